From an optimization exercise on the open Yosys and OpenROAD flow, aimed at small area; shortcuts taken in it are not production practice.
RTL that was checked went through simulation tests only; none was proved equivalent to the original.
Runs are listed by start time; runs that overlapped did not see each other's results, and the first one shown may already differ from the original design.
Some runs may be left out. An edit can pass the tests and still lose a function that they never use.
Only the layout flow was run in runs 1 to 3; the RTL was not checked for function there.

File: flow/run.sh
#!/bin/bash
# synth_recipe.tcl (not shown) runs the flow's synth.tcl, then flattens the netlist and writes it again
# the make line also repeats each setting of config.mk as NAME=value (left out here)
make -C /OpenROAD-flow-scripts/flow DESIGN_CONFIG=/design/flow/config.mk WORK_HOME=/design/flow/orfs CLKGATE_MAP_FILE= SYNTH_SCRIPT=/design/flow/synth_recipe.tcl finish
File: flow/config.mk
export PLATFORM = sky130hd
export DESIGN_NAME = dsp_top
export DESIGN_NICKNAME = dsp_top
export VERILOG_FILES = /design/flow/design.v
export SDC_FILE = /design/flow/constraint.sdc
export NUM_CORES = 4
export LEC_CHECK = 0
export CAP_MARGIN = 20
export CORE_MARGIN = 2
export CORE_UTILIZATION = 40
export SLEW_MARGIN = 20
File: flow/constraint.sdc
create_clock -name core_clock -period 26.0 [get_ports {clk}]
set_input_delay 5.2000 -clock core_clock [delete_from_list [all_inputs] [get_ports {clk}]]
set_output_delay 5.2000 -clock core_clock [all_outputs]
set_load 0.01 [all_outputs]
File: flow/design.v
module dsp_top #(
  parameter DATA_WIDTH = 16,
  parameter COEF_WIDTH = 16,
  parameter MAX_TAPS   = 8,
  parameter IIR_SECTIONS = 2,
  parameter FFT_N      = 8
)(
  input  logic clk,
  input  logic rst_n,
  input  logic [1:0] mode,
  input  logic signed [DATA_WIDTH-1:0] din_real,
  input  logic signed [DATA_WIDTH-1:0] din_imag,
  input  logic                         din_valid,
  output logic                         din_ready,
  output logic signed [DATA_WIDTH-1:0] dout_real,
  output logic signed [DATA_WIDTH-1:0] dout_imag,
  output logic                         dout_valid,
  input  logic                         fir_coeff_wr_en,
  input  logic [$clog2(MAX_TAPS)-1:0]  fir_coeff_index,
  input  logic signed [COEF_WIDTH-1:0] fir_coeff_value,
  input  logic                         iir_coeff_wr_en,
  input  logic [$clog2(IIR_SECTIONS)-1:0] iir_section_index,
  input  logic [2:0]                   iir_coeff_sel,
  input  logic signed [COEF_WIDTH-1:0] iir_coeff_value,
  input  logic start,
  output logic done
);
  logic fir_valid_out;
  logic signed [DATA_WIDTH-1:0] fir_dout;
  fir #(
    .DATA_WIDTH(DATA_WIDTH), .COEF_WIDTH(COEF_WIDTH), .MAX_TAPS(MAX_TAPS)
  ) u_fir (
    .clk(clk), .rst_n(rst_n),
    .din(din_real), .din_valid(din_valid && (mode == 2'd0)),
    .dout(fir_dout), .dout_valid(fir_valid_out),
    .coeff_wr_en(fir_coeff_wr_en), .coeff_index(fir_coeff_index), .coeff_value(fir_coeff_value)
  );
  logic iir_valid_out;
  logic signed [DATA_WIDTH-1:0] iir_dout;
  iir #(
    .DATA_WIDTH(DATA_WIDTH), .COEF_WIDTH(COEF_WIDTH), .NUM_SECTIONS(IIR_SECTIONS)
  ) u_iir (
    .clk(clk), .rst_n(rst_n),
    .din(din_real), .din_valid(din_valid && (mode == 2'd1)),
    .dout(iir_dout), .dout_valid(iir_valid_out),
    .coeff_wr_en(iir_coeff_wr_en), .section_index(iir_section_index),
    .coeff_sel(iir_coeff_sel), .coeff_value(iir_coeff_value)
  );
  logic fft_valid_out;
  logic signed [DATA_WIDTH-1:0] fft_dout_real, fft_dout_imag;
  logic fft_din_ready;
  fft_radix2 #(
    .N(FFT_N), .DATA_WIDTH(DATA_WIDTH), .TWID_WIDTH(COEF_WIDTH)
  ) u_fft (
    .clk(clk), .rst_n(rst_n),
    .din_ready(fft_din_ready),
    .din_real(din_real), .din_imag(din_imag),
    .din_valid(din_valid && (mode == 2'd2)),
    .dout_real(fft_dout_real), .dout_imag(fft_dout_imag),
    .dout_valid(fft_valid_out),
    .start(start), .done(done)
  );
  always_comb begin
    case (mode)
      2'd0: begin
        dout_real  = fir_dout;
        dout_imag  = 0;
        dout_valid = fir_valid_out;
        din_ready  = 1;
      end
      2'd1: begin
        dout_real  = iir_dout;
        dout_imag  = 0;
        dout_valid = iir_valid_out;
        din_ready  = 1;
      end
      2'd2: begin
        dout_real  = fft_dout_real;
        dout_imag  = fft_dout_imag;
        dout_valid = fft_valid_out;
        din_ready  = fft_din_ready; 
      end
      default: begin
        dout_real  = 0;
        dout_imag  = 0;
        dout_valid = 0;
        din_ready  = 0;
      end
    endcase
  end
endmodule
module fir #(
  parameter DATA_WIDTH = 16,
  parameter COEF_WIDTH = 16,
  parameter MAX_TAPS   = 8
)(
  input  logic                      clk,
  input  logic                      rst_n,
  input  logic signed [DATA_WIDTH-1:0] din,
  input  logic                          din_valid,
  output logic                         dout_valid,
  output logic signed [DATA_WIDTH-1:0] dout,
  input  logic                          coeff_wr_en,
  input  logic [$clog2(MAX_TAPS)-1:0]   coeff_index,
  input  logic signed [COEF_WIDTH-1:0]  coeff_value
);
  logic signed [DATA_WIDTH-1:0] shift_reg [0:MAX_TAPS-1];
  logic signed [COEF_WIDTH-1:0] coeffs    [0:MAX_TAPS-1];
  always_ff @(posedge clk or negedge rst_n) begin
    if (!rst_n) begin
      for (int i = 0; i < MAX_TAPS; i++) coeffs[i] <= 0;
    end else if (coeff_wr_en) begin
      coeffs[coeff_index] <= coeff_value;
    end
  end
  logic signed [DATA_WIDTH + COEF_WIDTH - 1:0] acc;
  always_ff @(posedge clk or negedge rst_n) begin
    if (!rst_n) begin
      for (int i = 0; i < MAX_TAPS; i++) shift_reg[i] <= 0;
      dout <= 0;
      dout_valid <= 0;
    end else if (din_valid) begin
      for (int i = MAX_TAPS-1; i > 0; i--)
        shift_reg[i] <= shift_reg[i-1];
      shift_reg[0] <= din;
      acc = 0;
      for (int i = 0; i < MAX_TAPS; i++)
        acc += shift_reg[i] * coeffs[i];
      dout <= acc >>> COEF_WIDTH;  
      dout_valid <= 1;
    end else begin
      dout_valid <= 0;
    end
  end
endmodule
module iir #(
  parameter DATA_WIDTH   = 16,
  parameter COEF_WIDTH   = 16,
  parameter NUM_SECTIONS = 2
)(
  input  logic clk,
  input  logic rst_n,
  input  logic signed [DATA_WIDTH-1:0] din,
  input  logic                         din_valid,
  output logic signed [DATA_WIDTH-1:0] dout,
  output logic                         dout_valid,
  input  logic                         coeff_wr_en,
  input  logic [$clog2(NUM_SECTIONS)-1:0] section_index,
  input  logic [2:0]                   coeff_sel,   
  input  logic signed [COEF_WIDTH-1:0] coeff_value
);
  logic signed [DATA_WIDTH-1:0] x1 [0:NUM_SECTIONS-1];
  logic signed [DATA_WIDTH-1:0] x2 [0:NUM_SECTIONS-1];
  logic signed [DATA_WIDTH-1:0] y1 [0:NUM_SECTIONS-1];
  logic signed [DATA_WIDTH-1:0] y2 [0:NUM_SECTIONS-1];
  logic signed [COEF_WIDTH-1:0] b0 [0:NUM_SECTIONS-1];
  logic signed [COEF_WIDTH-1:0] b1 [0:NUM_SECTIONS-1];
  logic signed [COEF_WIDTH-1:0] b2 [0:NUM_SECTIONS-1];
  logic signed [COEF_WIDTH-1:0] a1 [0:NUM_SECTIONS-1];
  logic signed [COEF_WIDTH-1:0] a2 [0:NUM_SECTIONS-1];
  always_ff @(posedge clk or negedge rst_n) begin
    if (!rst_n) begin
      for (int s = 0; s < NUM_SECTIONS; s++) begin
        b0[s] <= 16'sd4096;
        b1[s] <= 16'sd8192;
        b2[s] <= 16'sd4096;
        a1[s] <= 16'sd8192;
        a2[s] <= 16'sd4096;
      end
    end else if (coeff_wr_en) begin
      case (coeff_sel)
        3'd0: b0[section_index] <= coeff_value;
        3'd1: b1[section_index] <= coeff_value;
        3'd2: b2[section_index] <= coeff_value;
        3'd3: a1[section_index] <= coeff_value;
        3'd4: a2[section_index] <= coeff_value;
        default: ; 
      endcase
    end
  end
  logic signed [DATA_WIDTH-1:0] section_in, section_out;
  logic signed [DATA_WIDTH+COEF_WIDTH-1:0] acc;
  assign dout = section_out;
  always_ff @(posedge clk or negedge rst_n) begin
    if (!rst_n) begin
      for (int s = 0; s < NUM_SECTIONS; s++) begin
        x1[s] <= 0; x2[s] <= 0;
        y1[s] <= 0; y2[s] <= 0;
      end
      dout_valid <= 0;
    end else if (din_valid) begin
      section_in = din;
      for (int s = 0; s < NUM_SECTIONS; s++) begin
        acc =  b0[s] * section_in +
               b1[s] * x1[s] +
               b2[s] * x2[s] -
               a1[s] * y1[s] -
               a2[s] * y2[s];
        section_out = acc >>> COEF_WIDTH;
        x2[s] <= x1[s];
        x1[s] <= section_in;
        y2[s] <= y1[s];
        y1[s] <= section_out;
        section_in = section_out; 
      end
      dout_valid <= 1;
    end else begin
      dout_valid <= 0;
    end
  end
endmodule
module fft_radix2 #(
  parameter N = 8,
  parameter DATA_WIDTH = 16,
  parameter TWID_WIDTH = 16
)(
  input  logic clk,
  input  logic rst_n,
  input  logic signed [DATA_WIDTH-1:0] din_real,
  input  logic signed [DATA_WIDTH-1:0] din_imag,
  input  logic                         din_valid,
  output logic                         din_ready,
  output logic signed [DATA_WIDTH-1:0] dout_real,
  output logic signed [DATA_WIDTH-1:0] dout_imag,
  output logic                         dout_valid,
  input  logic start,
  output logic done
);
  localparam STAGES = $clog2(N);
  logic signed [DATA_WIDTH-1:0] real_buf [0:N-1];
  logic signed [DATA_WIDTH-1:0] imag_buf [0:N-1];
  logic [$clog2(N)-1:0] sample_idx;
  logic [$clog2(N)-1:0] output_idx;
  logic loading, computing, outputting;
  assign din_ready = loading;
  assign dout_real = real_buf[output_idx];
  assign dout_imag = imag_buf[output_idx];
  function automatic [2*TWID_WIDTH-1:0] get_twiddle(input integer k);
    case (k)
      0:       get_twiddle = {16'sh8000,  16'sd0};
      1:       get_twiddle = {16'sd23170, -16'sd23170};
      2:       get_twiddle = {16'sd0,     16'sh8000};
      3:       get_twiddle = {-16'sd23170, -16'sd23170};
      default: get_twiddle = {2*TWID_WIDTH{1'b0}};
    endcase
  endfunction
  typedef enum logic [1:0] {IDLE, LOAD, COMPUTE, OUTPUT} state_t;
  state_t state;
  logic signed [DATA_WIDTH+TWID_WIDTH-1:0] tempr, tempi;
  logic signed [TWID_WIDTH-1:0] wr, wi;
  integer fs, fk, fj, fh, fi1, fi2;
  always_ff @(posedge clk or negedge rst_n) begin
    if (!rst_n) begin
      state <= IDLE;
      sample_idx <= 0;
      output_idx <= 0;
      loading <= 0;
      computing <= 0;
      outputting <= 0;
      done <= 0;
      dout_valid <= 0;
    end else begin
      case (state)
        IDLE: begin
          if (start) begin
            loading <= 1;
            sample_idx <= 0;
            state <= LOAD;
            done <= 0;
          end
        end
        LOAD: begin
          if (din_valid && loading) begin
            real_buf[sample_idx] <= din_real;
            imag_buf[sample_idx] <= din_imag;
            sample_idx <= sample_idx + 1;
            if (sample_idx == N - 1) begin
              loading <= 0;
              state <= COMPUTE;
            end
          end
        end
        COMPUTE: begin
          for (fs = 0; fs < STAGES; fs = fs + 1) begin
            for (fk = 0; fk < N / 2; fk = fk + 1) begin
              fh  = 1 << fs;                           
              fj  = fk % fh;                           
              fi1 = (fk / fh) * (2 * fh) + fj;         
              fi2 = fi1 + fh;                          
              {wr, wi} = get_twiddle(fj << (STAGES - fs - 1));
              tempr = (real_buf[fi2] * wr - imag_buf[fi2] * wi) >>> (TWID_WIDTH - 1);
              tempi = (real_buf[fi2] * wi + imag_buf[fi2] * wr) >>> (TWID_WIDTH - 1);
              real_buf[fi2] <= real_buf[fi1] - tempr;
              imag_buf[fi2] <= imag_buf[fi1] - tempi;
              real_buf[fi1] <= real_buf[fi1] + tempr;
              imag_buf[fi1] <= imag_buf[fi1] + tempi;
            end
          end
          state <= OUTPUT;
          output_idx <= 0;
        end
        OUTPUT: begin
          dout_valid <= 1;
          output_idx <= output_idx + 1;
          if (output_idx == N - 1) begin
            state <= IDLE;
            dout_valid <= 0;
            done <= 1;
          end
        end
      endcase
    end
  end
endmodule
==> metrics.cfg, run 1 <==
[placement]
portBuffers = 113
dp_cells = 34870
gp_congestion = 0.9516
dp_hpwl_um = 685100

[clocking]
ctsHoldBuffers = 0
cts.sinks = 813
cts_max_path_buffers = 4
cts-root-buf = clkbuf_16
clk_pin_slew_ns = 0.06
clk_latency_ns = 0.98
h-tree-depth = 3
cts_tree = yes
post-cts-setup-buffers = 0
cts_resized = 0
cts_made_buffers = 120

[die]
ioPinCount = 114
die-area_um2 = 659600
fp-row-count = 296
die_h_um = 812.2
start_util = 0.4017
core_um2 = 650300
die_x_um = 812.2

[detailed_routing]
antenna_left = 0
num_vias = 177300
wl_per_cell_um = 23.14
drc = 0
drt_iter0_markers = 13000
drt_wl_total_um = 812900
viasPerCell = 5.047
dr.pass1.iters = 12

[grt]
antenna_found_initial = 59
grt_util_all_layers = 0.2542
grt_pass1_vias = 195700
grt_pass1_wl_um = 1256000
grt_max_degree = 70
grt-ovfl-total = 0

[cells_and_area]
fin_cells = 35120
final_layout_size_suffix_gt1_frac = 0.04008
final_cell_mix = 7687 x inv_1, 6594 x fa_1, 3504 x nand2_1
fillers = 63350
syn_to_final_growth_pct = 5.964
nets = 35290
final_common_cell = inv_1

[sta]
final-setup-viol-count = 0
finalCritPeriodShare = 0.8751
finalSetupTns_ns = 0
rsz0062_at_grt = false
maxSlewViolCount = 0
tightest_slew_ns = 1.238
finalCriticalPeriod_ns = 22.75
finalHoldViolCount = 0
fmax_mhz = 43.95
max_slew_margin = 0.1747
final.setup_skew_ns = 0.1001

[synth]
synth_edf_count = 272
yosys_warnings = 17
synthCells = 26720
synth_fa_ha_area_frac = 0.6138
synthSimpleGateAreaFrac = 0.1105
async_reset_ff_frac = 0.6654
synth_top_family_by_area = adder cells
synth_cell_types = 92
seq_area_frac_synth = 0.08313
syn-mean-instance-area_um2 = 9.779
synth-seq-cells = 813
synth_xor_area_frac = 0.02362
synth_mux_area_frac = 0.01618
yosys_most_used_dff = dfrtp_1
synth_compound_area_frac = 0.02768
netlist_area_um2 = 261300

[hold_path]
hold_path.class = flop to flop

[status]
status = complete, no violations

[worst_setup_path]
start_kind = input port
cp-end-kind = flop
cp.required_ns = 26.85
arrival_ns = 23.60
slowest_stage = clkdlybuf4s50_1
critPathMaxFanout = 13
critPathKind = input port to flop
critPathMaxStageDelay_ns = 1.26
crit_top_cell = fa_1

[run]
cap_violations = 0

[per-stage QoR]
stage,area (um^2),hold slack (ns),utilization,setup WS [ns]
final,276800,0.4789,0.4257,3.247
after global placement,272600,0.4520,0.4192,2.318
after global routing,276700,0.5131,0.4255,2.383
after CTS,276700,0.4798,0.4254,3.344
after floorplan,261300,0.4380,-,4.784
after detailed placement,272600,0.4545,0.4192,2.327
[critical path, delay by kind of cell]
| kind | cells | cell delay, ns |
|---|---|---|
| xor+xnor | 2 | 1.01 |
| simple gates | 4 | 0.60 |
| fa+ha+maj | 22 | 10.69 |
| mux | 1 | 0.26 |
| compound gates | 15 | 3.78 |
| buf+inv | 14 | 2.02 |
[path summary, 6_finish.rpt]
path                                            start                           endpoint  slack, ns  cells past startpoint
min in group asynchronous                       rst_n  u_fir.shift_reg[1][7]$_DFFE_PN0P_       4.19                      1
hold / removal             u_iir.y1[1][4]$_DFFE_PN0P_         u_iir.y1[1][4]$_DFFE_PN0P_       0.48                      2
setup reg to reg           u_iir.x1[0][0]$_DFFE_PN0P_        u_iir.y1[1][15]$_DFFE_PN0P_       7.28                     53
setup / recovery                          din_real[3]        u_iir.y1[1][15]$_DFFE_PN0P_       3.25                     58
hold reg to reg            u_iir.y1[1][4]$_DFFE_PN0P_         u_iir.y1[1][4]$_DFFE_PN0P_       0.48                      2
max in group asynchronous                       rst_n         u_iir.b2[0][3]$_DFFE_PN0P_      17.46                      6
[cell families (layout without fill, tap and decap cells)]
family                     count (synthesis)  in the layout
DFF                                      813            813
other                                      1             39
muxes                                    379            379
xor gates and xnor gates                 702            702
adders and majority gates               8860           8860
AOI/OAI and AO/OA                       1120           1120
and+or+nand+nor                         6143           6143
buffers and inverters                   8698           8426
[Yosys cell counts, types with 12 or more instances]
library cell	n	area, um^2
nand4_1	15	93.84
clkbuf_1	958	3596
o21bai_1	80	600.6
fa_1	6595	132000
xnor2_1	559	4896
buf_1	32	120.1
buf_2	12	60.06
a31oi_1	45	281.5
and3_1	42	262.8
o31ai_1	20	150.1
a22oi_1	16	120.1
a211oi_1	26	195.2
o211ai_1	17	127.6
or3_1	20	125.1
xor2_1	140	1226
o22ai_1	20	125.1
nor3_1	76	380.4
a221oi_1	21	183.9
mux2_2	345	3885
and2_1	1718	10750
nand3_1	79	395.4
or2_2	22	137.6
a21oi_1	363	1817
o21ai_0	227	1136
a222oi_1	34	340.3
o21a_1	27	202.7
ha_1	2265	28340
a21o_1	88	660.6
edfxtp_1	272	8168
nor2_1	277	1040
inv_1	7688	28860
mux2i_1	33	330.3
nand2_1	3504	13150
or4_1	15	112.6
dfrtp_1	531	13290
nand2b_1	232	1451
nor2b_1	96	600.6
[layout make-up]
type,instances,area (um^2),area share
multi-input combinational,17210,207200,0.7484
timing repair buffer,512,4114,0.01486
inverter,7694,28890,0.1043
clock inverter,65,704.4,0.002545
clock buffer,155,3331,0.01203
sequential,813,21720,0.07846
tap,8642,10810,0.03906
antenna,37,92.59,0.0003345
[routing by layer]
layer / vias up / routed length, um / part of all wire / GRT usage
met5: - / 125 / 0.00015 / 0
met2: 6088 / 379100 / 0.47 / 0.4124
met4: 20 / 30670 / 0.038 / 0.07952
met3: 1116 / 64260 / 0.079 / 0.04736
met1: 94250 / 338800 / 0.42 / 0.3465
li1: 75790 / - / - / -
Power of run 1 is left out: the tool's default activity adds up to more than one toggle a clock period on the data nets, which glitch-free logic cannot reach.
## Run 2: large edit since run 1, in outline
flow/design.v: 314 -> 9275 lines; modules unchanged: 0
  dsp_top: edited, 91 -> 168 lines
  dsp_sop0: new, 4473 lines, not shown
  dsp_sop1: new, 4537 lines, shown in part
  dsp_addsub16: new, 97 lines
  removed: fir, iir, fft_radix2
==> module dsp_top as of run 2 <==
module dsp_top #(
  parameter DATA_WIDTH = 16,
  parameter COEF_WIDTH = 16,
  parameter MAX_TAPS   = 8,
  parameter IIR_SECTIONS = 2,
  parameter FFT_N      = 8
)(
  input  logic clk,
  input  logic rst_n,
  input  logic [1:0] mode,
  input  logic signed [DATA_WIDTH-1:0] din_real,
  input  logic signed [DATA_WIDTH-1:0] din_imag,
  input  logic                         din_valid,
  output logic                         din_ready,
  output logic signed [DATA_WIDTH-1:0] dout_real,
  output logic signed [DATA_WIDTH-1:0] dout_imag,
  output logic                         dout_valid,
  input  logic                         fir_coeff_wr_en,
  input  logic [$clog2(MAX_TAPS)-1:0]  fir_coeff_index,
  input  logic signed [COEF_WIDTH-1:0] fir_coeff_value,
  input  logic                         iir_coeff_wr_en,
  input  logic [$clog2(IIR_SECTIONS)-1:0] iir_section_index,
  input  logic [2:0]                   iir_coeff_sel,
  input  logic signed [COEF_WIDTH-1:0] iir_coeff_value,
  input  logic start,
  output logic done
);
  localparam logic [1:0] S_IDLE = 2'd0, S_LOAD = 2'd1, S_COMP = 2'd2, S_OUT = 2'd3;
  wire m_fir = (mode == 2'd0);
  wire m_iir = (mode == 2'd1);
  wire m_fft = (mode == 2'd2);
  wire fir_acc = din_valid & m_fir;
  wire iir_acc = din_valid & m_iir;
  logic [15:0] h [0:7];      
  logic [15:0] sr [0:7];     
  logic [15:0] fir_q;
  logic        fir_v;
  for (genvar i = 0; i < 8; i++) begin : g_fir
    always_ff @(posedge clk or negedge rst_n) begin
      if (!rst_n) h[i] <= 16'd0;
      else if (fir_coeff_wr_en && fir_coeff_index == i) h[i] <= fir_coeff_value;
    end
    always_ff @(posedge clk or negedge rst_n) begin
      if (!rst_n) sr[i] <= 16'd0;
      else if (fir_acc) sr[i] <= (i == 0) ? din_real : sr[(i == 0) ? 0 : i-1];
    end
  end
  logic [15:0] cb0 [0:1], cb1 [0:1], cb2 [0:1], ca1 [0:1], ca2 [0:1];
  logic [15:0] x1, x2, y1a, y2a, y1b, y2b;
  logic        iir_v;
  for (genvar s = 0; s < 2; s++) begin : g_iirc
    always_ff @(posedge clk or negedge rst_n) begin
      if (!rst_n) begin
        cb0[s] <= 16'd4096; cb1[s] <= 16'd8192; cb2[s] <= 16'd4096;
        ca1[s] <= 16'd8192; ca2[s] <= 16'd4096;
      end else if (iir_coeff_wr_en && iir_section_index == s) begin
        case (iir_coeff_sel)
          3'd0: cb0[s] <= iir_coeff_value;
          3'd1: cb1[s] <= iir_coeff_value;
          3'd2: cb2[s] <= iir_coeff_value;
          3'd3: ca1[s] <= iir_coeff_value;
          3'd4: ca2[s] <= iir_coeff_value;
          default: ;
        endcase
      end
    end
  end
  logic [1:0]  st;
  logic [2:0]  cnt;           
  logic        done_q;
  logic [15:0] fr [0:7], fi [0:7];
  wire fft_acc = din_valid & m_fft & (st == S_LOAD);
  wire fft_rot = (st == S_OUT);
  always_ff @(posedge clk or negedge rst_n) begin
    if (!rst_n) begin
      st <= S_IDLE;
      cnt <= 3'd0;
      done_q <= 1'b0;
    end else begin
      case (st)
        S_IDLE: if (start) begin st <= S_LOAD; done_q <= 1'b0; end
        S_LOAD: if (fft_acc) begin
                  cnt <= cnt + 3'd1;
                  if (cnt == 3'd7) st <= S_COMP;
                end
        S_COMP: st <= S_OUT;
        S_OUT:  begin
                  cnt <= cnt + 3'd1;
                  if (cnt == 3'd7) begin st <= S_IDLE; done_q <= 1'b1; end
                end
      endcase
    end
  end
  for (genvar i = 0; i < 8; i++) begin : g_fft
    always_ff @(posedge clk) begin
      if (fft_acc || fft_rot) begin
        if (i == 0) begin
          fr[i] <= fft_acc ? din_real : fr[3];
          fi[i] <= fft_acc ? din_imag : fi[3];
        end else if (i == 4) begin
          fr[i] <= fft_acc ? fr[3] : fr[7];
          fi[i] <= fft_acc ? fi[3] : fi[7];
        end else begin
          fr[i] <= fr[(i == 0) ? 0 : i-1];
          fi[i] <= fi[(i == 0) ? 0 : i-1];
        end
      end
    end
  end
  logic [15:0] wr, wi;
  always_comb begin
    case (cnt[1:0])
      2'd0: begin wr = 16'h8000; wi = 16'h0000; end
      2'd1: begin wr = 16'h5A82; wi = 16'hA57E; end
      2'd2: begin wr = 16'h0000; wi = 16'h8000; end
      default: begin wr = 16'hA57E; wi = 16'hA57E; end
    endcase
  end
  wire md1 = mode[1];
  wire md0 = mode[0];
  logic [31:0] acc0, acc1;
  dsp_sop0 u_s0 (
    .a0(md1 ? wr : md0 ? cb0[0] : h[0]),                 .b0(md1 ? fr[3] : md0 ? din_real : sr[0]),
    .a1({16{~md1}} & (md0 ? cb1[0] : h[1])),             .b1(md0 ? x1 : sr[1]),
    .a2({16{~md1}} & (md0 ? cb2[0] : h[2])),             .b2(md0 ? x2 : sr[2]),
    .a3(md1 ? wi : md0 ? ca1[0] : h[3]),                 .b3(md1 ? fi[3] : md0 ? y1a : sr[3]),
    .a4({16{~md1}} & (md0 ? ca2[0] : h[4])),             .b4(md0 ? y2a : sr[4]),
    .sub(md1 | md0),
    .y(acc0)
  );
  dsp_sop1 u_s1 (
    .a0({16{~md1}} & (md0 ? cb0[1] : h[5])),             .b0(md0 ? acc0[31:16] : sr[5]),
    .a1(md1 ? wi : md0 ? cb1[1] : h[6]),                 .b1(md1 ? fr[3] : md0 ? y1a : sr[6]),
    .a2(md1 ? wr : md0 ? cb2[1] : h[7]),                 .b2(md1 ? fi[3] : md0 ? y2a : sr[7]),
    .a3({16{~md1 & md0}} & ca1[1]),                      .b3(y1b),
    .a4({16{~md1 & md0}} & ca2[1]),                      .b4(y2b),
    .e({32{m_fir}} & acc0),
    .y(acc1)
  );
  logic [15:0] xr_o, xi_o;
  dsp_addsub16 u_br (.x(fr[7]), .t(acc0[30:15]), .s(cnt[2]), .y(xr_o));
  dsp_addsub16 u_bi (.x(fi[7]), .t(acc1[30:15]), .s(cnt[2]), .y(xi_o));
  always_ff @(posedge clk) fir_q <= acc1[31:16];
  always_ff @(posedge clk or negedge rst_n) begin
    if (!rst_n) begin
      fir_v <= 1'b0;
      iir_v <= 1'b0;
    end else begin
      fir_v <= fir_acc;
      iir_v <= iir_acc;
    end
  end
  always_ff @(posedge clk or negedge rst_n) begin
    if (!rst_n) begin
      x1 <= 16'd0; x2 <= 16'd0; y1a <= 16'd0; y2a <= 16'd0; y1b <= 16'd0; y2b <= 16'd0;
    end else if (iir_acc) begin
      x1 <= din_real; x2 <= x1;
      y1a <= acc0[31:16]; y2a <= y1a;
      y1b <= acc1[31:16]; y2b <= y1b;
    end
  end
  wire fft_valid = (st == S_OUT) && (cnt != 3'd0);
  assign done       = done_q;
  assign din_ready  = ~md1 | (~md0 & (st == S_LOAD));
  assign dout_valid = m_fir ? fir_v : m_iir ? iir_v : m_fft ? fft_valid : 1'b0;
  assign dout_real  = md1 ? xr_o : md0 ? y1b : fir_q;
  assign dout_imag  = {16{md1}} & xi_o;
endmodule
==> module dsp_sop1 as of run 2, first 107 of 4537 lines <==
module dsp_sop1 (input logic [15:0] a0, input logic [15:0] b0, input logic [15:0] a1, input logic [15:0] b1, input logic [15:0] a2, input logic [15:0] b2, input logic [15:0] a3, input logic [15:0] b3, input logic [15:0] a4, input logic [15:0] b4, input logic [31:0] e, output logic [31:0] y);
  logic one0;
  logic two1;
  logic neg2;
  logic pp3;
  logic pp4;
  logic pp5;
  logic pp6;
  logic pp7;
  logic pp8;
  logic pp9;
  logic pp10;
  logic pp11;
  logic pp12;
  logic pp13;
  logic pp14;
  logic pp15;
  logic pp16;
  logic pp17;
  logic pp18;
  logic pp19;
  logic one20;
  logic two21;
  logic neg22;
  logic pp23;
  logic pp24;
  logic pp25;
  logic pp26;
  logic pp27;
  logic pp28;
  logic pp29;
  logic pp30;
  logic pp31;
  logic pp32;
  logic pp33;
  logic pp34;
  logic pp35;
  logic pp36;
  logic pp37;
  logic pp38;
  logic pp39;
  logic one40;
  logic two41;
  logic neg42;
  logic pp43;
  logic pp44;
  logic pp45;
  logic pp46;
  logic pp47;
  logic pp48;
  logic pp49;
  logic pp50;
  logic pp51;
  logic pp52;
  logic pp53;
  logic pp54;
  logic pp55;
  logic pp56;
  logic pp57;
  logic pp58;
  logic pp59;
  logic one60;
  logic two61;
  logic neg62;
  logic pp63;
  logic pp64;
  logic pp65;
  logic pp66;
  logic pp67;
  logic pp68;
  logic pp69;
  logic pp70;
  logic pp71;
  logic pp72;
  logic pp73;
  logic pp74;
  logic pp75;
  logic pp76;
  logic pp77;
  logic pp78;
  logic pp79;
  logic one80;
  logic two81;
  logic neg82;
  logic pp83;
  logic pp84;
  logic pp85;
  logic pp86;
  logic pp87;
  logic pp88;
  logic pp89;
  logic pp90;
  logic pp91;
  logic pp92;
  logic pp93;
  logic pp94;
  logic pp95;
  logic pp96;
  logic pp97;
  logic pp98;
  logic pp99;
  logic one100;
  logic two101;
  logic neg102;
  logic pp103;
  logic pp104;
  logic pp105;
==> module dsp_addsub16 as of run 2 <==
module dsp_addsub16 (input logic [15:0] x, input logic [15:0] t, input logic s, output logic [15:0] y);
  logic w0;
  logic w1;
  logic w2;
  logic w3;
  logic w4;
  logic w5;
  logic w6;
  logic w7;
  logic w8;
  logic w9;
  logic w10;
  logic w11;
  logic w12;
  logic w13;
  logic w14;
  logic w15;
  logic w16;
  logic w17;
  logic w18;
  logic w19;
  logic w20;
  logic w21;
  logic w22;
  logic w23;
  logic w24;
  logic w25;
  logic w26;
  logic w27;
  logic w28;
  logic w29;
  logic w30;
  logic w31;
  logic w32;
  logic w33;
  logic w34;
  logic w35;
  logic w36;
  logic w37;
  logic w38;
  logic w39;
  logic w40;
  logic w41;
  logic w42;
  logic w43;
  logic w44;
  logic w45;
  logic w46;
  assign w0 = t[0] ^ s;
  assign w1 = x[0] ^ w0 ^ s;
  assign w2 = (x[0] & w0) | (x[0] & s) | (w0 & s);
  assign w3 = t[1] ^ s;
  assign w4 = x[1] ^ w3 ^ w2;
  assign w5 = (x[1] & w3) | (x[1] & w2) | (w3 & w2);
  assign w6 = t[2] ^ s;
  assign w7 = x[2] ^ w6 ^ w5;
  assign w8 = (x[2] & w6) | (x[2] & w5) | (w6 & w5);
  assign w9 = t[3] ^ s;
  assign w10 = x[3] ^ w9 ^ w8;
  assign w11 = (x[3] & w9) | (x[3] & w8) | (w9 & w8);
  assign w12 = t[4] ^ s;
  assign w13 = x[4] ^ w12 ^ w11;
  assign w14 = (x[4] & w12) | (x[4] & w11) | (w12 & w11);
  assign w15 = t[5] ^ s;
  assign w16 = x[5] ^ w15 ^ w14;
  assign w17 = (x[5] & w15) | (x[5] & w14) | (w15 & w14);
  assign w18 = t[6] ^ s;
  assign w19 = x[6] ^ w18 ^ w17;
  assign w20 = (x[6] & w18) | (x[6] & w17) | (w18 & w17);
  assign w21 = t[7] ^ s;
  assign w22 = x[7] ^ w21 ^ w20;
  assign w23 = (x[7] & w21) | (x[7] & w20) | (w21 & w20);
  assign w24 = t[8] ^ s;
  assign w25 = x[8] ^ w24 ^ w23;
  assign w26 = (x[8] & w24) | (x[8] & w23) | (w24 & w23);
  assign w27 = t[9] ^ s;
  assign w28 = x[9] ^ w27 ^ w26;
  assign w29 = (x[9] & w27) | (x[9] & w26) | (w27 & w26);
  assign w30 = t[10] ^ s;
  assign w31 = x[10] ^ w30 ^ w29;
  assign w32 = (x[10] & w30) | (x[10] & w29) | (w30 & w29);
  assign w33 = t[11] ^ s;
  assign w34 = x[11] ^ w33 ^ w32;
  assign w35 = (x[11] & w33) | (x[11] & w32) | (w33 & w32);
  assign w36 = t[12] ^ s;
  assign w37 = x[12] ^ w36 ^ w35;
  assign w38 = (x[12] & w36) | (x[12] & w35) | (w36 & w35);
  assign w39 = t[13] ^ s;
  assign w40 = x[13] ^ w39 ^ w38;
  assign w41 = (x[13] & w39) | (x[13] & w38) | (w39 & w38);
  assign w42 = t[14] ^ s;
  assign w43 = x[14] ^ w42 ^ w41;
  assign w44 = (x[14] & w42) | (x[14] & w41) | (w42 & w41);
  assign w45 = t[15] ^ s;
  assign w46 = x[15] ^ w45 ^ w44;
  assign y = {w46, w43, w40, w37, w34, w31, w28, w25, w22, w19, w16, w13, w10, w7, w4, w1};
endmodule
==> metrics.cfg, run 2 <==
[synth]
yosys_warnings = 19  ; +2
synth_top_cells_by_count = 1508 x inv_1, 1406 x fa_1, 1132 x o21ai_0
synthTopCellsByArea = fa_1 26%, dfrtp_1 12%, edfxtp_1 7.0%
synth_top_family_by_area = adder cells
synthCells = 12570  ; -53%
synth_xor_area_frac = 0.03665  ; +0.01303
seq_area_frac_synth = 0.1911  ; +0.1079
async_reset_ff_frac = 0.6566  ; -0.008871
synth_compound_area_frac = 0.2412  ; +0.2135
synth_cell_types = 96  ; +4.3%
synth_edf_count = 256  ; -5.9%
netlist_area_um2 = 110100  ; -58%
yosysMostFrequentCell = inv_1
syn-mean-instance-area_um2 = 8.757  ; -10%
synthSimpleGateAreaFrac = 0.07552  ; -0.03496
synth_top_area_frac = 0.2557  ; -0.2497
synth-seq-cells = 792  ; -2.6%
yosys_most_used_dff = dfrtp_1
yosysTopAreaCell = fa_1
synth_fa_ha_area_frac = 0.2689  ; -0.3449
synth_mux_area_frac = 0.07918  ; +0.06300

[placement]
portBuffers = 113  ; unchanged
dp_cells = 17180  ; -51%
dp_hpwl_um = 451000  ; -34%
preCtsSetupSlack_ns = -6.950  ; -9.277 ns
gp_congestion = 1.102  ; +16%

[worst_setup_path]
crit_top_cell = fa_2
arrival_ns = 26.91  ; +3.31 ns
critPathMaxFanout = 8  ; -5
r2r-start = cnt[0]$_DFFE_PN0P_
start_kind = input port
reg2reg_setup_slack_ns = 4.61  ; -2.67 ns
critPathKind = input port to output pin
r2r_cells = 81  ; +53%
slowest_stage = fa_1
cp-end-kind = output pin
r2r_end = y1b[15]$_DFFE_PN0P_
critPathMaxStageDelay_ns = 0.60  ; -0.66 ns
cp.required_ns = 20.80  ; -6.05 ns

[clocking]
cts.sinks = 792  ; -2.6%
cts_made_buffers = 95  ; -21%
clk_latency_ns = 0.84  ; -0.14 ns
cts_max_path_buffers = 3  ; -1
clk_pin_slew_ns = 0.06  ; about the same
ctsHoldBuffers = 0  ; unchanged
h-tree-depth = 3  ; unchanged
cts_tree = yes
cts-root-buf = clkbuf_16

[grt]
grt-ovfl-total = 0  ; unchanged
grt_pass1_vias = 102400  ; -48%
antenna_found_initial = 58  ; -1.7%
grt_max_degree = 180  ; +160%
grt_pass1_wl_um = 781000  ; -38%
grt_util_all_layers = 0.3900  ; +0.1358

[run]
cap_violations = 0  ; unchanged

[hold_path]
hp-start = fr[2][4]$_DFFE_PP_
min_path_cells = 0  ; -2
hold_path.class = flop to flop
hold_path_end = fr[3][4]$_DFFE_PP_

[sta]
whs_ns = 0.3921  ; -0.08680 ns
rsz0062_at_grt = true
finalCritPeriodShare = 1.235  ; +0.3597
final.setup_skew_ns = 0.09292  ; -0.007229 ns
max_slew_margin = 0.1510  ; -0.02371
fmax_mhz = 31.15  ; -29%
maxSlewViolCount = 0  ; unchanged
finalHoldViolCount = 0  ; unchanged
finalCriticalPeriod_ns = 32.11  ; +9.352 ns
tightest_slew_ns = 1.273  ; +0.03557 ns
finalSetupTns_ns = -59.05  ; -59.05 ns
final-setup-viol-count = 17  ; +17
setup_slack_ns = -6.105  ; -9.352 ns

[status]
status = finished with violations
failed_checks = setup timing

[detailed_routing]
drt_wl_total_um = 555100  ; -32%
viasPerCell = 6.329  ; +25%
num_vias = 110200  ; -38%
drc = 0  ; unchanged
dr.pass1.iters = 12  ; unchanged
antenna_left = 0  ; unchanged
drt_iter0_markers = 18100  ; +39%
wl_per_cell_um = 31.88  ; +38%

[die]
start_util = 0.4023  ; +0.0006242
die_h_um = 528.6  ; -35%
fp-row-count = 192  ; -35%
core_um2 = 273600  ; -58%
ioPinCount = 114  ; unchanged
die_x_um = 528.6  ; -35%
die-area_um2 = 279400  ; -58%

[cells_and_area]
nets = 15250  ; -57%
final_layout_size_suffix_gt1_frac = 0.2569  ; +0.2168
syn_to_final_growth_pct = 20.73
final_common_cell = buf_4
fin_cells = 17410  ; -50%
final_cell_mix = 2102 x buf_4, 1487 x inv_1, 1309 x fa_1

==> run 2: how the worst max path moves through the flow <==
stage	from	to	slack [ns]	cells after the start
after floorplan	mode[0]	dout_imag[15]	-5.58	83
after global placement	mode[0]	dout_imag[15]	-6.83	76
after detailed placement	mode[0]	dout_imag[15]	-6.95	76
after CTS	mode[0]	dout_imag[15]	-6.20	78
after global routing	mode[0]	dout_imag[15]	-6.62	82
final	mode[0]	dout_imag[15]	-6.11	80
==> run 2: per-stage QoR <==
step                  util  instance area, um^2
finish              0.4857               132900
global route        0.4855               132800
CTS                 0.4826               132000
detailed placement  0.4691               128300
global placement    0.4690               128300
floorplan                -               110500
==> run 2: cell type report <==
| cell class | instances | area (um^2) |
|---|---|---|
| fill | 26190 | 140700 |
| timing repair inverter | 1 | 7.507 |
| tap | 3589 | 4491 |
| timing repair buffer | 2359 | 19600 |
| inverter | 1548 | 5828 |
| clock inverter | 59 | 765.7 |
| antenna | 38 | 95.09 |
| clock buffer | 121 | 2555 |
| multi-input combinational | 8904 | 78530 |
| sequential | 792 | 21040 |
==> run 2: what timing repair did <==
item                                    in CTS  in global routing
endpoints found under the setup margin      22                 24
resized for setup                          179                181
hold endpoints to repair                     0                  0
pin swaps                                   20                 61
gates cloned                                 2                  4
setup buffers                                5                  6
==> run 2: logic make-up (layout without fill, tap and decap cells) <==
logic type / after synthesis / count (layout)
xor gates and xnor gates: 459 / 459
DFF: 792 / 792
adders and majority gates: 1536 / 1536
other: 0 / 38
buffers and inverters: 2875 / 4088
muxes: 771 / 771
and+or+nand+nor: 1887 / 1887
AOI/OAI and AO/OA: 4251 / 4251
==> run 2: critical path, delay by kind of cell <==
family	cells	cell delay [ns]
and+or+nand+nor	3	0.44
buffers and inverters	19	1.81
AOI/OAI and AO/OA	7	0.79
muxes	3	0.65
xor gates and xnor gates	3	0.47
adders and majority gates	45	17.46
==> run 2: per-layer routing <==
metal / GRT usage / vias to the layer above / part of all wire
met4: 0.1973 / 44 / 0.063
li1: - / 46100 / -
met5: 0 / - / 0.00063
met1: 0.5246 / 54830 / 0.38
met2: 0.5281 / 7785 / 0.40
met3: 0.1662 / 1429 / 0.16
Power of run 2 is left out for the same reason.
==> run 3: too many edits to list; what changed since run 2 <==
flow/design.v: 9275 -> 11355 lines; modules unchanged: 0
  dsp_top: edited, 168 -> 170 lines
  dsp_fa: new, 4 lines
  dsp_ha: new, 4 lines
  dsp_xor: new, 3 lines
  dsp_ao: new, 3 lines
  dsp_sop0: edited, 4473 -> 5539 lines, not shown
  dsp_sop1: edited, 4537 -> 5632 lines, shown in part
  removed: dsp_addsub16
==> module dsp_top, changes in run 3 <==
@@ -118,28 +118,30 @@
   end
   wire md1 = mode[1];
   wire md0 = mode[0];
+  wire fk2 = md1 & cnt[2];
+  wire [15:0] rnd = {1'b0, {15{fk2}}};
   logic [31:0] acc0, acc1;
   dsp_sop0 u_s0 (
-    .a0(md1 ? wr : md0 ? cb0[0] : h[0]),                 .b0(md1 ? fr[3] : md0 ? din_real : sr[0]),
-    .a1({16{~md1}} & (md0 ? cb1[0] : h[1])),             .b1(md0 ? x1 : sr[1]),
-    .a2({16{~md1}} & (md0 ? cb2[0] : h[2])),             .b2(md0 ? x2 : sr[2]),
-    .a3(md1 ? wi : md0 ? ca1[0] : h[3]),                 .b3(md1 ? fi[3] : md0 ? y1a : sr[3]),
-    .a4({16{~md1}} & (md0 ? ca2[0] : h[4])),             .b4(md0 ? y2a : sr[4]),
-    .sub(md1 | md0),
+    .a0(md1 ? wr : md0 ? cb0[0] : h[0]),            .b0(md1 ? fr[3] : md0 ? din_real : sr[0]),
+    .a1(md1 ? 16'h0001 : md0 ? cb1[0] : h[1]),      .b1(md1 ? rnd : md0 ? x1 : sr[1]),
+    .a2({16{~md1}} & (md0 ? cb2[0] : h[2])),        .b2(md0 ? x2 : sr[2]),
+    .a3(md1 ? wi : md0 ? ca1[0] : h[3]),            .b3(md1 ? fi[3] : md0 ? y1a : sr[3]),
+    .a4(md1 ? 16'h8000 : md0 ? ca2[0] : h[4]),      .b4(md1 ? fr[7] : md0 ? y2a : sr[4]),
+    .sub0(fk2),
+    .sub3((md1 | md0) & ~fk2),
+    .sub4(md1 | md0),
     .y(acc0)
   );
   dsp_sop1 u_s1 (
-    .a0({16{~md1}} & (md0 ? cb0[1] : h[5])),             .b0(md0 ? acc0[31:16] : sr[5]),
-    .a1(md1 ? wi : md0 ? cb1[1] : h[6]),                 .b1(md1 ? fr[3] : md0 ? y1a : sr[6]),
-    .a2(md1 ? wr : md0 ? cb2[1] : h[7]),                 .b2(md1 ? fi[3] : md0 ? y2a : sr[7]),
-    .a3({16{~md1 & md0}} & ca1[1]),                      .b3(y1b),
-    .a4({16{~md1 & md0}} & ca2[1]),                      .b4(y2b),
+    .a0({16{~md1}} & (md0 ? cb0[1] : h[5])),        .b0(md0 ? acc0[31:16] : sr[5]),
+    .a1(md1 ? wi : md0 ? cb1[1] : h[6]),            .b1(md1 ? fr[3] : md0 ? y1a : sr[6]),
+    .a2(md1 ? wr : md0 ? cb2[1] : h[7]),            .b2(md1 ? fi[3] : md0 ? y2a : sr[7]),
+    .a3(md1 ? 16'h8000 : {16{md0}} & ca1[1]),       .b3(md1 ? fi[7] : y1b),
+    .a4(md1 ? 16'hFFFF : {16{md0}} & ca2[1]),       .b4(md1 ? rnd : y2b),
+    .sub12(fk2),
     .e({32{m_fir}} & acc0),
     .y(acc1)
   );
-  logic [15:0] xr_o, xi_o;
-  dsp_addsub16 u_br (.x(fr[7]), .t(acc0[30:15]), .s(cnt[2]), .y(xr_o));
-  dsp_addsub16 u_bi (.x(fi[7]), .t(acc1[30:15]), .s(cnt[2]), .y(xi_o));
   always_ff @(posedge clk) fir_q <= acc1[31:16];
   always_ff @(posedge clk or negedge rst_n) begin
     if (!rst_n) begin
@@ -163,6 +165,6 @@
   assign done       = done_q;
   assign din_ready  = ~md1 | (~md0 & (st == S_LOAD));
   assign dout_valid = m_fir ? fir_v : m_iir ? iir_v : m_fft ? fft_valid : 1'b0;
-  assign dout_real  = md1 ? xr_o : md0 ? y1b : fir_q;
-  assign dout_imag  = {16{md1}} & xi_o;
+  assign dout_real  = md1 ? acc0[30:15] : md0 ? y1b : fir_q;
+  assign dout_imag  = {16{md1}} & acc1[30:15];
 endmodule
==> module dsp_fa as of run 3 <==
module dsp_fa (input logic a, input logic b, input logic c, output logic s, output logic co);
  assign s = a ^ b ^ c;
  assign co = (a & b) | (a & c) | (b & c);
endmodule
==> module dsp_ha as of run 3 <==
module dsp_ha (input logic a, input logic b, output logic s, output logic co);
  assign s = a ^ b;
  assign co = a & b;
endmodule
==> module dsp_xor as of run 3 <==
module dsp_xor (input logic a, input logic b, output logic y);
  assign y = a ^ b;
endmodule
==> module dsp_ao as of run 3 <==
module dsp_ao (input logic a, input logic b, input logic c, input logic d, output logic y);
  assign y = (a & b) | (c & d);
endmodule
==> module dsp_sop1, changes in run 3, first 83 of 7532 lines <==
@@ -1,804 +1,804 @@
-module dsp_sop1 (input logic [15:0] a0, input logic [15:0] b0, input logic [15:0] a1, input logic [15:0] b1, input logic [15:0] a2, input logic [15:0] b2, input logic [15:0] a3, input logic [15:0] b3, input logic [15:0] a4, input logic [15:0] b4, input logic [31:0] e, output logic [31:0] y);
+module dsp_sop1 (input logic [15:0] a0, input logic [15:0] b0, input logic [15:0] a1, input logic [15:0] b1, input logic sub12, input logic [15:0] a2, input logic [15:0] b2, input logic [15:0] a3, input logic [15:0] b3, input logic [15:0] a4, input logic [15:0] b4, input logic [31:0] e, output logic [31:0] y);
   logic one0;
   logic two1;
-  logic neg2;
-  logic pp3;
-  logic pp4;
-  logic pp5;
-  logic pp6;
-  logic pp7;
-  logic pp8;
-  logic pp9;
-  logic pp10;
-  logic pp11;
-  logic pp12;
-  logic pp13;
-  logic pp14;
-  logic pp15;
-  logic pp16;
-  logic pp17;
-  logic pp18;
-  logic pp19;
-  logic one20;
-  logic two21;
-  logic neg22;
-  logic pp23;
-  logic pp24;
-  logic pp25;
-  logic pp26;
-  logic pp27;
-  logic pp28;
-  logic pp29;
-  logic pp30;
-  logic pp31;
-  logic pp32;
-  logic pp33;
-  logic pp34;
-  logic pp35;
+  logic nz2;
+  logic neg3;
+  logic w4;
+  logic w5;
+  logic w6;
+  logic w7;
+  logic w8;
+  logic w9;
+  logic w10;
+  logic w11;
+  logic w12;
+  logic w13;
+  logic w14;
+  logic w15;
+  logic w16;
+  logic w17;
+  logic w18;
+  logic w19;
+  logic w20;
+  logic w21;
+  logic w22;
+  logic w23;
+  logic w24;
+  logic w25;
+  logic w26;
+  logic w27;
+  logic w28;
+  logic w29;
+  logic w30;
+  logic w31;
+  logic w32;
+  logic w33;
+  logic w34;
+  logic w35;
   logic pp36;
-  logic pp37;
-  logic pp38;
-  logic pp39;
-  logic one40;
-  logic two41;
-  logic neg42;
-  logic pp43;
-  logic pp44;
-  logic pp45;
--- a/flow/config.mk
+++ b/flow/config.mk
@@ -9,3 +9,4 @@
 export CORE_MARGIN = 2
 export CORE_UTILIZATION = 40
 export SLEW_MARGIN = 20
+export SYNTH_HIERARCHICAL = 1
==> metrics.cfg, run 3 <==
[worst_setup_path]
start_kind = input port
crit_top_cell = fa_1
slowest_stage = fa_1
r2r_end = y1b[15]$_DFFE_PN0P_
cp.required_ns = 20.80  ; about the same
critPathKind = input port to output pin
arrival_ns = 20.46  ; -6.45 ns
critPathMaxStageDelay_ns = 0.56  ; -0.04 ns
critPathMaxFanout = 44  ; +36
r2r_cells = 49  ; -40%
r2r-start = cnt[0]$_DFFE_PN0P_
reg2reg_setup_slack_ns = 10.30  ; +5.69 ns
cp-end-kind = output pin

[die]
start_util = 0.4033  ; +0.0009404
die-area_um2 = 231000  ; -17%
ioPinCount = 114  ; unchanged
die_x_um = 480.6  ; -9.1%
die_h_um = 480.6  ; -9.1%
core_um2 = 225300  ; -18%
fp-row-count = 174  ; -9.4%

[placement]
dp_cells = 11070  ; -36%
place_area_um2 = 100500  ; -22%
preCtsSetupSlack_ns = -0.3701  ; +6.579 ns
dp_hpwl_um = 326000  ; -28%
portBuffers = 113  ; unchanged
gp_congestion = 0.9905  ; -10%

[detailed_routing]
routed.top_layer = met5
wl_per_cell_um = 33.96  ; +6.5%
wl_met2_um = 159900  ; -27%
wl_met1_um = 170400  ; -20%
drc = 0  ; unchanged
wl_met3_um = 35640  ; -59%
dr.pass1.iters = 6  ; -6
antenna_left = 0  ; unchanged
drt_wl_total_um = 381900  ; -31%
drt_iter0_markers = 9539  ; -47%
num_vias = 69260  ; -37%
viasPerCell = 6.159  ; -2.7%

[clocking]
cts_max_path_buffers = 3  ; unchanged
clk_pin_slew_ns = 0.06  ; about the same
clk_latency_ns = 0.79  ; -0.05 ns
cts_tree = yes
h-tree-depth = 3  ; unchanged
ctsHoldBuffers = 0  ; unchanged
cts-root-buf = clkbuf_16
cts_made_buffers = 91  ; -4.2%
cts.sinks = 792  ; unchanged

[cells_and_area]
final_layout_size_suffix_gt1_frac = 0.2010  ; -0.05587
syn_to_final_growth_pct = 14.48
final_common_cell = xor2_1
fin_cells = 11250  ; -35%
postLayoutCoreUtil = 0.4617  ; -0.02407
final_cell_mix = 1351 x xor2_1, 1349 x fa_1, 1280 x a22o_1
final_cell_area_um2 = 104000  ; -22%
fillers = 20840  ; -20%
nets = 9735  ; -36%

[grt]
grt_max_degree = 162  ; -10%
grt-ovfl-total = 0  ; unchanged
antenna_found_initial = 14  ; -76%
grt_pass1_vias = 69930  ; -32%
grt_pass1_wl_um = 534800  ; -32%
grt_util_all_layers = 0.3274  ; -0.06260

[sta]
tightest_slew_ns = 1.268  ; -0.005815 ns
final.setup_skew_ns = 0.05972  ; -0.03319 ns
finalCriticalPeriod_ns = 25.66  ; -6.448 ns
finalHoldViolCount = 0  ; unchanged
final-setup-viol-count = 0  ; -17
fmax_mhz = 38.97  ; +25%
finalCritPeriodShare = 0.9868  ; -0.2480
maxSlewViolCount = 0  ; unchanged
max_slew_margin = 0.1549  ; +0.003877
setup_slack_ns = 0.3425  ; +6.448 ns

[hold_path]
hold_path_end = fr[1][3]$_DFFE_PP_
min_path_cells = 0  ; unchanged
hold_path.class = flop to flop
hp-start = fr[0][3]$_DFFE_PP_

[synth]
syn-mean-instance-area_um2 = 12.09  ; +38%
yosys_warnings = 16  ; -3
synthCells = 7514  ; -40%
netlist_area_um2 = 90870  ; -17%

[run]
cap_violations = 0  ; unchanged

[status]
status = complete, no violations

run 3: changes by cell type in the layout (fill, tap and decap cells not counted), sizes merged, moves of 374 or more:
cell and delta:
nor2 -374, a21oi -935, o22ai -746, inv -1431, xor2 +1219, o21ai -963, buf -1558, o221ai -448
a22o +1270, nand2 -484
run 3: through the flow:
step                       TNS, ns  hold slack (ns)
after floorplan                  0           0.4003
after global placement      -1.137           0.4003
after detailed placement    -1.471           0.4045
after CTS                        0           0.3920
after global routing      -0.03965           0.4071
final                            0           0.4023
run 3: final cells by class:
cell class | count | area [um^2] | share of cell area
multi-input combinational | 6347 | 68700 | 0.6605
sequential | 792 | 21030 | 0.2022
timing repair buffer | 826 | 6890 | 0.06624
tap | 2992 | 3744 | 0.03599
clock buffer | 119 | 2566 | 0.02467
clock inverter | 53 | 656.9 | 0.006315
inverter | 111 | 416.7 | 0.004005
antenna | 6 | 15.01 | 0.0001443
run 3: worst max-delay path by stage:
stage / startpoint / end / slack, ns
4_1_cts: mode[1] / dout_imag[15] / 0.16
5_1_grt: mode[1] / dout_imag[14] / -0.03
6_report: mode[1] / dout_imag[4] / 0.34
3_5_place_dp: mode[1] / dout_imag[15] / -0.37
2_1_floorplan: mode[1] / dout_imag[12] / 0.33
3_3_place_gp: mode[1] / dout_imag[15] / -0.29
run 3: worst max-delay path, delay by kind of cell:
family | cells | cell delay (ns)
adder cells (fa/ha/maj) | 16 | 7.48
AO/OA/AOI/OAI | 11 | 2.92
buffers and inverters | 10 | 2.46
XOR/XNOR | 4 | 1.10
AND/OR/NAND/NOR | 5 | 0.76
multiplexers | 1 | 0.37
run 3: routing by layer:
layer	vias to the layer above	GRT usage
li1	28330	-
met1	36670	0.4853
met2	3807	0.4673
met3	445	0.07215
met4	6	0.1155
met5	-	0.003728
run 3: timing repair:
item                                    4_1_cts  5_1_grt
pin swaps                                     0        2
buffers inserted                              0        1
endpoints found under the setup margin        8       14
gates resized for setup                       5       48
Power of run 3 is left out for the same reason.
--- run 4: outline of the changes from run 3 ---
flow/design.v: 11355 -> 11386 lines; modules unchanged: 4
  dsp_top: edited, 170 -> 201 lines
  dsp_sop0: edited, 5539 -> 5539 lines, shown in part
  dsp_sop1: edited, 5632 -> 5632 lines, not shown
==> module dsp_top as of run 4 <==
module dsp_top #(
  parameter DATA_WIDTH = 16,
  parameter COEF_WIDTH = 16,
  parameter MAX_TAPS   = 8,
  parameter IIR_SECTIONS = 2,
  parameter FFT_N      = 8
)(
  input  logic clk,
  input  logic rst_n,
  input  logic [1:0] mode,
  input  logic signed [DATA_WIDTH-1:0] din_real,
  input  logic signed [DATA_WIDTH-1:0] din_imag,
  input  logic                         din_valid,
  output logic                         din_ready,
  output logic signed [DATA_WIDTH-1:0] dout_real,
  output logic signed [DATA_WIDTH-1:0] dout_imag,
  output logic                         dout_valid,
  input  logic                         fir_coeff_wr_en,
  input  logic [$clog2(MAX_TAPS)-1:0]  fir_coeff_index,
  input  logic signed [COEF_WIDTH-1:0] fir_coeff_value,
  input  logic                         iir_coeff_wr_en,
  input  logic [$clog2(IIR_SECTIONS)-1:0] iir_section_index,
  input  logic [2:0]                   iir_coeff_sel,
  input  logic signed [COEF_WIDTH-1:0] iir_coeff_value,
  input  logic start,
  output logic done
);
  localparam logic [1:0] S_IDLE = 2'd0, S_LOAD = 2'd1, S_COMP = 2'd2, S_OUT = 2'd3;
  wire m_fir = (mode == 2'd0);
  wire m_iir = (mode == 2'd1);
  wire m_fft = (mode == 2'd2);
  wire fir_acc = din_valid & m_fir;
  wire iir_acc = din_valid & m_iir;
  logic [15:0] h [0:7];      
  logic [15:0] sr [0:7];     
  logic [7:0]  fh, fs;
  logic [15:0] fir_q;
  logic        fir_v;
  for (genvar i = 0; i < 8; i++) begin : g_fir
    always_ff @(posedge clk) begin
      if (fir_coeff_wr_en && fir_coeff_index == i) h[i] <= fir_coeff_value;
    end
    always_ff @(posedge clk) begin
      if (fir_acc) sr[i] <= (i == 0) ? din_real : sr[(i == 0) ? 0 : i-1];
    end
  end
  always_ff @(posedge clk or negedge rst_n) begin
    if (!rst_n) begin
      fh <= 8'd0;
      fs <= 8'd0;
    end else begin
      if (fir_coeff_wr_en) fh[fir_coeff_index] <= 1'b1;
      if (fir_acc) fs <= {fs[6:0], 1'b1};
    end
  end
  logic [15:0] hz [0:7];
  for (genvar i = 0; i < 8; i++) begin : g_hz
    assign hz[i] = {16{fh[i] & fs[i]}} & h[i];
  end
  logic [15:0] cb0 [0:1], cb1 [0:1], cb2 [0:1], ca1 [0:1], ca2 [0:1];
  logic [4:0]  fc [0:1];
  logic [15:0] x1, x2, y1a, y2a, y1b, y2b;
  logic        f1, f2;
  logic        iir_v;
  for (genvar s = 0; s < 2; s++) begin : g_iirc
    always_ff @(posedge clk) begin
      if (iir_coeff_wr_en && iir_section_index == s) begin
        case (iir_coeff_sel)
          3'd0: cb0[s] <= iir_coeff_value;
          3'd1: cb1[s] <= iir_coeff_value;
          3'd2: cb2[s] <= iir_coeff_value;
          3'd3: ca1[s] <= iir_coeff_value;
          3'd4: ca2[s] <= iir_coeff_value;
          default: ;
        endcase
      end
    end
    always_ff @(posedge clk or negedge rst_n) begin
      if (!rst_n) fc[s] <= 5'd0;
      else if (iir_coeff_wr_en && iir_section_index == s && iir_coeff_sel <= 3'd4)
        fc[s][iir_coeff_sel] <= 1'b1;
    end
  end
  always_ff @(posedge clk or negedge rst_n) begin
    if (!rst_n) begin
      f1 <= 1'b0;
      f2 <= 1'b0;
    end else if (iir_acc) begin
      f1 <= 1'b1;
      f2 <= f1;
    end
  end
  logic [15:0] eb0 [0:1], eb1 [0:1], eb2 [0:1], ea1 [0:1], ea2 [0:1];
  for (genvar s = 0; s < 2; s++) begin : g_iire
    assign eb0[s] = fc[s][0] ? cb0[s] : 16'd4096;
    assign eb1[s] = fc[s][1] ? cb1[s] : 16'd8192;
    assign eb2[s] = fc[s][2] ? cb2[s] : 16'd4096;
    assign ea1[s] = fc[s][3] ? ca1[s] : 16'd8192;
    assign ea2[s] = fc[s][4] ? ca2[s] : 16'd4096;
  end
  logic [1:0]  st;
  logic [2:0]  cnt;           
  logic        done_q;
  logic [15:0] fr [0:7], fi [0:7];
  wire fft_acc = din_valid & m_fft & (st == S_LOAD);
  wire fft_rot = (st == S_OUT);
  always_ff @(posedge clk or negedge rst_n) begin
    if (!rst_n) begin
      st <= S_IDLE;
      cnt <= 3'd0;
      done_q <= 1'b0;
    end else begin
      case (st)
        S_IDLE: if (start) begin st <= S_LOAD; done_q <= 1'b0; end
        S_LOAD: if (fft_acc) begin
                  cnt <= cnt + 3'd1;
                  if (cnt == 3'd7) st <= S_COMP;
                end
        S_COMP: st <= S_OUT;
        S_OUT:  begin
                  cnt <= cnt + 3'd1;
                  if (cnt == 3'd7) begin st <= S_IDLE; done_q <= 1'b1; end
                end
      endcase
    end
  end
  for (genvar i = 0; i < 8; i++) begin : g_fft
    always_ff @(posedge clk) begin
      if (fft_acc || fft_rot) begin
        if (i == 0) begin
          fr[i] <= fft_acc ? din_real : fr[3];
          fi[i] <= fft_acc ? din_imag : fi[3];
        end else if (i == 4) begin
          fr[i] <= fft_acc ? fr[3] : fr[7];
          fi[i] <= fft_acc ? fi[3] : fi[7];
        end else begin
          fr[i] <= fr[(i == 0) ? 0 : i-1];
          fi[i] <= fi[(i == 0) ? 0 : i-1];
        end
      end
    end
  end
  logic [15:0] wr, wi;
  always_comb begin
    case (cnt[1:0])
      2'd0: begin wr = 16'h8000; wi = 16'h0000; end
      2'd1: begin wr = 16'h5A82; wi = 16'hA57E; end
      2'd2: begin wr = 16'h0000; wi = 16'h8000; end
      default: begin wr = 16'hA57E; wi = 16'hA57E; end
    endcase
  end
  wire md1 = mode[1];
  wire md0 = mode[0];
  wire fk2 = md1 & cnt[2];
  wire [15:0] rnd = {1'b0, {15{fk2}}};
  logic [31:0] acc0, acc1;
  dsp_sop0 u_s0 (
    .a0(md1 ? wr : md0 ? eb0[0] : hz[0]),            .b0(md1 ? fr[3] : md0 ? din_real : sr[0]),
    .a1(md1 ? 16'h0001 : md0 ? ({16{f1}} & eb1[0]) : hz[1]),      .b1(md1 ? rnd : md0 ? x1 : sr[1]),
    .a2({16{~md1}} & (md0 ? ({16{f2}} & eb2[0]) : hz[2])),        .b2(md0 ? x2 : sr[2]),
    .a3(md1 ? wi : md0 ? ({16{f1}} & ea1[0]) : hz[3]),            .b3(md1 ? fi[3] : md0 ? y1a : sr[3]),
    .a4(md1 ? 16'h8000 : md0 ? ({16{f2}} & ea2[0]) : hz[4]),      .b4(md1 ? fr[7] : md0 ? y2a : sr[4]),
    .sub0(fk2),
    .sub3((md1 | md0) & ~fk2),
    .sub4(md1 | md0),
    .y(acc0)
  );
  dsp_sop1 u_s1 (
    .a0({16{~md1}} & (md0 ? eb0[1] : hz[5])),        .b0(md0 ? acc0[31:16] : sr[5]),
    .a1(md1 ? wi : md0 ? ({16{f1}} & eb1[1]) : hz[6]),            .b1(md1 ? fr[3] : md0 ? y1a : sr[6]),
    .a2(md1 ? wr : md0 ? ({16{f2}} & eb2[1]) : hz[7]),            .b2(md1 ? fi[3] : md0 ? y2a : sr[7]),
    .a3(md1 ? 16'h8000 : {16{md0 & f1}} & ea1[1]),       .b3(md1 ? fi[7] : y1b),
    .a4(md1 ? 16'hFFFF : {16{md0 & f2}} & ea2[1]),       .b4(md1 ? rnd : y2b),
    .sub12(fk2),
    .e({32{m_fir}} & acc0),
    .y(acc1)
  );
  always_ff @(posedge clk) fir_q <= acc1[31:16];
  always_ff @(posedge clk or negedge rst_n) begin
    if (!rst_n) begin
      fir_v <= 1'b0;
      iir_v <= 1'b0;
    end else begin
      fir_v <= fir_acc;
      iir_v <= iir_acc;
    end
  end
  always_ff @(posedge clk) begin
    if (iir_acc) begin
      x1 <= din_real; x2 <= x1;
      y1a <= acc0[31:16]; y2a <= y1a;
      y1b <= acc1[31:16]; y2b <= y1b;
    end
  end
  wire fft_valid = (st == S_OUT) && (cnt != 3'd0);
  assign done       = done_q;
  assign din_ready  = ~md1 | (~md0 & (st == S_LOAD));
  assign dout_valid = m_fir ? fir_v : m_iir ? iir_v : m_fft ? fft_valid : 1'b0;
  assign dout_real  = md1 ? acc0[30:15] : md0 ? y1b : fir_q;
  assign dout_imag  = {16{md1}} & acc1[30:15];
endmodule
==> module dsp_sop0, changes in run 4, first 25 of 1302 lines <==
@@ -4591,645 +4591,645 @@
   dsp_ha u1484 (.a(neg1150), .b(neg1446), .s(w1482), .co(w1483));
   dsp_fa u1486 (.a(neg151), .b(neg447), .c(neg743), .s(w1484), .co(w1485));
   dsp_fa u1488 (.a(neg188), .b(neg484), .c(neg780), .s(w1486), .co(w1487));
-  dsp_fa u1490 (.a(neg1076), .b(neg1372), .c(w326), .s(w1488), .co(w1489));
-  dsp_fa u1492 (.a(w361), .b(w396), .c(w431), .s(w1490), .co(w1491));
-  dsp_ha u1494 (.a(w466), .b(w501), .s(w1492), .co(w1493));
-  dsp_fa u1496 (.a(w327), .b(w362), .c(w397), .s(w1494), .co(w1495));
-  dsp_fa u1498 (.a(w432), .b(w467), .c(w502), .s(w1496), .co(w1497));
-  dsp_fa u1500 (.a(w623), .b(w658), .c(w693), .s(w1498), .co(w1499));
+  dsp_fa u1490 (.a(neg1076), .b(neg1372), .c(w30), .s(w1488), .co(w1489));
+  dsp_fa u1492 (.a(w65), .b(w100), .c(w135), .s(w1490), .co(w1491));
+  dsp_ha u1494 (.a(w170), .b(w205), .s(w1492), .co(w1493));
+  dsp_fa u1496 (.a(w31), .b(w66), .c(w101), .s(w1494), .co(w1495));
+  dsp_fa u1498 (.a(w136), .b(w171), .c(w206), .s(w1496), .co(w1497));
+  dsp_fa u1500 (.a(w327), .b(w362), .c(w397), .s(w1498), .co(w1499));
   dsp_fa u1502 (.a(neg225), .b(neg521), .c(neg817), .s(w1500), .co(w1501));
-  dsp_fa u1504 (.a(neg1113), .b(neg1409), .c(w328), .s(w1502), .co(w1503));
-  dsp_fa u1506 (.a(w363), .b(w398), .c(w433), .s(w1504), .co(w1505));
-  dsp_fa u1508 (.a(w468), .b(w503), .c(w538), .s(w1506), .co(w1507));
-  dsp_fa u1510 (.a(w624), .b(w659), .c(w694), .s(w1508), .co(w1509));
-  dsp_fa u1512 (.a(w729), .b(w764), .c(w799), .s(w1510), .co(w1511));
-  dsp_fa u1514 (.a(w834), .b(w920), .c(w955), .s(w1512), .co(w1513));
-  dsp_ha u1516 (.a(w990), .b(w1025), .s(w1514), .co(w1515));
-  dsp_fa u1518 (.a(w329), .b(w364), .c(w399), .s(w1516), .co(w1517));
==> metrics.cfg, run 4 <==
[detailed_routing]
wl_met2_um = 155900  ; -2.5%
drt_iter0_markers = 9278  ; -2.7%
drc = 0  ; unchanged
drt_wl_total_um = 366900  ; -3.9%
antenna_left = 0  ; unchanged
dr.pass1.iters = 6  ; unchanged
wl_met3_um = 34340  ; -3.7%
wl_met1_um = 160400  ; -5.9%
viasPerCell = 6.234  ; +1.2%
wl_per_cell_um = 34.36  ; +1.2%
routed.top_layer = met5
num_vias = 66570  ; -3.9%

[sta]
maxSlewViolCount = 0  ; unchanged
tightest_slew_ns = 1.250  ; -0.01800 ns
final.setup_skew_ns = 0.07020  ; +0.01048 ns
finalSetupTns_ns = 0  ; unchanged
whs_ns = 0.3854  ; -0.01692 ns
finalHoldViolCount = 0  ; unchanged
fmax_mhz = 39.01  ; about the same
rsz0062_at_grt = false
final-setup-viol-count = 0  ; unchanged
setup_slack_ns = 0.3657  ; +0.02326 ns
finalCritPeriodShare = 0.9859  ; about the same
max_slew_margin = 0.1669  ; +0.01200
finalCriticalPeriod_ns = 25.63  ; -0.02326 ns

[hold_path]
hold_path.class = flop to flop
hp-start = fr[6][11]$_DFFE_PP_

[worst_setup_path]
r2r_cells = 47  ; -4.1%
cp-startpoint = mode[0]
worstSetupEndpoint = dout_imag[9]
cp_top_family = adder cells
arrival_ns = 20.43  ; -0.03 ns
start_kind = input port
critPathMaxStageDelay_ns = 0.56  ; about the same
cp.required_ns = 20.80  ; about the same
crit_top_cell = fa_1
cp.depth = 50  ; +6.4%
critPathMaxFanout = 18  ; -59%
r2r-start = cnt[0]$_DFFE_PN0P_
r2r_end = y1b[15]$_DFFE_PP_
slowest_stage = fa_1
critPathKind = input port to output pin
reg2reg_setup_slack_ns = 10.41  ; +0.11 ns
cp-end-kind = output pin
path_buf_inv = 11  ; +1

[clocking]
cts.sinks = 820  ; +3.5%
h-tree-depth = 3  ; unchanged
cts-root-buf = clkbuf_16
cts_made_buffers = 91  ; unchanged
cts_tree = yes
clk_pin_slew_ns = 0.06  ; about the same
cts_max_path_buffers = 3  ; unchanged
ctsHoldBuffers = 0  ; unchanged
clk_latency_ns = 0.79  ; about the same

[die]
die-area_um2 = 224400  ; -2.9%
die_h_um = 473.7  ; -1.4%
die_x_um = 473.7  ; -1.4%
fp-row-count = 172  ; -1.1%
core_um2 = 219500  ; -2.6%
start_util = 0.4020  ; -0.001230
ioPinCount = 114  ; unchanged

[placement]
preCtsSetupSlack_ns = -0.6201  ; -0.2500 ns
gp_congestion = 0.9975  ; +0.71%
dp_cells = 10480  ; -5.3%
dp_hpwl_um = 312600  ; -4.1%
portBuffers = 113  ; unchanged

[synth]
synthCells = 7004  ; -6.8%
netlist_area_um2 = 88250  ; -2.9%
yosys_warnings = 23  ; +7
syn-mean-instance-area_um2 = 12.60  ; +4.2%

[grt]
grt-ovfl-total = 0  ; unchanged
grt_pass1_wl_um = 509100  ; -4.8%
antenna_found_initial = 11  ; -3
grt_pass1_vias = 66400  ; -5.0%
grt_max_degree = 87  ; -46%
grt_util_all_layers = 0.3220  ; -0.005450

[cells_and_area]
nets = 9303  ; -4.4%
final_common_cell = fa_1
final_cell_mix = 1345 x fa_1, 1340 x xor2_1, 1298 x a22o_1
syn_to_final_growth_pct = 15.25
fin_cells = 10680  ; -5.1%
final_layout_size_suffix_gt1_frac = 0.1496  ; -0.05140

[status]
status = complete, no violations

[run]
cap_violations = 0  ; unchanged

## run 4: changes by cell type in the layout (fill, tap and decap cells not counted), moves of 14 or more
cell | before | now
a211oi_1 | 67 | 31
nor2_1 | 250 | 214
nand3_1 | 28 | 14
dfrtp_1 | 510 | 36
a22o_1 | 1280 | 1298
mux2i_1 | 111 | 35
mux2_4 | 20 | 0
mux2_2 | 590 | 124
edfxtp_1 | 256 | 768
nor2b_1 | 101 | 69
a22oi_1 | 0 | 72
## run 4: what timing repair did
item                       CTS  global route
gates cloned                 0             2
pin swaps                    0             8
buffers inserted             0            24
setup endpoints to repair   15            13
resized for setup            9           100
## run 4: cell type report
type	instances	area, um^2
antenna	7	17.52
clock inverter	61	721.9
timing repair buffer	833	7079
multi-input combinational	5858	63190
sequential	820	24280
inverter	120	452.9
tap	2871	3592
fill	20040	117800
clock buffer	108	2371
## run 4: how the worst min path moves through the flow
| stage | endpoint | slack [ns] | cells past startpoint |
|---|---|---|---|
| 4_1_cts | fr[7][11]$_DFFE_PP_ | 0.38 | 0 |
| 5_1_grt | fr[7][11]$_DFFE_PP_ | 0.39 | 0 |
| 3_3_place_gp | fi[2][9]$_DFFE_PP_ | 0.40 | 0 |
| 3_5_place_dp | fi[3][14]$_DFFE_PP_ | 0.40 | 0 |
| 6_report | fr[7][11]$_DFFE_PP_ | 0.39 | 0 |
| 2_1_floorplan | fi[1][0]$_DFFE_PP_ | 0.40 | 0 |
## run 4: per-layer routing
metal | vias to the layer above | GRT usage
li1 | 27040 | -
met1 | 35060 | 0.4752
met2 | 3988 | 0.4684
met3 | 476 | 0.06071
met4 | 2 | 0.1188
met5 | - | 0
## run 4: metrics by stage
step	cell area, um^2	util
2_1_floorplan	88250	-
3_3_place_gp	97750	0.4453
3_5_place_dp	97790	0.4455
4_1_cts	100900	0.4598
5_1_grt	101700	0.4633
6_report	101700	0.4633
Power of run 4 is left out for the same reason.
## Run 5: large edit since run 4, in outline
flow/design.v: 11386 -> 11175 lines; modules unchanged: 4
  dsp_top: edited, 201 -> 204 lines
  dsp_sop0: edited, 5539 -> 5405 lines, not shown
  dsp_sop1: edited, 5632 -> 5470 lines, shown in part
  dsp_addsub16: new, 82 lines
==> module dsp_top, changes in run 5 <==
@@ -124,12 +124,15 @@
       endcase
     end
   end
+  logic [15:0] tr, ti;    
+  wire [15:0] ld_r = cnt[2] ? tr : din_real;
+  wire [15:0] ld_i = cnt[2] ? ti : din_imag;
   for (genvar i = 0; i < 8; i++) begin : g_fft
     always_ff @(posedge clk) begin
       if (fft_acc || fft_rot) begin
         if (i == 0) begin
-          fr[i] <= fft_acc ? din_real : fr[3];
-          fi[i] <= fft_acc ? din_imag : fi[3];
+          fr[i] <= fft_acc ? ld_r : fr[3];
+          fi[i] <= fft_acc ? ld_i : fi[3];
         end else if (i == 4) begin
           fr[i] <= fft_acc ? fr[3] : fr[7];
           fi[i] <= fft_acc ? fi[3] : fi[7];
@@ -151,30 +154,30 @@
   end
   wire md1 = mode[1];
   wire md0 = mode[0];
-  wire fk2 = md1 & cnt[2];
-  wire [15:0] rnd = {1'b0, {15{fk2}}};
-  logic [31:0] acc0, acc1;
+  logic [31:0] acc0, acc1;   
   dsp_sop0 u_s0 (
-    .a0(md1 ? wr : md0 ? eb0[0] : hz[0]),            .b0(md1 ? fr[3] : md0 ? din_real : sr[0]),
-    .a1(md1 ? 16'h0001 : md0 ? ({16{f1}} & eb1[0]) : hz[1]),      .b1(md1 ? rnd : md0 ? x1 : sr[1]),
-    .a2({16{~md1}} & (md0 ? ({16{f2}} & eb2[0]) : hz[2])),        .b2(md0 ? x2 : sr[2]),
-    .a3(md1 ? wi : md0 ? ({16{f1}} & ea1[0]) : hz[3]),            .b3(md1 ? fi[3] : md0 ? y1a : sr[3]),
-    .a4(md1 ? 16'h8000 : md0 ? ({16{f2}} & ea2[0]) : hz[4]),      .b4(md1 ? fr[7] : md0 ? y2a : sr[4]),
-    .sub0(fk2),
-    .sub3((md1 | md0) & ~fk2),
-    .sub4(md1 | md0),
+    .a0(md1 ? wr : md0 ? eb0[0] : hz[0]),                           .b0(md1 | md0 ? din_real : sr[0]),
+    .a1({16{~md1}} & (md0 ? ({16{f1}} & eb1[0]) : hz[1])),          .b1(md0 ? x1 : sr[1]),
+    .a2({16{~md1}} & (md0 ? ({16{f2}} & eb2[0]) : hz[2])),          .b2(md0 ? x2 : sr[2]),
+    .a3(md1 ? wi : md0 ? ({16{f1}} & ea1[0]) : hz[3]),              .b3(md1 ? din_imag : md0 ? y1a : sr[3]),
+    .a4({16{~md1}} & (md0 ? ({16{f2}} & ea2[0]) : hz[4])),          .b4(md0 ? y2a : sr[4]),
+    .sub34(md1 | md0),
     .y(acc0)
   );
   dsp_sop1 u_s1 (
-    .a0({16{~md1}} & (md0 ? eb0[1] : hz[5])),        .b0(md0 ? acc0[31:16] : sr[5]),
-    .a1(md1 ? wi : md0 ? ({16{f1}} & eb1[1]) : hz[6]),            .b1(md1 ? fr[3] : md0 ? y1a : sr[6]),
-    .a2(md1 ? wr : md0 ? ({16{f2}} & eb2[1]) : hz[7]),            .b2(md1 ? fi[3] : md0 ? y2a : sr[7]),
-    .a3(md1 ? 16'h8000 : {16{md0 & f1}} & ea1[1]),       .b3(md1 ? fi[7] : y1b),
-    .a4(md1 ? 16'hFFFF : {16{md0 & f2}} & ea2[1]),       .b4(md1 ? rnd : y2b),
-    .sub12(fk2),
+    .a0({16{~md1}} & (md0 ? eb0[1] : hz[5])),                       .b0(md0 ? acc0[31:16] : sr[5]),
+    .a1(md1 ? wi : md0 ? ({16{f1}} & eb1[1]) : hz[6]),              .b1(md1 ? din_real : md0 ? y1a : sr[6]),
+    .a2(md1 ? wr : md0 ? ({16{f2}} & eb2[1]) : hz[7]),              .b2(md1 ? din_imag : md0 ? y2a : sr[7]),
+    .a3({16{~md1 & md0 & f1}} & ea1[1]),                            .b3(y1b),
+    .a4({16{~md1 & md0 & f2}} & ea2[1]),                            .b4(y2b),
     .e({32{m_fir}} & acc0),
     .y(acc1)
   );
+  assign tr = acc0[30:15];
+  assign ti = acc1[30:15];
+  logic [15:0] xo_r, xo_i;
+  dsp_addsub16 u_xr (.x(fr[7]), .t(fr[3]), .s(cnt[2]), .y(xo_r));
+  dsp_addsub16 u_xi (.x(fi[7]), .t(fi[3]), .s(cnt[2]), .y(xo_i));
   always_ff @(posedge clk) fir_q <= acc1[31:16];
   always_ff @(posedge clk or negedge rst_n) begin
     if (!rst_n) begin
@@ -196,6 +199,6 @@
   assign done       = done_q;
   assign din_ready  = ~md1 | (~md0 & (st == S_LOAD));
   assign dout_valid = m_fir ? fir_v : m_iir ? iir_v : m_fft ? fft_valid : 1'b0;
-  assign dout_real  = md1 ? acc0[30:15] : md0 ? y1b : fir_q;
-  assign dout_imag  = {16{md1}} & acc1[30:15];
+  assign dout_real  = md1 ? xo_r : md0 ? y1b : fir_q;
+  assign dout_imag  = {16{md1}} & xo_i;
 endmodule
==> module dsp_sop1, changes in run 5, first 76 of 1112 lines <==
@@ -1,4 +1,4 @@
-module dsp_sop1 (input logic [15:0] a0, input logic [15:0] b0, input logic [15:0] a1, input logic [15:0] b1, input logic sub12, input logic [15:0] a2, input logic [15:0] b2, input logic [15:0] a3, input logic [15:0] b3, input logic [15:0] a4, input logic [15:0] b4, input logic [31:0] e, output logic [31:0] y);
+module dsp_sop1 (input logic [15:0] a0, input logic [15:0] b0, input logic [15:0] a1, input logic [15:0] b1, input logic [15:0] a2, input logic [15:0] b2, input logic [15:0] a3, input logic [15:0] b3, input logic [15:0] a4, input logic [15:0] b4, input logic [31:0] e, output logic [31:0] y);
   logic one0;
   logic two1;
   logic nz2;
@@ -3089,87 +3089,6 @@
   logic w3087;
   logic w3088;
   logic w3089;
-  logic w3090;
-  logic w3091;
-  logic w3092;
-  logic w3093;
-  logic w3094;
-  logic w3095;
-  logic w3096;
-  logic w3097;
-  logic w3098;
-  logic w3099;
-  logic w3100;
-  logic w3101;
-  logic w3102;
-  logic w3103;
-  logic w3104;
-  logic w3105;
-  logic w3106;
-  logic w3107;
-  logic w3108;
-  logic w3109;
-  logic w3110;
-  logic w3111;
-  logic w3112;
-  logic w3113;
-  logic w3114;
-  logic w3115;
-  logic w3116;
-  logic w3117;
-  logic w3118;
-  logic w3119;
-  logic w3120;
-  logic w3121;
-  logic w3122;
-  logic w3123;
-  logic w3124;
-  logic w3125;
-  logic w3126;
-  logic w3127;
-  logic w3128;
-  logic w3129;
-  logic w3130;
-  logic w3131;
-  logic w3132;
-  logic w3133;
-  logic w3134;
-  logic w3135;
-  logic w3136;
-  logic w3137;
-  logic w3138;
-  logic w3139;
-  logic w3140;
-  logic w3141;
-  logic w3142;
-  logic w3143;
-  logic w3144;
-  logic w3145;
-  logic w3146;
-  logic w3147;
-  logic w3148;
-  logic w3149;
-  logic w3150;
-  logic w3151;
-  logic w3152;
-  logic w3153;
-  logic w3154;
-  logic w3155;
==> module dsp_addsub16 as of run 5 <==
module dsp_addsub16 (input logic [15:0] x, input logic [15:0] t, input logic s, output logic [15:0] y);
  logic w0;
  logic w1;
  logic w2;
  logic w3;
  logic w4;
  logic w5;
  logic w6;
  logic w7;
  logic w8;
  logic w9;
  logic w10;
  logic w11;
  logic w12;
  logic w13;
  logic w14;
  logic w15;
  logic w16;
  logic w17;
  logic w18;
  logic w19;
  logic w20;
  logic w21;
  logic w22;
  logic w23;
  logic w24;
  logic w25;
  logic w26;
  logic w27;
  logic w28;
  logic w29;
  logic w30;
  logic w31;
  logic w32;
  logic w33;
  logic w34;
  logic w35;
  logic w36;
  logic w37;
  logic w38;
  logic w39;
  logic w40;
  logic w41;
  logic w42;
  logic w43;
  logic w44;
  logic w45;
  logic w46;
  assign w0 = t[0] ^ s;
  dsp_fa u3 (.a(x[0]), .b(w0), .c(s), .s(w1), .co(w2));
  assign w3 = t[1] ^ s;
  dsp_fa u6 (.a(x[1]), .b(w3), .c(w2), .s(w4), .co(w5));
  assign w6 = t[2] ^ s;
  dsp_fa u9 (.a(x[2]), .b(w6), .c(w5), .s(w7), .co(w8));
  assign w9 = t[3] ^ s;
  dsp_fa u12 (.a(x[3]), .b(w9), .c(w8), .s(w10), .co(w11));
  assign w12 = t[4] ^ s;
  dsp_fa u15 (.a(x[4]), .b(w12), .c(w11), .s(w13), .co(w14));
  assign w15 = t[5] ^ s;
  dsp_fa u18 (.a(x[5]), .b(w15), .c(w14), .s(w16), .co(w17));
  assign w18 = t[6] ^ s;
  dsp_fa u21 (.a(x[6]), .b(w18), .c(w17), .s(w19), .co(w20));
  assign w21 = t[7] ^ s;
  dsp_fa u24 (.a(x[7]), .b(w21), .c(w20), .s(w22), .co(w23));
  assign w24 = t[8] ^ s;
  dsp_fa u27 (.a(x[8]), .b(w24), .c(w23), .s(w25), .co(w26));
  assign w27 = t[9] ^ s;
  dsp_fa u30 (.a(x[9]), .b(w27), .c(w26), .s(w28), .co(w29));
  assign w30 = t[10] ^ s;
  dsp_fa u33 (.a(x[10]), .b(w30), .c(w29), .s(w31), .co(w32));
  assign w33 = t[11] ^ s;
  dsp_fa u36 (.a(x[11]), .b(w33), .c(w32), .s(w34), .co(w35));
  assign w36 = t[12] ^ s;
  dsp_fa u39 (.a(x[12]), .b(w36), .c(w35), .s(w37), .co(w38));
  assign w39 = t[13] ^ s;
  dsp_fa u42 (.a(x[13]), .b(w39), .c(w38), .s(w40), .co(w41));
  assign w42 = t[14] ^ s;
  dsp_fa u45 (.a(x[14]), .b(w42), .c(w41), .s(w43), .co(w44));
  assign w45 = t[15] ^ s;
  assign w46 = x[15] ^ w45 ^ w44;
  assign y = {w46, w43, w40, w37, w34, w31, w28, w25, w22, w19, w16, w13, w10, w7, w4, w1};
endmodule
==> metrics.cfg, run 5 <==
[sta]
maxSlewViolCount = 0  ; unchanged
final-setup-viol-count = 0  ; unchanged
finalHoldViolCount = 0  ; unchanged
final.setup_skew_ns = 0.08631  ; +0.01611 ns
finalCritPeriodShare = 0.8268  ; -0.1591
tightest_slew_ns = 1.171  ; -0.07901 ns
finalSetupTns_ns = 0  ; unchanged
max_slew_margin = 0.2196  ; +0.05267
whs_ns = 0.4108  ; +0.02540 ns
fmax_mhz = 46.52  ; +19%
rsz0062_at_grt = false
finalCriticalPeriod_ns = 21.50  ; -4.138 ns

[clocking]
cts-root-buf = clkbuf_16
clk_pin_slew_ns = 0.06  ; about the same
cts_tree = yes
cts_made_buffers = 89  ; -2.2%
cts_max_path_buffers = 3  ; unchanged
cts_resized = 0  ; -9
cts.sinks = 820  ; unchanged
h-tree-depth = 3  ; unchanged
clk_latency_ns = 0.76  ; -0.03 ns
ctsHoldBuffers = 0  ; unchanged
post-cts-setup-buffers = 0  ; unchanged

[die]
die_h_um = 472.8  ; -0.20%
core_um2 = 219100  ; -0.20%
fp-row-count = 172  ; unchanged
die-area_um2 = 223500  ; -0.39%
start_util = 0.4012  ; -0.0008092
die_x_um = 472.8  ; -0.20%
ioPinCount = 114  ; unchanged

[synth]
yosys_warnings = 39  ; +70%
syn-mean-instance-area_um2 = 13.04  ; +3.5%
netlist_area_um2 = 87900  ; -0.40%
synthCells = 6741  ; -3.8%

[worst_setup_path]
start_kind = input port
crit_top_cell = fa_1
critPathMaxStageDelay_ns = 0.97  ; +0.41 ns
arrival_ns = 21.95  ; +1.52 ns
r2r-start = cnt[0]$_DFFE_PN0P_
r2r_cells = 50  ; +6.4%
cp-end-kind = flop
r2r_end = fi[0][15]$_DFFE_PP_
critPathKind = input port to flop
cp.required_ns = 26.45  ; +5.65 ns
critPathMaxFanout = 19  ; +1
reg2reg_setup_slack_ns = 8.83  ; -1.58 ns
slowest_stage = a22o_1

[detailed_routing]
wl_per_cell_um = 32.81  ; -4.5%
num_vias = 62350  ; -6.3%
drc = 0  ; unchanged
dr.pass1.iters = 8  ; +2
antenna_left = 0  ; unchanged
drt_iter0_markers = 8389  ; -9.6%
drt_wl_total_um = 328100  ; -11%
viasPerCell = 6.235  ; about the same

[cells_and_area]
final_cell_mix = 1396 x xor2_1, 1396 x fa_1, 1355 x a22o_1
syn_to_final_growth_pct = 10.23
seq_area_um2 = 24290  ; about the same
fin_cells = 10000  ; -6.3%
final_cell_area_um2 = 96890  ; -4.7%
nets = 8676  ; -6.7%
multi_input_area_um2 = 62260  ; -1.5%
final_layout_size_suffix_gt1_frac = 0.09249  ; -0.05712
fillers = 20170  ; +0.69%

[grt]
grt_max_degree = 77  ; -11%
grt_pass1_vias = 63930  ; -3.7%
grt-ovfl-total = 0  ; unchanged
grt_pass1_wl_um = 466200  ; -8.4%
antenna_found_initial = 2  ; -9
grt_util_all_layers = 0.2908  ; -0.03120

[hold_path]
hp-start = fr[4][12]$_DFFE_PP_
hold_path.class = flop to flop
min_path_cells = 0  ; unchanged
hold_path_end = fr[5][12]$_DFFE_PP_

[placement]
portBuffers = 113  ; unchanged
dp_cells = 9832  ; -6.1%
dp_hpwl_um = 277900  ; -11%
place_area_um2 = 93970  ; -3.9%
gp_congestion = 1.009  ; +1.1%

[status]
status = complete, no violations

[run]
cap_violations = 0  ; unchanged

## run 5: worst max path at each step
stage | startpoint | end | slack [ns] | cells after the start
after CTS | mode[1] | fi[0][14]$_DFFE_PP_ | 4.62 | 47
after detailed placement | mode[1] | fi[0][12]$_DFFE_PP_ | 3.87 | 48
after floorplan | mode[0] | fi[0][12]$_DFFE_PP_ | 5.19 | 54
after global routing | mode[1] | fi[0][12]$_DFFE_PP_ | 3.79 | 48
after global placement | mode[1] | fi[0][14]$_DFFE_PP_ | 3.87 | 48
final | mode[0] | fi[0][14]$_DFFE_PP_ | 4.50 | 48
## run 5: through the flow
step / worst slack (ns) / utilization
after floorplan: 5.187 / -
after global routing: 3.786 / 0.4422
final: 4.504 / 0.4423
after CTS: 4.616 / 0.4422
after detailed placement: 3.871 / 0.4289
after global placement: 3.874 / 0.4288
## run 5: layer usage
| metal | vias up | GRT usage | wire length (um) |
|---|---|---|---|
| li1 | 25260 | - | - |
| met1 | 32720 | 0.4056 | 134900 |
| met2 | 3876 | 0.4390 | 145100 |
| met3 | 497 | 0.05988 | 31350 |
| met4 | 0 | 0.1256 | 16730 |
| met5 | - | 0 | 0 |
## run 5: cell type report
class | count | share of cell area
antenna | 4 | 0.0001033
clock buffer | 112 | 0.02429
clock inverter | 52 | 0.005656
inverter | 100 | 0.003874
multi-input combinational | 5618 | 0.6426
sequential | 820 | 0.2507
tap | 2871 | 0.03707
timing repair buffer | 423 | 0.03574
## run 5: critical path: cells and delay by family
| kind | cells | cell delay (ns) |
|---|---|---|
| compound gates | 12 | 3.17 |
| xor+xnor | 4 | 1.17 |
| fa+ha+maj | 20 | 8.96 |
| buf+inv | 2 | 0.54 |
| mux | 3 | 0.90 |
| simple gates | 7 | 1.94 |
Power of run 5 is left out for the same reason.
## Run 6: large edit since run 5, in outline
flow/design.v: 11175 -> 11655 lines; modules unchanged: 4
  dsp_xnor: new, 3 lines
  dsp_oai: new, 3 lines
  dsp_sop0: edited, 5405 -> 5645 lines, not shown
  dsp_sop1: edited, 5470 -> 5710 lines, shown in part
  removed: dsp_xor, dsp_ao
==> module dsp_xnor as of run 6 <==
module dsp_xnor (input logic a, input logic b, output logic y);
  assign y = ~(a ^ b);
endmodule
==> module dsp_oai as of run 6 <==
module dsp_oai (input logic a, input logic b, input logic c, input logic d, output logic y);
  assign y = ~((a | b) & (c | d));
endmodule
==> module dsp_sop1, changes in run 6, first 117 of 6374 lines <==
@@ -3,9 +3,9 @@
   logic two1;
   logic nz2;
   logic neg3;
-  logic w4;
-  logic w5;
-  logic w6;
+  logic onen4;
+  logic twon5;
+  logic negn6;
   logic w7;
   logic w8;
   logic w9;
@@ -35,17 +35,17 @@
   logic w33;
   logic w34;
   logic w35;
-  logic pp36;
-  logic one37;
-  logic two38;
-  logic nz39;
-  logic neg40;
-  logic w41;
-  logic w42;
-  logic w43;
-  logic w44;
-  logic w45;
-  logic w46;
+  logic w36;
+  logic w37;
+  logic w38;
+  logic pp39;
+  logic one40;
+  logic two41;
+  logic nz42;
+  logic neg43;
+  logic onen44;
+  logic twon45;
+  logic negn46;
   logic w47;
   logic w48;
   logic w49;
@@ -72,20 +72,20 @@
   logic w70;
   logic w71;
   logic w72;
-  logic pp73;
-  logic one74;
-  logic two75;
-  logic nz76;
-  logic neg77;
+  logic w73;
+  logic w74;
+  logic w75;
+  logic w76;
+  logic w77;
   logic w78;
-  logic w79;
-  logic w80;
-  logic w81;
-  logic w82;
-  logic w83;
-  logic w84;
-  logic w85;
-  logic w86;
+  logic pp79;
+  logic one80;
+  logic two81;
+  logic nz82;
+  logic neg83;
+  logic onen84;
+  logic twon85;
+  logic negn86;
   logic w87;
   logic w88;
   logic w89;
@@ -109,23 +109,23 @@
   logic w107;
   logic w108;
   logic w109;
-  logic pp110;
-  logic one111;
-  logic two112;
-  logic nz113;
-  logic neg114;
+  logic w110;
+  logic w111;
+  logic w112;
+  logic w113;
+  logic w114;
   logic w115;
   logic w116;
   logic w117;
   logic w118;
-  logic w119;
-  logic w120;
-  logic w121;
-  logic w122;
-  logic w123;
-  logic w124;
-  logic w125;
-  logic w126;
+  logic pp119;
+  logic one120;
+  logic two121;
+  logic nz122;
+  logic neg123;
+  logic onen124;
+  logic twon125;
+  logic negn126;
   logic w127;
   logic w128;
   logic w129;
@@ -146,11 +146,11 @@
   logic w144;
   logic w145;
   logic w146;
--- a/flow/config.mk
+++ b/flow/config.mk
@@ -7,6 +7,9 @@
 export LEC_CHECK = 0
 export CAP_MARGIN = 20
 export CORE_MARGIN = 2
-export CORE_UTILIZATION = 40
+export CORE_UTILIZATION = 60
+export CTS_BUF_LIST = sky130_fd_sc_hd__clkbuf_16
+export CTS_CLUSTER_DIAMETER = 100
+export CTS_CLUSTER_SIZE = 24
 export SLEW_MARGIN = 20
 export SYNTH_HIERARCHICAL = 1
==> metrics.cfg, run 6 <==
[detailed_routing]
viasPerCell = 7.329  ; +18%
wl_per_cell_um = 40.56  ; +24%
drt_iter0_markers = 10130  ; +21%
antenna_left = 0  ; unchanged
num_vias = 65810  ; +5.5%
dr.pass1.iters = 9  ; +1
drc = 0  ; unchanged
drt_wl_total_um = 364200  ; +11%

[grt]
grt_pass1_wl_um = 507500  ; +8.9%
grt_util_all_layers = 0.5045  ; +0.2137
antenna_found_initial = 16  ; +14
grt_max_degree = 88  ; +14%
grt_pass1_vias = 68440  ; +7.1%
grt-ovfl-total = 0  ; unchanged

[worst_setup_path]
critPathMaxStageDelay_ns = 1.19  ; +0.22 ns
cp.required_ns = 26.41  ; -0.04 ns
r2r_cells = 47  ; -6.0%
slowest_stage = xnor2_1
arrival_ns = 23.59  ; +1.64 ns
critPathMaxFanout = 50  ; +31
cp-end-kind = flop
crit_top_cell = fa_1
critPathKind = input port to flop
start_kind = input port

[placement]
dp_hpwl_um = 295700  ; +6.4%
portBuffers = 113  ; unchanged
gp_congestion = 1.136  ; +13%

[sta]
tightest_slew_ns = 1.320  ; +0.1493 ns
finalCritPeriodShare = 0.8914  ; +0.06461
finalSetupTns_ns = 0  ; unchanged
finalCriticalPeriod_ns = 23.18  ; +1.680 ns
rsz0062_at_grt = false
finalHoldViolCount = 0  ; unchanged
max_slew_margin = 0.1137  ; -0.1059
final.setup_skew_ns = 0.05289  ; -0.03342 ns
maxSlewViolCount = 0  ; unchanged
fmax_mhz = 43.15  ; -7.2%
final-setup-viol-count = 0  ; unchanged

[cells_and_area]
final_common_cell = fa_1
seq_area_um2 = 24290  ; unchanged
nets = 8666  ; -0.12%
syn_to_final_growth_pct = 7.089
fillers = 10800  ; -46%
multi_input_area_um2 = 59060  ; -5.1%
final_layout_size_suffix_gt1_frac = 0.07691  ; -0.01558
final_cell_mix = 1396 x fa_1, 1362 x xnor2_1, 1279 x o22ai_1

[clocking]
post-cts-setup-buffers = 0  ; unchanged
cts_made_buffers = 46  ; -48%
cts-root-buf = clkbuf_16
clk_latency_ns = 0.71  ; -0.05 ns
cts_tree = yes
cts_resized = 0  ; unchanged
h-tree-depth = 2  ; -1
cts_max_path_buffers = 3  ; unchanged
cts.sinks = 820  ; unchanged
ctsHoldBuffers = 0  ; unchanged
clk_pin_slew_ns = 0.10  ; +0.04 ns

[synth]
netlist_area_um2 = 85100  ; -3.2%
synthCells = 6817  ; +1.1%
syn-mean-instance-area_um2 = 12.48  ; -4.3%
yosys_warnings = 39  ; unchanged

[status]
status = complete, no violations

[hold_path]
hold_path.class = flop to flop
min_path_cells = 0  ; unchanged

[die]
ioPinCount = 114  ; unchanged
core_um2 = 141200  ; -36%
die_x_um = 380.6  ; -19%
die-area_um2 = 144900  ; -35%
start_util = 0.6025  ; +0.2013
fp-row-count = 138  ; -20%
die_h_um = 380.6  ; -19%

[run]
cap_violations = 0  ; unchanged

run 6: cell types whose count changed in the layout (fill, tap and decap cells not counted), moves of 38 or more:
| cell | delta |
|---|---|
| xor2_1 | -1351 |
| o22ai_1 | +1279 |
| inv_1 | +106 |
| a22o_1 | -1280 |
| o21ai_0 | -63 |
| a21o_1 | +55 |
| o21ai_1 | -72 |
| xnor2_1 | +1347 |
| buf_4 | -38 |
| clkbuf_16 | -43 |
| a21oi_1 | +80 |
run 6: final timing paths:
kind                                      from                  end  slack (ns)
max in group asynchronous                rst_n   cnt[2]$_DFFE_PN0P_       20.80
min in group asynchronous                rst_n    fh[6]$_DFFE_PN0P_        4.61
max reg2reg                 cnt[1]$_DFFE_PN0P_  fi[0][15]$_DFFE_PP_        7.77
min                        fi[6][10]$_DFFE_PP_  fi[7][10]$_DFFE_PP_        0.42
min reg2reg                fi[6][10]$_DFFE_PP_  fi[7][10]$_DFFE_PP_        0.42
max                                    mode[0]  fi[0][15]$_DFFE_PP_        2.82
run 6: worst max-delay path, delay by kind of cell:
family | cells | cell delay, ns
xor+xnor | 3 | 1.96
mux | 2 | 0.73
simple gates | 8 | 2.33
fa+ha+maj | 19 | 8.54
buf+inv | 3 | 1.25
compound gates | 12 | 3.41
run 6: cell type report:
type | count | share of cell area
Inverter | 188 | 0.007743
Clock inverter | 34 | 0.003775
Sequential cell | 820 | 0.2665
Tap cell | 1890 | 0.02595
Multi-Input combinational cell | 5599 | 0.6480
Timing Repair Buffer | 386 | 0.03497
Antenna cell | 16 | 0.0004393
Clock buffer | 46 | 0.01263
run 6: per-layer routing:
metal  track usage  share of wire
met1        0.5819           0.32
met2        0.7448           0.43
met3        0.1732           0.13
met4        0.4567           0.12
met5      0.002976        0.00012
run 6: stage by stage:
step	instances	cell area, um^2	utilization	hold WS, ns	setup slack, ns
2_1_floorplan	6817	85100	-	0.4003	6.400
3_3_place_gp	8879	89520	0.6338	0.4004	2.579
3_5_place_dp	8880	89550	0.6340	0.4045	2.737
4_1_cts	8960	91040	0.6446	0.4231	3.431
5_1_grt	8968	91110	0.6451	0.4250	2.691
6_report	8979	91140	0.6453	0.4159	2.824
Power of run 6 is left out for the same reason.
==> run 7, diff against run 6 <==
--- a/flow/config.mk
+++ b/flow/config.mk
@@ -5,11 +5,11 @@
 export SDC_FILE = /design/flow/constraint.sdc
 export NUM_CORES = 4
 export LEC_CHECK = 0
-export CAP_MARGIN = 20
+export CAP_MARGIN = 10
 export CORE_MARGIN = 2
 export CORE_UTILIZATION = 60
 export CTS_BUF_LIST = sky130_fd_sc_hd__clkbuf_16
 export CTS_CLUSTER_DIAMETER = 100
 export CTS_CLUSTER_SIZE = 24
-export SLEW_MARGIN = 20
+export SLEW_MARGIN = 10
 export SYNTH_HIERARCHICAL = 1
==> metrics.cfg, run 7 <==
[clocking]
clk_pin_slew_ns = 0.10  ; about the same
clk_latency_ns = 0.71  ; about the same
ctsHoldBuffers = 0  ; unchanged
cts_tree = yes
cts.sinks = 820  ; unchanged
cts_made_buffers = 46  ; unchanged
cts-root-buf = clkbuf_16
cts_max_path_buffers = 3  ; unchanged
h-tree-depth = 2  ; unchanged
post-cts-setup-buffers = 0  ; unchanged
cts_resized = 0  ; unchanged

[sta]
tightest_slew_ns = 1.431  ; +0.1109 ns
maxSlewViolCount = 0  ; unchanged
final.setup_skew_ns = 0.05270  ; -0.0001982 ns
finalHoldViolCount = 0  ; unchanged
finalCriticalPeriod_ns = 23.73  ; +0.5572 ns
rsz0062_at_grt = false
whs_ns = 0.4224  ; +0.006510 ns
final-setup-viol-count = 0  ; unchanged
fmax_mhz = 42.13  ; -2.3%
finalCritPeriodShare = 0.9128  ; +0.02143
max_slew_margin = 0.04283  ; -0.07084
finalSetupTns_ns = 0  ; unchanged

[cells_and_area]
final_layout_size_suffix_gt1_frac = 0.07538  ; -0.001534
nets = 8664  ; -0.023%
postLayoutCoreUtil = 0.6448  ; about the same
final_cell_area_um2 = 91080  ; about the same
final_cell_mix = 1396 x fa_1, 1364 x xnor2_1, 1280 x o22ai_1
final_common_cell = fa_1
syn_to_final_growth_pct = 7.019  ; about the same

[synth]
netlist_area_um2 = 85100  ; unchanged
synthCells = 6817  ; unchanged
yosys_warnings = 39  ; unchanged
syn-mean-instance-area_um2 = 12.48  ; unchanged

[worst_setup_path]
arrival_ns = 24.15  ; +0.56 ns
start_kind = input port
crit_top_cell = fa_1
cp-end-kind = flop
slowest_stage = xnor2_1
cp.required_ns = 26.42  ; about the same
critPathMaxFanout = 50  ; unchanged
critPathKind = input port to flop
critPathMaxStageDelay_ns = 1.22  ; +0.03 ns

[placement]
place_area_um2 = 89520  ; about the same
dp_hpwl_um = 295400  ; -0.12%
gp_congestion = 1.136  ; unchanged
portBuffers = 113  ; unchanged

[grt]
grt_pass1_vias = 68390  ; -0.072%
grt-ovfl-total = 0  ; unchanged
grt_max_degree = 88  ; unchanged
antenna_found_initial = 18  ; +2
grt_util_all_layers = 0.5039  ; -0.0006420
grt_pass1_wl_um = 506800  ; -0.13%

[detailed_routing]
wl_per_cell_um = 40.57  ; about the same
dr.pass1.iters = 8  ; -1
viasPerCell = 7.368  ; +0.53%
wl_met2_um = 156200  ; -0.16%
antenna_left = 0  ; unchanged
drt_iter0_markers = 10240  ; +1.1%
num_vias = 66090  ; +0.42%
drc = 0  ; unchanged
routed.top_layer = met5
drt_wl_total_um = 363800  ; about the same
wl_met1_um = 116300  ; +0.60%
wl_met3_um = 48100  ; -1.4%

[die]
start_util = 0.6025  ; unchanged
fp-row-count = 138  ; unchanged
core_um2 = 141200  ; unchanged
die_h_um = 380.6  ; unchanged
die_x_um = 380.6  ; unchanged
ioPinCount = 114  ; unchanged
die-area_um2 = 144900  ; unchanged

[status]
status = complete, no violations

[run]
cap_violations = 0  ; unchanged

[hold_path]
hold_path.class = flop to flop

==> run 7: worst max-delay path: cells and delay by family <==
family          cells  cell delay (ns)
simple gates        8             2.35
fa+ha+maj          19             8.56
compound gates     12             3.93
mux                 2             0.73
xor+xnor            3             1.99
buf+inv             3             1.25
==> run 7: final cells by class <==
cell class | instances | area, um^2
diodes | 8 | 20.02
clock buffers | 46 | 1151
clock inverters | 34 | 344.1
fillers | 10830 | 50160
inverters | 188 | 705.7
multi-input cells | 5599 | 59030
flip-flops and latches | 820 | 24290
well taps | 1890 | 2365
repair buffers | 384 | 3179
==> run 7: path summary, 6_finish.rpt <==
| check | startpoint | end | slack (ns) | depth (start not counted) |
|---|---|---|---|---|
| worst max register to register | cnt[1]$_DFFE_PN0P_ | fi[0][15]$_DFFE_PP_ | 7.22 | 47 |
| worst min-delay path | fr[2][4]$_DFFE_PP_ | fr[3][4]$_DFFE_PP_ | 0.42 | 0 |
| max in group asynchronous | rst_n | cnt[2]$_DFFE_PN0P_ | 20.80 | 1 |
| min in group asynchronous | rst_n | cnt[0]$_DFFE_PN0P_ | 4.61 | 1 |
| worst min register to register | fr[2][4]$_DFFE_PP_ | fr[3][4]$_DFFE_PP_ | 0.42 | 0 |
| worst max-delay path | mode[0] | fi[0][15]$_DFFE_PP_ | 2.27 | 47 |
==> run 7: per-layer routing <==
layer  up-vias  GRT usage
li1      25300          -
met1     33300     0.5893
met2      5810     0.7398
met3      1658     0.1625
met4        12     0.4629
met5         -   0.001984
==> run 7: stage by stage <==
step	worst slack (ns)	cells
after global routing	2.231	8963
after global placement	2.579	8879
after detailed placement	2.369	8879
final	2.267	8969
after floorplan	6.400	6817
after CTS	3.035	8959
Power of run 7 is left out for the same reason.
--- run 8: outline of the changes from run 7 ---
flow/design.v: 11655 -> 10236 lines; modules unchanged: 4
  dsp_top: edited, 204 -> 204 lines
  dsp_nor: new, 3 lines
  dsp_xor: new, 3 lines
  dsp_or: new, 3 lines
  dsp_aoi3: new, 3 lines
  dsp_ao: new, 3 lines
  dsp_oa: new, 3 lines
  dsp_sop0: edited, 5645 -> 4927 lines, not shown
  dsp_sop1: edited, 5710 -> 4994 lines, shown in part
  removed: dsp_oai
==> module dsp_top, changes in run 8 <==
@@ -159,18 +159,18 @@
     .a0(md1 ? wr : md0 ? eb0[0] : hz[0]),                           .b0(md1 | md0 ? din_real : sr[0]),
     .a1({16{~md1}} & (md0 ? ({16{f1}} & eb1[0]) : hz[1])),          .b1(md0 ? x1 : sr[1]),
     .a2({16{~md1}} & (md0 ? ({16{f2}} & eb2[0]) : hz[2])),          .b2(md0 ? x2 : sr[2]),
-    .a3(md1 ? wi : md0 ? ({16{f1}} & ea1[0]) : hz[3]),              .b3(md1 ? din_imag : md0 ? y1a : sr[3]),
-    .a4({16{~md1}} & (md0 ? ({16{f2}} & ea2[0]) : hz[4])),          .b4(md0 ? y2a : sr[4]),
-    .sub34(md1 | md0),
+    .a3(md1 ? ~wi : md0 ? ~({16{f1}} & ea1[0]) : hz[3]),            .b3(md1 ? din_imag : md0 ? y1a : sr[3]),
+    .a4(md1 ? 16'hFFFF : md0 ? ~({16{f2}} & ea2[0]) : hz[4]),       .b4(md0 ? y2a : sr[4]),
+    .c34(md1 | md0),
     .y(acc0)
   );
   dsp_sop1 u_s1 (
     .a0({16{~md1}} & (md0 ? eb0[1] : hz[5])),                       .b0(md0 ? acc0[31:16] : sr[5]),
     .a1(md1 ? wi : md0 ? ({16{f1}} & eb1[1]) : hz[6]),              .b1(md1 ? din_real : md0 ? y1a : sr[6]),
     .a2(md1 ? wr : md0 ? ({16{f2}} & eb2[1]) : hz[7]),              .b2(md1 ? din_imag : md0 ? y2a : sr[7]),
-    .a3({16{~md1 & md0 & f1}} & ea1[1]),                            .b3(y1b),
-    .a4({16{~md1 & md0 & f2}} & ea2[1]),                            .b4(y2b),
-    .e({32{m_fir}} & acc0),
+    .a3(~({16{~md1 & md0 & f1}} & ea1[1])),                         .b3(y1b),
+    .a4(~({16{~md1 & md0 & f2}} & ea2[1])),                         .b4(y2b),
+    .en(~({32{m_fir}} & acc0)),
     .y(acc1)
   );
   assign tr = acc0[30:15];
==> module dsp_nor as of run 8 <==
module dsp_nor (input logic a, input logic b, output logic y);
  assign y = ~(a | b);
endmodule
==> module dsp_xor as of run 8 <==
module dsp_xor (input logic a, input logic b, output logic y);
  assign y = a ^ b;
endmodule
==> module dsp_or as of run 8 <==
module dsp_or (input logic a, input logic b, output logic y);
  assign y = a | b;
endmodule
==> module dsp_aoi3 as of run 8 <==
module dsp_aoi3 (input logic a, input logic b, input logic c, input logic d, input logic e, input logic f, output logic y);
  assign y = ~((a & b) | (c & d) | (e & f));
endmodule
==> module dsp_ao as of run 8 <==
module dsp_ao (input logic a, input logic b, input logic c, input logic d, output logic y);
  assign y = (a & b) | (c & d);
endmodule
==> module dsp_oa as of run 8 <==
module dsp_oa (input logic a, input logic b, input logic c, input logic d, output logic y);
  assign y = (a | b) & (c | d);
endmodule
==> module dsp_sop1, changes in run 8, first 84 of 6549 lines <==
@@ -1,20 +1,20 @@
-module dsp_sop1 (input logic [15:0] a0, input logic [15:0] b0, input logic [15:0] a1, input logic [15:0] b1, input logic [15:0] a2, input logic [15:0] b2, input logic [15:0] a3, input logic [15:0] b3, input logic [15:0] a4, input logic [15:0] b4, input logic [31:0] e, output logic [31:0] y);
-  logic one0;
-  logic two1;
-  logic nz2;
-  logic neg3;
-  logic onen4;
-  logic twon5;
-  logic negn6;
-  logic w7;
-  logic w8;
-  logic w9;
-  logic w10;
-  logic w11;
-  logic w12;
-  logic w13;
-  logic w14;
-  logic w15;
+module dsp_sop1 (input logic [15:0] a0, input logic [15:0] b0, input logic [15:0] a1, input logic [15:0] b1, input logic [15:0] a2, input logic [15:0] b2, input logic [15:0] a3, input logic [15:0] b3, input logic [15:0] a4, input logic [15:0] b4, input logic [31:0] en, output logic [31:0] y);
+  logic bn0;
+  logic bn1;
+  logic bn2;
+  logic bn3;
+  logic bn4;
+  logic bn5;
+  logic bn6;
+  logic bn7;
+  logic bn8;
+  logic bn9;
+  logic bn10;
+  logic bn11;
+  logic bn12;
+  logic bn13;
+  logic bn14;
+  logic bn15;
   logic w16;
   logic w17;
   logic w18;
@@ -38,19 +38,19 @@
   logic w36;
   logic w37;
   logic w38;
-  logic pp39;
-  logic one40;
-  logic two41;
-  logic nz42;
-  logic neg43;
-  logic onen44;
-  logic twon45;
-  logic negn46;
+  logic w39;
+  logic w40;
+  logic w41;
+  logic w42;
+  logic w43;
+  logic w44;
+  logic w45;
+  logic w46;
   logic w47;
-  logic w48;
-  logic w49;
-  logic w50;
-  logic w51;
+  logic op48;
+  logic on49;
+  logic tw50;
+  logic nz51;
   logic w52;
   logic w53;
   logic w54;
@@ -68,35 +68,35 @@
   logic w66;
   logic w67;
   logic w68;
-  logic w69;
+  logic nn69;
   logic w70;
-  logic w71;
-  logic w72;
-  logic w73;
-  logic w74;
+  logic op71;
+  logic on72;
+  logic tw73;
--- a/flow/config.mk
+++ b/flow/config.mk
@@ -6,8 +6,10 @@
 export NUM_CORES = 4
 export LEC_CHECK = 0
 export CAP_MARGIN = 10
+export CELL_PAD_IN_SITES_DETAIL_PLACEMENT = 1
+export CELL_PAD_IN_SITES_GLOBAL_PLACEMENT = 1
 export CORE_MARGIN = 2
-export CORE_UTILIZATION = 60
+export CORE_UTILIZATION = 45
 export CTS_BUF_LIST = sky130_fd_sc_hd__clkbuf_16
 export CTS_CLUSTER_DIAMETER = 100
 export CTS_CLUSTER_SIZE = 24
==> metrics.cfg, run 8 <==
[grt]
grt_util_all_layers = 0.4667  ; -0.03718
grt_pass1_wl_um = 599200  ; +18%
antenna_found_initial = 33  ; +15
grt_pass1_vias = 72630  ; +6.2%
grt-ovfl-total = 0  ; unchanged
grt_max_degree = 77  ; -13%

[synth]
netlist_area_um2 = 82050  ; -3.6%
yosys_warnings = 39  ; unchanged
synthCells = 6236  ; -8.5%
syn-mean-instance-area_um2 = 13.16  ; +5.4%

[worst_setup_path]
critPathMaxFanout = 38  ; -24%
r2r-start = cnt[0]$_DFFE_PN0P_
crit_top_cell = fa_1
start_kind = input port
cp-startpoint = mode[0]
reg2reg_setup_slack_ns = 5.98  ; -1.24 ns
cp.required_ns = 26.57  ; +0.15 ns
cp-end-kind = flop
critPathKind = input port to flop
arrival_ns = 25.26  ; +1.11 ns
slowest_stage = xor2_1
critPathMaxStageDelay_ns = 0.83  ; -0.39 ns

[sta]
tightest_slew_ns = 1.321  ; -0.1101 ns
final-setup-viol-count = 0  ; unchanged
finalCritPeriodShare = 0.9497  ; +0.03684
max_slew_margin = 0.1195  ; +0.07664
final.setup_skew_ns = 0.07552  ; +0.02283 ns
finalSetupTns_ns = 0  ; unchanged
maxSlewViolCount = 0  ; unchanged
rsz0062_at_grt = false
finalCriticalPeriod_ns = 24.69  ; +0.9578 ns
finalHoldViolCount = 0  ; unchanged
fmax_mhz = 40.50  ; -3.9%

[detailed_routing]
dr.pass1.iters = 19  ; +11
num_vias = 71550  ; +8.3%
viasPerCell = 7.927  ; +7.6%
antenna_left = 0  ; unchanged
drt_wl_total_um = 440400  ; +21%
drc = 0  ; unchanged
wl_per_cell_um = 48.79  ; +20%
drt_iter0_markers = 18750  ; +83%

[cells_and_area]
syn_to_final_growth_pct = 8.913
final_common_cell = fa_1
nets = 8107  ; -6.4%
fin_cells = 9026  ; +0.64%
final_cell_mix = 1371 x fa_1, 1120 x a222oi_1, 768 x edfxtp_1
final_cell_area_um2 = 89370  ; -1.9%
final_layout_size_suffix_gt1_frac = 0.09857  ; +0.02319
postLayoutCoreUtil = 0.4939  ; -0.1509

[run]
cap_violations = 0  ; unchanged

[hold_path]
hp-start = fi[4][11]$_DFFE_PP_
hold_path.class = flop to flop

[placement]
dp_hpwl_um = 347300  ; +18%
dp_cells = 8936  ; +0.64%
portBuffers = 113  ; unchanged
gp_congestion = 1.077  ; -5.2%
place_area_um2 = 87880  ; -1.8%

[clocking]
clk_latency_ns = 0.75  ; +0.04 ns
h-tree-depth = 2  ; unchanged
cts_tree = yes
cts_max_path_buffers = 3  ; unchanged
cts.sinks = 820  ; unchanged
ctsHoldBuffers = 0  ; unchanged
cts_resized = 0  ; unchanged
post-cts-setup-buffers = 0  ; unchanged
cts_made_buffers = 45  ; -2.2%
cts-root-buf = clkbuf_16
clk_pin_slew_ns = 0.10  ; about the same

[die]
die_h_um = 431.0  ; +13%
die_x_um = 431.0  ; +13%
ioPinCount = 114  ; unchanged
fp-row-count = 156  ; +13%
core_um2 = 180900  ; +28%
die-area_um2 = 185800  ; +28%
start_util = 0.4535  ; -0.1491

[status]
status = complete, no violations

-- run 8: worst paths after layout --
kind | end | depth (start not counted)
max in group asynchronous | cnt[2]$_DFFE_PN0P_ | 1
min reg2reg | fi[5][11]$_DFFE_PP_ | 0
max | fi[0][15]$_DFFE_PP_ | 51
min | fi[5][11]$_DFFE_PP_ | 0
min in group asynchronous | f2$_DFFE_PN0P_ | 1
max reg2reg | fi[0][15]$_DFFE_PP_ | 49
-- run 8: worst max-delay path: cells and delay by family --
kind,cells,cell delay (ns)
xor+xnor,6,2.71
mux,2,0.63
compound gates,17,5.13
simple gates,8,3.17
fa+ha+maj,14,7.02
buf+inv,4,1.27
-- run 8: through the flow --
step                worst slack [ns]  hold slack, ns
floorplan                      5.858          0.4003
global placement               1.702          0.4005
detailed placement             1.343          0.4052
CTS                            2.088          0.3967
global route                   1.028          0.3960
finish                         1.309          0.3985
-- run 8: layout make-up --
cell class | instances | area (um^2)
tap | 2370 | 2965
multi-input combinational | 4977 | 55780
clock buffer | 45 | 1126
clock inverter | 24 | 310.3
sequential | 820 | 24290
timing repair buffer | 447 | 3636
antenna | 21 | 52.55
inverter | 322 | 1209
fill | 18260 | 91570
-- run 8: layer usage --
metal / GRT usage / part of all wire / wire length [um]
met1: 0.6025 / 0.36 / 160000
met2: 0.6503 / 0.40 / 178000
met3: 0.1856 / 0.15 / 64830
met4: 0.2992 / 0.085 / 37260
met5: 0.0007806 / 0.00048 / 212
Power of run 8 is left out for the same reason.
==> run 9, diff against run 8 <==
--- a/flow/config.mk
+++ b/flow/config.mk
@@ -6,10 +6,10 @@
 export NUM_CORES = 4
 export LEC_CHECK = 0
 export CAP_MARGIN = 10
-export CELL_PAD_IN_SITES_DETAIL_PLACEMENT = 1
-export CELL_PAD_IN_SITES_GLOBAL_PLACEMENT = 1
+export CELL_PAD_IN_SITES_DETAIL_PLACEMENT = 2
+export CELL_PAD_IN_SITES_GLOBAL_PLACEMENT = 2
 export CORE_MARGIN = 2
-export CORE_UTILIZATION = 45
+export CORE_UTILIZATION = 30
 export CTS_BUF_LIST = sky130_fd_sc_hd__clkbuf_16
 export CTS_CLUSTER_DIAMETER = 100
 export CTS_CLUSTER_SIZE = 24
==> metrics.cfg, run 9 <==
[cells_and_area]
nets = 8126  ; +0.23%
syn_to_final_growth_pct = 11.40
final_common_cell = fa_1
final_cell_mix = 1371 x fa_1, 1120 x a222oi_1, 768 x edfxtp_1
fillers = 28410  ; +56%
seq_area_um2 = 24290  ; unchanged
final_layout_size_suffix_gt1_frac = 0.1035  ; +0.004911
multi_input_area_um2 = 55830  ; about the same

[die]
die_h_um = 527.0  ; +22%
fp-row-count = 192  ; +23%
die-area_um2 = 277700  ; +49%
ioPinCount = 114  ; unchanged
start_util = 0.3007  ; -0.1528
die_x_um = 527.0  ; +22%
core_um2 = 272900  ; +51%

[worst_setup_path]
r2r_cells = 50  ; +2.0%
start_kind = input port
cp_top_family = adder cells
arrival_ns = 26.01  ; +0.75 ns
critPathMaxStageDelay_ns = 0.78  ; -0.05 ns
critPathKind = input port to flop
reg2reg_setup_slack_ns = 4.95  ; -1.03 ns
r2r-start = f1$_DFFE_PN0P_
crit_top_cell = fa_1
slowest_stage = xor2_1
cp.required_ns = 26.62  ; +0.05 ns
r2r_end = fi[0][15]$_DFFE_PP_
cp-end-kind = flop
path_buf_inv = 8  ; +4
critPathMaxFanout = 52  ; +37%

[sta]
tightest_slew_ns = 1.407  ; +0.08609 ns
final-setup-viol-count = 0  ; unchanged
setup_slack_ns = 0.6151  ; -0.6937 ns
max_slew_margin = 0.05783  ; -0.06164
rsz0062_at_grt = false
finalHoldViolCount = 0  ; unchanged
finalSetupTns_ns = 0  ; unchanged
final.setup_skew_ns = 0.06339  ; -0.01213 ns
finalCritPeriodShare = 0.9763  ; +0.02668
fmax_mhz = 39.39  ; -2.7%
maxSlewViolCount = 0  ; unchanged
whs_ns = 0.4008  ; +0.002313 ns
finalCriticalPeriod_ns = 25.38  ; +0.6937 ns

[detailed_routing]
drt_iter0_markers = 16990  ; -9.4%
dr.pass1.iters = 17  ; -2
drt_wl_total_um = 474300  ; +7.7%
wl_per_cell_um = 46.19  ; -5.3%
num_vias = 70370  ; -1.6%
viasPerCell = 6.852  ; -14%
drc = 0  ; unchanged
antenna_left = 0  ; unchanged

[clocking]
post-cts-setup-buffers = 0  ; unchanged
clk_pin_slew_ns = 0.10  ; about the same
ctsHoldBuffers = 0  ; unchanged
cts-root-buf = clkbuf_16
cts_resized = 0  ; unchanged
cts.sinks = 820  ; unchanged
cts_tree = yes
clk_latency_ns = 0.78  ; +0.03 ns
h-tree-depth = 2  ; unchanged
cts_max_path_buffers = 3  ; unchanged
cts_made_buffers = 53  ; +18%

[grt]
grt-ovfl-total = 0  ; unchanged
grt_pass1_vias = 72580  ; -0.073%
grt_pass1_wl_um = 636900  ; +6.3%
grt_util_all_layers = 0.3316  ; -0.1351
grt_max_degree = 90  ; +17%
antenna_found_initial = 38  ; +15%

[hold_path]
hp-start = fr[6][15]$_DFFE_PP_
min_path_cells = 0  ; unchanged
hold_path_end = fr[7][15]$_DFFE_PP_
hold_path.class = flop to flop

[run]
cap_violations = 0  ; unchanged

[placement]
gp_congestion = 1.029  ; -4.4%
dp_hpwl_um = 386100  ; +11%
preCtsSetupSlack_ns = 0.4160  ; -0.9268 ns
portBuffers = 113  ; unchanged

[synth]
syn-mean-instance-area_um2 = 13.16  ; unchanged
netlist_area_um2 = 82050  ; unchanged
synthCells = 6236  ; unchanged
yosys_warnings = 39  ; unchanged

[status]
status = complete, no violations

==> run 9: cell types whose count changed in the layout (fill, tap and decap cells not counted), sizes merged <==
cell      delta
buf         +10
clkinv       +7
diode        -8
inv          +6
bufinv       -1
clkinvlp     +1
clkbuf      +10
==> run 9: how the worst max path moves through the flow <==
stage | startpoint | to | slack (ns) | depth (start not counted)
final | mode[1] | fi[0][15]$_DFFE_PP_ | 0.62 | 53
after global placement | mode[1] | fi[0][15]$_DFFE_PP_ | 0.90 | 53
after floorplan | mode[1] | fi[0][15]$_DFFE_PP_ | 5.86 | 55
after CTS | mode[1] | fi[0][15]$_DFFE_PP_ | 1.23 | 53
after detailed placement | mode[1] | fi[0][15]$_DFFE_PP_ | 0.42 | 53
after global routing | mode[1] | fi[0][15]$_DFFE_PP_ | 0.40 | 53
==> run 9: cell type report <==
type,instances,area share
Multi-Input combinational cell,4977,0.6108
Sequential cell,820,0.2657
Tap cell,3589,0.04913
Timing Repair Buffer,458,0.04096
Clock buffer,54,0.01478
Inverter,322,0.01322
Clock inverter,37,0.005051
Antenna cell,13,0.0003559
==> run 9: routing by layer <==
| metal | vias to the layer above | track usage | routed length (um) |
|---|---|---|---|
| met4 | 34 | 0.1708 | 30320 |
| met2 | 5165 | 0.4757 | 197100 |
| li1 | 25880 | - | - |
| met1 | 38430 | 0.4548 | 192200 |
| met3 | 859 | 0.08979 | 54100 |
| met5 | - | 0.01195 | 617 |
==> run 9: worst reg2reg max path: cells and delay by family (launching register included) <==
family          cells  cell delay (ns)
buf+inv             5             1.28
simple gates        6             2.04
xor+xnor            5             2.53
mux                 2             0.75
flops               1             0.63
fa+ha+maj          15             7.55
compound gates     17             6.12
==> run 9: stage by stage <==
step | std cells | util | area, um^2
2_1_floorplan | 6311 | - | 82340
3_3_place_gp | 10170 | 0.3281 | 89540
3_5_place_dp | 10170 | 0.3281 | 89540
4_1_cts | 10260 | 0.3348 | 91360
5_1_grt | 10260 | 0.3348 | 91380
6_report | 10270 | 0.3349 | 91410
Power of run 9 is left out for the same reason.
==> run 10, diff against run 9 <==
==> flow/config.mk (replaced) <==
export PLATFORM = sky130hd
export DESIGN_NAME = dsp_top
export DESIGN_NICKNAME = dsp_top
export VERILOG_FILES = /design/flow/design.v
export SDC_FILE = /design/flow/constraint.sdc
export NUM_CORES = 4
export LEC_CHECK = 0
export CAP_MARGIN = 5
export CELL_PAD_IN_SITES_DETAIL_PLACEMENT = 1
export CELL_PAD_IN_SITES_GLOBAL_PLACEMENT = 1
export CORE_MARGIN = 2
export CORE_UTILIZATION = 45
export CTS_BUF_LIST = sky130_fd_sc_hd__clkbuf_16
export CTS_CLUSTER_DIAMETER = 100
export CTS_CLUSTER_SIZE = 28
export SLEW_MARGIN = 5
export SYNTH_HIERARCHICAL = 1
==> metrics.cfg, run 10 <==
[status]
status = complete, no violations

[cells_and_area]
nets = 8104  ; -0.27%
fin_cells = 9018  ; -12%
syn_to_final_growth_pct = 8.855
final_layout_size_suffix_gt1_frac = 0.09827  ; -0.005213
postLayoutCoreUtil = 0.4936  ; +0.1587
final_common_cell = fa_1
final_cell_mix = 1371 x fa_1, 1120 x a222oi_1, 768 x edfxtp_1

[worst_setup_path]
slowest_stage = a211oi_2
critPathKind = input port to flop
critPathMaxStageDelay_ns = 0.80  ; +0.02 ns
path_buf_inv = 4  ; -4
reg2reg_setup_slack_ns = 6.04  ; +1.09 ns
crit_top_cell = fa_1
r2r-start = cnt[0]$_DFFE_PN0P_
r2r_end = fi[0][15]$_DFFE_PP_
cp.required_ns = 26.58  ; -0.04 ns
cp_top_family = adder cells
cp-startpoint = mode[0]
arrival_ns = 25.25  ; -0.76 ns
worstSetupEndpoint = fi[0][15]$_DFFE_PP_
r2r_cells = 48  ; -4.0%
start_kind = input port
critPathMaxFanout = 38  ; -27%
cp.depth = 52  ; -1.9%
cp-end-kind = flop

[clocking]
clk_latency_ns = 0.75  ; -0.03 ns
cts_made_buffers = 42  ; -21%
post-cts-setup-buffers = 0  ; unchanged
cts_resized = 0  ; unchanged
cts_max_path_buffers = 3  ; unchanged
h-tree-depth = 2  ; unchanged
ctsHoldBuffers = 0  ; unchanged
cts-root-buf = clkbuf_16
clk_pin_slew_ns = 0.11  ; about the same
cts_tree = yes
cts.sinks = 820  ; unchanged

[detailed_routing]
wl_per_cell_um = 48.83  ; +5.7%
num_vias = 71540  ; +1.7%
dr.pass1.iters = 28  ; +11
drt_wl_total_um = 440400  ; -7.2%
antenna_left = 0  ; unchanged
viasPerCell = 7.933  ; +16%
drt_iter0_markers = 18520  ; +9.0%
drc = 0  ; unchanged

[die]
fp-row-count = 156  ; -19%
core_um2 = 180900  ; -34%
ioPinCount = 114  ; unchanged
die-area_um2 = 185800  ; -33%
die_x_um = 431.0  ; -18%
die_h_um = 431.0  ; -18%
start_util = 0.4535  ; +0.1528

[placement]
gp_congestion = 1.077  ; +4.6%
portBuffers = 113  ; unchanged
dp_cells = 8936  ; -12%
dp_hpwl_um = 347300  ; -10%

[synth]
netlist_area_um2 = 82050  ; unchanged
syn-mean-instance-area_um2 = 13.16  ; unchanged
yosys_warnings = 39  ; unchanged
synthCells = 6236  ; unchanged

[sta]
finalSetupTns_ns = 0  ; unchanged
tightest_slew_ns = 1.304  ; -0.1033 ns
max_slew_margin = 0.1270  ; +0.06915
final.setup_skew_ns = 0.08990  ; +0.02651 ns
finalCriticalPeriod_ns = 24.66  ; -0.7205 ns
rsz0062_at_grt = false
maxSlewViolCount = 0  ; unchanged
finalCritPeriodShare = 0.9486  ; -0.02771
finalHoldViolCount = 0  ; unchanged
fmax_mhz = 40.54  ; +2.9%
final-setup-viol-count = 0  ; unchanged

[grt]
antenna_found_initial = 32  ; -16%
grt_util_all_layers = 0.4667  ; +0.1351
grt-ovfl-total = 0  ; unchanged
grt_pass1_vias = 72620  ; +0.062%
grt_max_degree = 77  ; -14%
grt_pass1_wl_um = 599100  ; -5.9%

[run]
cap_violations = 0  ; unchanged

[hold_path]
hold_path.class = flop to flop

-- run 10: worst min-delay path by stage --
stage,start,cells after the start,to,slack [ns]
finish,sr[6][3]$_DFFE_PP_,0,sr[7][3]$_DFFE_PP_,0.36
global route,sr[6][3]$_DFFE_PP_,0,sr[7][3]$_DFFE_PP_,0.38
CTS,sr[6][3]$_DFFE_PP_,0,sr[7][3]$_DFFE_PP_,0.37
detailed placement,fi[4][0]$_DFFE_PP_,0,fi[5][0]$_DFFE_PP_,0.41
global placement,fi[5][10]$_DFFE_PP_,0,fi[6][10]$_DFFE_PP_,0.40
floorplan,fi[0][0]$_DFFE_PP_,0,fi[1][0]$_DFFE_PP_,0.40
-- run 10: routing by layer --
metal	vias up	track usage	wire length [um]
met3	1465	0.1881	65050
met1	37430	0.5994	159100
met2	6801	0.6485	178300
li1	25820	-	-
met4	30	0.3060	37650
met5	-	0.002862	344
-- run 10: cell type report --
class | instances | area, um^2
clock inverters | 27 | 357.8
well taps | 2370 | 2965
fillers | 18250 | 91620
diodes | 13 | 32.53
flip-flops and latches | 820 | 24290
multi-input cells | 4977 | 55780
repair buffers | 447 | 3636
clock buffers | 42 | 1051
inverters | 322 | 1209
-- run 10: metrics by stage --
step	hold WS [ns]	cell area, um^2	setup WS (ns)
2_1_floorplan	0.4003	82340	5.858
3_3_place_gp	0.4005	87870	1.702
3_5_place_dp	0.4052	87880	1.343
4_1_cts	0.3691	89290	2.123
5_1_grt	0.3769	89290	0.9085
6_report	0.3583	89320	1.336
Power of run 10 is left out for the same reason.

## port drivers added, routing unchanged
The flow's constraints put no driver on any port. The routed layouts listed below were extracted and timed again, unchanged, in two steps.
Step 1 (the two cells are an assumption about what drives the block):
set clk [get_ports {clk}]
set_driving_cell -lib_cell sky130_fd_sc_hd__clkbuf_16 $clk
set_driving_cell -lib_cell sky130_fd_sc_hd__buf_2 [delete_from_list [all_inputs] $clk]
Step 2 adds t to the input delays and takes it off the output delays; t is the mean of the earliest and latest rising clock arrival at the registers after step 1. Input paths then give back, and output paths get back, about the clock's delay inside the block.
Slacks: ideal / step 1 / step 2; pairs: ideal / step 1.
| run | shift t [ns] | setup slack, ns | worst slew at a driven data input, ns |
|---|---|---|---|
| run 1 | 1.059 | 3.247 / 3.267 / 2.208 | 0.32 |
| run 2 | 0.881 | -6.105 / -6.243 / -6.243 | 0.37 |
| run 3 | 0.846 | 0.342 / 0.295 / 0.295 | 0.10 |
| run 4 | 0.850 | 0.366 / 0.313 / 0.313 | 0.16 |
| run 5 | 0.803 | 4.504 / 4.551 / 3.748 | 0.11 |
| run 6 | 0.778 | 2.824 / 2.877 / 2.099 | 0.10 |
| run 7 | 0.777 | 2.267 / 2.321 / 1.544 | 0.11 |
| run 8 | 0.807 | 1.309 / 1.355 / 0.548 | 0.31 |
| run 9 | 0.859 | 0.615 / 0.690 / -0.169 | 0.47 |
| run 10 | 0.802 | 1.336 / 1.385 / 0.583 | 0.32 |
With both steps, setup timing fails in run 9, where it was met with ideal ports. For run 1, which loses most, drivers alone change the setup slack by +0.020 ns; drivers and shift together by -1.039 ns.
